Background: an optimization exercise with open tools, aiming at small area. Do not read the settings as production practice. Where RTL was checked, it was by simulation tests only, not by an equivalence proof against the original. Order is by start time. A run may have started before the one above it ended, and the first run may already hold edits. Some runs may be left out. An edit can pass the tests and still lose a function that they never use. No functional check of the RTL was part of run 3. The clock input has no modelled driver; a real chip could not lean on it and would need a root buffer or a full tree. Power is estimated from default activity; no workload was simulated.

[design/flow/run.sh]
#!/bin/bash
# synth_recipe.tcl (not shown) runs the flow's synth.tcl, then flattens the netlist and writes it again
# the make line also repeats each setting of config.mk as NAME=value (left out here)
make -C /OpenROAD-flow-scripts/flow DESIGN_CONFIG=/design/flow/config.mk WORK_HOME=/design/flow/orfs CLKGATE_MAP_FILE= SYNTH_SCRIPT=/design/flow/synth_recipe.tcl finish
[design/flow/config.mk]
export PLATFORM = sky130hd
export DESIGN_NAME = upcounter
export DESIGN_NICKNAME = upcounter
export VERILOG_FILES = /design/flow/design.v
export SDC_FILE = /design/flow/constraint.sdc
export NUM_CORES = 4
export LEC_CHECK = 0
export CAP_MARGIN = 20
export CORE_MARGIN = 2
export CORE_UTILIZATION = 40
export CTS_BUF_LIST = sky130_fd_sc_hd__clkbuf_8
export SLEW_MARGIN = 20
[design/flow/design.v]
`timescale 1ns / 1ps
module clock_divider #(
    parameter HALF_PERIOD = 5_000
    )(
    input i_clk, i_reset,
    output o_clk,
    output o_tick   
    );
    localparam CW = (HALF_PERIOD > 2) ? $clog2(HALF_PERIOD) : 1;
    reg [CW-1:0] r_counter;
    reg r_clk;
    assign o_clk = r_clk;
    assign o_tick = (r_counter == HALF_PERIOD - 1) && !r_clk;
    always @(posedge i_clk or posedge i_reset) begin
        if(i_reset) begin
            r_clk <= 0;
            r_counter <= 0;
        end
        else begin
            if(r_counter == HALF_PERIOD - 1) begin
                r_counter <= 0;
                r_clk <= ~r_clk;
            end
            else begin
                r_counter <= r_counter + 1;
            end
        end
    end
endmodule
`timescale 1ns / 1ps
module clock_digit_divider #(
    parameter HALF_PERIOD = 5_000_000
    )(
    input i_clk, i_reset,
    output o_clk,
    output o_tick   
    );
    localparam CW = (HALF_PERIOD > 2) ? $clog2(HALF_PERIOD) : 1;
    reg [CW-1:0] r_counter;
    reg r_clk;
    assign o_clk = r_clk;
    assign o_tick = (r_counter == HALF_PERIOD - 1) && !r_clk;
    always @(posedge i_clk or posedge i_reset) begin
        if(i_reset) begin
            r_clk <= 0;
            r_counter <= 0;
        end
        else begin
            if(r_counter == HALF_PERIOD - 1) begin
                r_counter <= 0;
                r_clk <= ~r_clk;
            end
            else begin
                r_counter <= r_counter + 1;
            end
        end
    end
endmodule
`timescale 1ns / 1ps
module counter_fnd(
    input i_clk, i_reset,
    input i_en,
    output [1:0] o_counter
    );
    reg r_clk;
    reg [1:0] r_counter;
    assign o_counter = r_counter;
    always @(posedge i_clk or posedge i_reset) begin
        if(i_reset) begin
            r_counter <= 0;
            r_clk <= 0;
        end
        else if (i_en) begin
            r_counter <= r_counter + 1;
        end
    end
endmodule
`timescale 1ns / 1ps
module counter_data(
    input i_clk, i_reset,
    input i_en,
    output [31:0] o_counter
    );
    reg r_clk;
    reg [31:0] r_counter;
    assign o_counter = r_counter;
    always @(posedge i_clk or posedge i_reset) begin
        if (i_reset) begin
            r_clk <= 0;
            r_counter <= 0;
        end
        else if (i_en) begin
            if(r_counter == 10_000 - 1) begin
                r_counter <= 0;
                r_clk <= ~r_clk;
            end
            else begin
                r_counter <= r_counter + 1;
            end
        end
    end
endmodule
`timescale 1ns / 1ps
module decoder_2x4(
    input [1:0] i_digit,
    output [3:0] o_digit
    );
    reg [3:0] r_digit;
    assign o_digit = r_digit;
    always @(*) begin
        r_digit = 4'b1111;
        case(i_digit)
            2'b00 : r_digit = 4'b1110;
            2'b01 : r_digit = 4'b1101;
            2'b10 : r_digit = 4'b1011;
            2'b11 : r_digit = 4'b0111;
        endcase
    end
endmodule
`timescale 1ns / 1ps
module digit_divider(
    input [31:0] i_value,
    output [3:0] o_four, o_three, o_two, o_one
);
    assign o_four = i_value/1000%10;
    assign o_three = i_value/100%10;
    assign o_two = i_value/10%10;
    assign o_one = i_value%10;
endmodule
`timescale 1ns / 1ps
module mux_4x1(
    input [1:0] i_digit,
    input [3:0] i_four, i_three, i_two, i_one,
    output [3:0] o_value
    );
    reg [3:0] r_value;
    assign o_value = r_value;
    always @(*) begin
        case (i_digit)
            2'b00 : r_value = i_one;
            2'b01 : r_value = i_two;
            2'b10 : r_value = i_three;
            2'b11 : r_value = i_four;
        endcase
    end
endmodule
`timescale 1ns / 1ps
module BCDtoFND_decoder(
    input [3:0] i_value,
    input i_En,
    output [7:0] o_font
    );
    reg [7:0] r_font;
    assign o_font = r_font;
    always @(*) begin
        if (i_En) begin
            r_font = 8'hff;
        end
        else begin
            r_font = 8'hff;
            case (i_value)
                4'h0 : r_font = 8'hc0;
                4'h1 : r_font = 8'hf9;
                4'h2 : r_font = 8'ha4;
                4'h3 : r_font = 8'hb0;
                4'h4 : r_font = 8'h99;
                4'h5 : r_font = 8'h92;
                4'h6 : r_font = 8'h82;
                4'h7 : r_font = 8'hf8;
                4'h8 : r_font = 8'h80;
                4'h9 : r_font = 8'h90;
                4'ha : r_font = 8'h7f;
            endcase
        end
    end
endmodule
`timescale 1ns / 1ps
module upcounter #(
    parameter SCAN_HALF_PERIOD = 2,
    parameter COUNT_HALF_PERIOD = 16
    )(
    input i_clk, i_reset,
    output [7:0] o_font,
    output [3:0] o_digit
    );
    wire w_clk, w_digit_clk, w_tick, w_digit_tick;
    wire [1:0] w_cnt_digit;
    wire [31:0] w_value;
    wire [3:0] w_four, w_three, w_two, w_one, w_BCD;
    clock_divider #(.HALF_PERIOD(SCAN_HALF_PERIOD)) clk_div(
        .i_clk(i_clk),
        .i_reset(i_reset),
        .o_clk(w_clk),
        .o_tick(w_tick)
    );
    counter_fnd clk_fnd(
        .i_clk(i_clk),
        .i_en(w_tick),
        .i_reset(i_reset),
        .o_counter(w_cnt_digit)
    );
    decoder_2x4 decoder2x4(
        .i_digit(w_cnt_digit),
        .o_digit(o_digit)
    );
    clock_digit_divider #(.HALF_PERIOD(COUNT_HALF_PERIOD)) clk_digit_div(
        .i_clk(i_clk),
        .i_reset(i_reset),
        .o_clk(w_digit_clk),
        .o_tick(w_digit_tick)
    );
    counter_data cnt_data(
        .i_clk(i_clk),
        .i_en(w_digit_tick),
        .i_reset(i_reset),
        .o_counter(w_value)
    );
    digit_divider digit_data(
        .i_value(w_value),
        .o_four(w_four),
        .o_three(w_three),
        .o_two(w_two),
        .o_one(w_one)
    );
    mux_4x1 mux_1(
        .i_digit(w_cnt_digit),
        .i_four(w_four),
        .i_three(w_three),
        .i_two(w_two),
        .i_one(w_one),
        .o_value(w_BCD)
    );
    BCDtoFND_decoder BCD(
        .i_value(w_BCD),
        .i_En(i_reset),
        .o_font(o_font)
    );
endmodule
[design/flow/constraint.sdc]
create_clock -name core_clock -period 120.0 [get_ports {i_clk}]
set_input_delay 24.0000 -clock core_clock [delete_from_list [all_inputs] [get_ports {i_clk}]]
set_output_delay 24.0000 -clock core_clock [all_outputs]
set_load 0.01 [all_outputs]
==> run summary, run 1 <==
status=no timing/DRC/antenna violations; Critical Path Slowest Stage Cell=o31ai_2; Setup crit start=clk_fnd.r_counter[1]; CTS tree=built; worst hold path class=reg2reg; IO Pins=14; Max Slew Vio Count=0; Crit. End Element=output port; Max Fclk=0.00956 GHz; Syn Inst Count=3861; total number of vias=29.1k; actual slew at the worst max-slew pin=1.09 ns; drt drc=0; Final Critical Period=104.55 ns; Critical R2R Launch=cnt_data.r_counter[18]; Die H=262 microns; worst-path fanout max=43; # hold bufs at CTS=0; kind of critical path=reg2out; CTS buffer count=5; largest net degree at the start of global routing=49; initial antenna violation count=0; Root Buffer=clkbuf_8; fin crit share=0.871; WP data required=96.00 ns; Total GRT Usage=0.232; Core Footprint=65900 sq um; Die ar.=68800 sq um; PortBufs=13; FF-to-FF setup slack=117.29 ns; FILL cells=6895; Setup Viol. Count Final=0; Final #Nets=4005; drt wl/cell=18.3 microns; number of synthesized register bits=41; leading area contributor after synthesis=ha_1; Area Overhead vs Synth=3.15%; clk slew on worst S/H paths=0.09 ns; antenna viol nets, final=0; dpl cells=4625; Detailed Route Iter0 Violations=2361; Post-Syn Area=26700 sq um; Yosys top cell area share=0.110; dominant synthesized flop cell=dfrtp_1; Synth area leaders=ha_1 11%, xnor2_1 6.1%, a21oi_1 5.5%; Pre-antenna DRT Iters=9; max incr delay on CP=0.95 ns; setup TNS=0 ns; r2r worst-path depth=6; Syn Area/Cell=6.91 sq um; Initial Utilization=0.405; Fin. Hold Viols=0; FP Rows=94; post_cts resized=0; number of max-cap violations=0; Die Wd=262 microns; number of synthesized flops with an enable pin=0; routability-driven placement congestion ratio=0.949; share of layout cells above drive strength 1=0.0730; Final HPWL DP=67400 microns; Seq/Total Area, Yosys=0.0385; post-CTS setup buffers=0; clk latency of the worst-skew pair=0.30 ns; global-route wire length before repair=138000 microns; number of library cell types mapped by synthesis=151; CP endpoint=o_font[4]; DR vias/cell=6.27; ant diodes=0; CP Launch Type=flip-flop; clk_skew=0.0106 ns; clock sink count=41; largest buffer count on any clock path=2; global route overflow=0; terminus of the critical flop-to-flop path=cnt_data.r_counter[10]; crit path DAT=80.55 ns; Max-slew headroom=0.270; H-tree levels=2; vias in the first global route=26.6k; most used cell, CP=ha_1; syn nets=4097; Finished Layout Cells=4633; fin util=0.418; async set-reset flop share out of synthesis=1.00; WL final=84800 microns; RSZ-0062 raised after global routing=no; Ys Warns=7
[area by class of cell]
class / instances / area [sq um] / share of cell area
inverter: 132 / 498 / 0.0181
multi-input combinational: 3544 / 24400 / 0.888
clock buffer: 5 / 68.8 / 0.00250
clock inverter: 2 / 35.0 / 0.00127
tap: 864 / 1080 / 0.0393
timing repair buffer: 45 / 380 / 0.0138
sequential: 41 / 1030 / 0.0373
[sequential cells by signal, indices dropped and copies added (netlist names)]
name                     count
clk_digit_div.r_clk          1
clk_digit_div.r_counter      4
clk_div.r_clk                1
clk_div.r_counter            1
clk_fnd.r_counter            2
cnt_data.r_counter          32
[layout by cell type (no fill, tap or decap), types with 16 or more instances in the layout]
cell	instances
nand2b_1	76
o2111ai_1	16
and4_1	26
or3_1	49
nand3_1	133
nor4_1	38
xnor2_1	186
xor2_1	91
mux2_2	41
a31oi_1	48
mux2i_1	83
a211o_1	17
nor2_1	382
nand2_1	353
or4_1	22
buf_4	30
o21ai_0	241
and2_1	61
nor2b_1	37
o31ai_1	44
nor3b_1	18
nor3_1	124
o21ai_1	43
o31a_1	17
or2_2	32
o21a_1	81
dfrtp_1	41
nand4_1	70
o21bai_1	22
ha_1	232
a21boi_0	18
o22ai_1	17
and3_1	45
o211a_1	20
a21oi_1	295
a21o_1	86
a211oi_1	39
inv_1	125
o211ai_1	51
[metrics by stage]
step	instance area (sq um)	worst slack, ns	hold slack [ns]
final	27500	15.45	0.471
after global routing	27500	8.60	0.502
after CTS	27500	16.45	0.474
after detailed placement	27400	17.09	0.460
after global placement	27400	18.67	0.452
after floorplan	26700	29.77	0.433
[Yosys cell counts, types with 18 or more instances]
library cell and number:
or3_1 49, mux2i_1 83, nor2b_1 37, nor3b_1 18, inv_1 127, xnor2_1 186
dfrtp_1 41, a211oi_1 39, and3_1 45, nand4_1 70, or2_2 31, a31oi_1 48
xor2_1 91, or4_1 22, o21ai_1 43, o31ai_1 44, o211ai_1 51, a21oi_1 295
nor3_1 124, and2_1 61, o21bai_1 22, nor4_1 39, o21a_1 81, a21boi_0 18
buf_4 30, clkbuf_1 89, nand3_1 133, o211a_1 20, nand2_1 353, nor2_1 382
mux2_2 41, nand2b_1 76, ha_1 234, o21ai_0 241, a21o_1 86, and4_1 26
[layer usage]
layer | up-vias | track usage | wire, microns
met5 | - | 0 | 0
met4 | 0 | 0.0461 | 1530
met3 | 121 | 0.0141 | 4180
met2 | 878 | 0.383 | 38300
met1 | 13600 | 0.332 | 40700
li1 | 14500 | - | -
[worst min path at each step]
stage | end | from | slack (ns) | cells after the start
2_1_floorplan | clk_div.r_clk | clk_div.r_clk | 0.43 | 1
3_3_place_gp | clk_div.r_counter | clk_div.r_counter | 0.45 | 1
3_5_place_dp | clk_div.r_counter | clk_div.r_counter | 0.46 | 1
4_1_cts | clk_div.r_counter | clk_div.r_counter | 0.47 | 1
5_1_grt | clk_div.r_counter | clk_div.r_counter | 0.50 | 1
6_report | clk_div.r_counter | clk_div.r_counter | 0.47 | 1
[worst max-delay path: cells and delay by family, from the launching register on]
family	cells	cell delay, ns
flip-flops	1	0.45
adder cells (fa/ha/maj)	33	10.41
multiplexers	14	4.77
buffers and inverters	11	1.95
AND/OR/NAND/NOR	110	30.12
AO/OA/AOI/OAI	134	32.45
[cell families after synthesis]
group / count (synthesis) / synth area share
adders and majority gates: 237 / 0.111
and+or+nand+nor: 1586 / 0.315
buffers and inverters: 276 / 0.0463
muxes: 135 / 0.0544
AOI/OAI and AO/OA: 1306 / 0.342
DFF: 41 / 0.0385
xor gates and xnor gates: 280 / 0.0928
Power of run 1 is not shown: the default activity estimate is doubtful for this run.
==> run 2: changes to the inputs <==
==> design/flow/design.v (replaced) <==
`timescale 1ns / 1ps
module upcounter (
    input i_clk, i_reset,
    output [7:0] o_font,
    output [3:0] o_digit
    );
    reg [1:0] q;
    reg [1:0] s;
    reg h;
    reg [3:0] d0, d1, d2, d3;
    wire q_is1 = ~q[1] & q[0];
    wire q_is3 = q[1] & ~q[0];
    wire s_adv = q_is1;
    wire tick = q_is3 & (s == 2'd0) & h;
    wire c0 = tick;
    wire c1 = c0 & d0[3] & d0[0];
    wire c2 = c1 & d1[3] & d1[0];
    wire c3 = c2 & d2[3] & d2[0];
    function [3:0] inc10(input [3:0] x);
        inc10 = (x[3] & x[0]) ? 4'd0 : x + 4'd1;
    endfunction
    always @(posedge i_clk or posedge i_reset) begin
        if (i_reset) begin
            q <= 2'b00;
            s <= 2'd0;
            h <= 1'b0;
            d0 <= 4'd0; d1 <= 4'd0; d2 <= 4'd0; d3 <= 4'd0;
        end else begin
            q <= {q[0], ~q[1]};
            if (s_adv) begin
                s <= s + 2'd1;
                if (s == 2'd3) h <= ~h;
            end
            if (c0) d0 <= inc10(d0);
            if (c1) d1 <= inc10(d1);
            if (c2) d2 <= inc10(d2);
            if (c3) d3 <= inc10(d3);
        end
    end
    reg [3:0] sel;
    always @(*) begin
        case (s)
            2'd0: sel = d0;
            2'd1: sel = d1;
            2'd2: sel = d2;
            default: sel = d3;
        endcase
    end
    reg [6:0] seg;
    always @(*) begin
        case (sel)
            4'd0: seg = 7'h40;
            4'd1: seg = 7'h79;
            4'd2: seg = 7'h24;
            4'd3: seg = 7'h30;
            4'd4: seg = 7'h19;
            4'd5: seg = 7'h12;
            4'd6: seg = 7'h02;
            4'd7: seg = 7'h78;
            4'd8: seg = 7'h00;
            default: seg = 7'h10;
        endcase
    end
    assign o_font = {1'b1, seg[6], seg[5:0] | {6{i_reset}}};
    assign o_digit = ~(4'b0001 << s);
endmodule
==> run 2 against run 1 <==
Highest routed layer unchanged. Sequential share of layout area grew 30 points. Clock-buffer cell count fell by 2. Final cell count decreased by 96%. Non-clock buffer count down 33. Utilization increased by 7.9 points. Synthesized cell count shrank 97%. Maximum frequency up 110%. Clock skew down 0.0084 ns. Die area shrank 94%. Critical endpoint is now o_font[0]. Still clean. First-iteration DRC count down 98%.
==> run summary, run 2 <==
syn nets=150; antenna viol nets, final=0; total number of vias=970; FP Rows=20; FF-to-FF setup slack=117.90 ns; clk latency of the worst-skew pair=0.25 ns; PD cells=7.73 nW/um^2; crit path DAT=25.83 ns; Finished Layout Cells=193; number of synthesized flops with an enable pin=0; LEAKAGE=0.691 nW; H-tree levels=1; Setup Viol. Count Final=0; hold path endpoint=q[1]; IO Pins=14; Syn Inst Count=135; Final HPWL DP=1880 microns; global-route wire length before repair=4260 microns; Initial Utilization=0.429; share of layout cells above drive strength 1=0.0604; drt drc=0; Critical Path Slowest Stage Cell=inv_1; max incr delay on CP=0.65 ns; Seq pwr share=0.594; Core Footprint=3100 sq um; Critical R2R Launch=s[0]; number of max-cap violations=0; WL final=2380 microns; worst hold path class=reg2reg; Die Wd=61.7 microns; Syn Area/Cell=9.87 sq um; post_cts resized=0; r2r worst-path depth=6; CTS buffer count=3; Ys Warns=1; switching share of power=0.201; dpl cells=189; status=no timing/DRC/antenna violations; Max-slew headroom=0.425; Detailed Route Iter0 Violations=47; clk slew on worst S/H paths=0.07 ns; WP data required=96.00 ns; Pre-antenna DRT Iters=4; routability-driven placement congestion ratio=0.809; vias in the first global route=968; Post-Syn Area=1330 sq um; worst-path fanout max=26; CTS tree=built; Total GRT Usage=0.153; Die H=61.7 microns; most frequent cells in the layout=21 x dfrtp_1, 19 x inv_1, 17 x nand2_1; Synth area leaders=dfrtp_1 39%, ha_1 12%, mux2i_1 6.0%; CP Launch Type=input pin; Hold Crit Start=q[0]; # hold bufs at CTS=0; ant diodes=0; Seq/Total Area, Yosys=0.394; CP cell instances=clkdlybuf4s50_1 > inv_1 > o21ai_0 > clkdlybuf4s50_1; Worst VDD drop=0.00378 mV; Seq. cell area=526 sq um; global route overflow=0; Crit. End Element=output port; combinational share of power=0.035; Final Critical Period=49.83 ns; dominant synthesized flop cell=dfrtp_1; clock sink count=21; FILL cells=307; DR vias/cell=5.03; most used cell, CP=clkdlybuf4s50_1; initial antenna violation count=0; Internal Power=9.51 uW; largest net degree at the start of global routing=27; Fin. Hold Viols=0; fin crit share=0.415; Yosys top cell area share=0.394; RSZ-0062 raised after global routing=no; terminus of the critical flop-to-flop path=d3[3]; Max Slew Vio Count=0; top cells by count, synth=21 x dfrtp_1, 18 x inv_1, 17 x nand2_1; leading area contributor after synthesis=dfrtp_1; Area Overhead vs Synth=15.7%; Max Fclk=0.0201 GHz; kind of critical path=in2out; drt wl/cell=12.3 microns; top-count cell post-synth=dfrtp_1; number of library cell types mapped by synthesis=33; Die ar.=3810 sq um; actual slew at the worst max-slew pin=0.861 ns; Clock power frac=0.371; clk_skew=0.00218 ns; PortBufs=12; P_sw=2.40 uW; hold path cells=0; multi-input logic area=728 sq um; largest buffer count on any clock path=2; Final #Nets=165; Root Buffer=clkbuf_8; post-CTS setup buffers=0; number of synthesized register bits=21; async set-reset flop share out of synthesis=1.00; most common cell after layout, fill and taps aside=dfrtp_1; setup TNS=0 ns
-- run 2: cell types whose count changed in the layout (fill, tap and decap cells not counted), sizes merged, moves of 109 or more --
| cell | change |
|---|---|
| nor2 | -381 |
| nand2 | -340 |
| a21oi | -299 |
| o21ai | -282 |
| ha | -221 |
| xnor2 | -183 |
| nor3 | -136 |
| nand3 | -135 |
| inv | -109 |
-- run 2: metrics by stage --
step / hold WS [ns] / utilization / area, sq um / power [mW] / setup WS (ns)
detailed placement: 0.406 / 0.482 / 1500 / 0.00765 / 70.06
CTS: 0.426 / 0.497 / 1540 / 0.0122 / 70.05
floorplan: 0.381 / - / 1330 / 0.00745 / 71.18
finish: 0.424 / 0.497 / 1540 / 0.0119 / 70.17
global route: 0.438 / 0.497 / 1540 / 0.0125 / 69.88
global placement: 0.399 / 0.482 / 1500 / 0.00764 / 70.13
-- run 2: cell type report --
class	count	area share
Sequential cell	21	0.341
Inverter	18	0.0438
Clock buffer	3	0.0268
Clock inverter	1	0.00244
Multi-Input combinational cell	94	0.472
Timing Repair Buffer	12	0.0779
Tap cell	44	0.0357
-- run 2: metal layers --
metal | vias up | GRT usage | share of wire
met1 | 446 | 0.208 | 0.46
met3 | 9 | 0.0248 | 0.045
met4 | 0 | 0.0881 | 0.037
met5 | - | 0 | 0
li1 | 484 | - | -
met2 | 31 | 0.232 | 0.45
-- run 2: power by group through the flow --
stage	Combinational [mW]	Sequential [mW]	Clock (mW)
2_1_floorplan	0.000237	0.00721	0
3_3_place_gp	0.000429	0.00721	0
3_5_place_dp	0.000440	0.00721	0
4_1_cts	0.000440	0.00707	0.00467
5_1_grt	0.000483	0.00707	0.00497
6_report	0.000416	0.00707	0.00443
-- run 2: worst max-delay path by stage --
stage	from	end	slack (ns)	cells past startpoint
CTS	i_reset	o_font[0]	70.05	4
finish	i_reset	o_font[0]	70.17	4
floorplan	i_reset	o_font[0]	71.18	2
global route	i_reset	o_font[0]	69.88	4
detailed placement	i_reset	o_font[0]	70.06	4
global placement	i_reset	o_font[1]	70.13	4
-- run 2: cell families (layout without fill, tap and decap cells) --
logic type      Yosys count  after routing  share of synthesized area
simple gates             42             42                      0.179
fa+ha+maj                13             13                      0.122
other cells               1              1                    0.00281
flops                    21             21                      0.394
buf+inv                  20             34                     0.0592
mux                      11             11                     0.0939
compound gates           18             18                     0.0892
xor+xnor                  9              9                     0.0592
-- run 2: worst max-delay path, delay by kind of cell --
family                 cells  cell delay, ns
buffers and inverters      3            1.62
AO/OA/AOI/OAI              1            0.20
==> run 3: changes to the inputs <==
--- a/design/flow/design.v
+++ b/design/flow/design.v
@@ -18,5 +18,8 @@
     wire c3 = c2 & d2[3] & d2[0];
     function [3:0] inc10(input [3:0] x);
-        inc10 = (x[3] & x[0]) ? 4'd0 : x + 4'd1;
+        inc10 = {x[3] ^ (x[0] & (x[3] | (x[1] & x[2]))),
+                 x[2] ^ (x[0] & x[1]),
+                 x[1] ^ (x[0] & ~x[3]),
+                 ~x[0]};
     endfunction
     always @(posedge i_clk or posedge i_reset) begin
@@ -29,6 +32,6 @@
             q <= {q[0], ~q[1]};
             if (s_adv) begin
-                s <= s + 2'd1;
-                if (s == 2'd3) h <= ~h;
+                s <= {s[1] ^ s[0], ~s[0]};
+                if (s[1] & s[0]) h <= ~h;
             end
             if (c0) d0 <= inc10(d0);
==> design/flow/flow/run.sh (new file) <==
#!/bin/bash
# Own layout flow: the standard ORFS flow, with
#  - the standard synthesis passes and register names, but an area-oriented ABC script
#    and no half/full-adder extraction (my_synth.tcl, area.abc);
#  - minimum-size port buffers;
#  - a small clock tree.
# Each tool's full output goes to orfs/logs (ORFS) and to flow_*.log here.
set -euo pipefail
W=$(pwd)
F=$W/flow
bash standard.sh \
  ADDER_MAP_FILE= \
  SYNTH_SCRIPT=$F/my_synth.tcl \
  MY_ABC_SCRIPT=$F/area.abc \
  "BUFFER_PORTS_ARGS=-buffer_cell sky130_fd_sc_hd__buf_1" \
  "CTS_ARGS=-sink_clustering_enable -repair_clock_nets -buf_list sky130_fd_sc_hd__clkbuf_4 -root_buf sky130_fd_sc_hd__clkbuf_4 -sink_clustering_size 30 -sink_clustering_max_diameter 300 -dont_use_dummy_load" \
  finish > $W/flow_make.log 2>&1
==> design/flow/flow/area.abc (new file) <==
strash
&get -n
&deepsyn -T 30
&put
dch -f
map -a
topo
==> design/flow/flow/my_synth.tcl (new file) <==
proc synth {args} { yosys synth -nofsm -noshare {*}$args }
proc abc {args} {
  set i [lsearch -exact $args -script]
  if { $i >= 0 } { lset args [expr { $i + 1 }] $::env(MY_ABC_SCRIPT) }
  set j [lsearch -exact $args -D]
  if { $j >= 0 } { set args [lreplace $args $j [expr { $j + 1 }]] }
  yosys abc {*}$args
}
source $::env(SCRIPTS_DIR)/synth.tcl
# left out here: clear keep_hierarchy, flatten, clean up, hide names made inside functions, write 1_2_yosys.v
==> design/flow/standard.sh (new file) <==
#!/bin/bash
# synth_recipe.tcl (not shown) runs the flow's synth.tcl, then flattens the netlist and writes it again
# the make line also repeats each setting of config.mk as NAME=value (left out here)
make -C /OpenROAD-flow-scripts/flow DESIGN_CONFIG=/design/flow/config.mk WORK_HOME=/design/flow/orfs CLKGATE_MAP_FILE= SYNTH_SCRIPT=/design/flow/synth_recipe.tcl "${@:-finish}"
--- a/design/flow/config.mk
+++ b/design/flow/config.mk
@@ -9,4 +9,3 @@
 export CORE_MARGIN = 2
 export CORE_UTILIZATION = 40
-export CTS_BUF_LIST = sky130_fd_sc_hd__clkbuf_8
 export SLEW_MARGIN = 20
removed: design/flow/run.sh
==> run 3 against run 2 <==
Still clean. Final cell count fell by 12%. Final area decreased by 27%. Synthesized cell count fell by 7.4%. Total power fell by 12%. Maximum frequency grew 0.88%. Clock power fell by 29%. Combinational power fell by 24%. Worst setup slack better by 0.43 ns. Critical path depth rose by 1. Die area is 22% lower. Sequential power barely moved. Sequential share of layout area up 13 points. Critical path type unchanged.
==> run summary, run 3 <==
Synth area leaders=dfrtp_1 51%, nor2_1 9.6%, clkinv_1 7.4%; ant diodes=0; Die ar.=2970 sq um; clk_skew=0.0161 ns; DR vias/cell=4.84; Final #Nets=143; kind of critical path=in2out; Detailed Route Iter0 Violations=9; Die H=54.5 microns; Critical R2R Launch=s[1]; clock sink count=21; WL final=1840 microns; global route overflow=0; Hold Crit Start=q[0]; IO Pins=14; worst-path fanout max=27; drt drc=0; most frequent cells in the layout=26 x nor2_1, 21 x dfrtp_1, 20 x clkinv_1; number of synthesized register bits=21; FP Rows=18; Pre-antenna DRT Iters=3; Final HPWL DP=1440 microns; most common cell after layout, fill and taps aside=nor2_1; Core Footprint=2450 sq um; largest buffer count on any clock path=2; Seq/Total Area, Yosys=0.515; Yosys top cell area share=0.515; FILL cells=260; Ys Warns=1; Root Buffer=clkbuf_4; number of max-cap violations=0; Initial Utilization=0.416; top cells by count, synth=26 x nor2_1, 21 x dfrtp_1, 20 x clkinv_1; largest net degree at the start of global routing=28; Die Wd=54.5 microns; Max-slew headroom=0.403; CTS tree=built; Syn Inst Count=125; Pwr Total=10.5 uW; hold path cells=0; Total GRT Usage=0.151; clk slew on worst S/H paths=0.12 ns; PD cells=9.41 nW/um^2; PortBufs=12; CTS buffer count=3; initial antenna violation count=0; # hold bufs at CTS=0; async set-reset flop share out of synthesis=1.00; crit path DAT=25.40 ns; CP Launch Type=input pin; LEAKAGE=0.520 nW; post-CTS setup buffers=0; clk latency of the worst-skew pair=0.30 ns; setup TNS=0 ns; share of layout cells above drive strength 1=0.0288; RSZ-0062 raised after global routing=no; Fin. Hold Viols=0; vias in the first global route=739; Worst VDD drop=0.00745 mV; routability-driven placement congestion ratio=0.817; number of library cell types mapped by synthesis=18; Max Fclk=0.0202 GHz; Post-Syn Area=1020 sq um; status=no timing/DRC/antenna violations; actual slew at the worst max-slew pin=0.891 ns; syn nets=127; leading area contributor after synthesis=dfrtp_1; worst hold path class=reg2reg; Setup crit start=i_reset; fin crit share=0.412; drt wl/cell=10.9 microns; Syn Area/Cell=8.17 sq um; antenna viol nets, final=0; WP data required=96.00 ns; number of synthesized flops with an enable pin=0; total number of vias=818; Max Slew Vio Count=0; Area Overhead vs Synth=9.56%; H-tree levels=1; top-count cell post-synth=nor2_1; r2r worst-path depth=16; Final Critical Period=49.40 ns; Seq. cell area=526 sq um; Setup Viol. Count Final=0; post_cts resized=0; Crit. End Element=output port; global-route wire length before repair=3160 microns; multi-input logic area=413 sq um; dominant synthesized flop cell=dfrtp_1
-- run 3: cell types whose count changed after synthesis, moves of 8 or more --
cell,change
clkinv_1,+20
ha_1,-13
inv_1,-18
mux2i_1,-8
nor2_1,+18
-- run 3: stage by stage --
| step | std cells | cell area [sq um] | setup WS (ns) | hold slack [ns] | utilization |
|---|---|---|---|---|---|
| 3_3_place_gp | 166 | 1100 | 70.57 | 0.410 | 0.446 |
| 6_report | 169 | 1120 | 70.60 | 0.448 | 0.456 |
| 3_5_place_dp | 166 | 1100 | 70.52 | 0.416 | 0.446 |
| 5_1_grt | 169 | 1120 | 70.33 | 0.462 | 0.456 |
| 2_1_floorplan | 125 | 1020 | 70.91 | 0.395 | - |
| 4_1_cts | 169 | 1120 | 70.53 | 0.444 | 0.456 |
-- run 3: cell families (layout without fill, tap and decap cells) --
kind of cell / after synthesis / in the layout / share of synthesized area
xor gates and xnor gates: 10 / 10 / 0.0858
AOI/OAI and AO/OA: 14 / 14 / 0.0784
other: 1 / 1 / 0.00367
and+or+nand+nor: 58 / 58 / 0.237
DFF: 21 / 21 / 0.515
buffers and inverters: 21 / 35 / 0.0809
-- run 3: final cells by class --
cell class              count  area share
flip-flops and latches     21       0.470
multi-input cells          83       0.369
inverters                  20      0.0671
clock buffers               3      0.0201
well taps                  30      0.0336
repair buffers             12      0.0403
-- run 3: routing by layer --
| metal | vias to the layer above | GRT usage | routed length (microns) |
|---|---|---|---|
| li1 | 428 | - | - |
| met1 | 374 | 0.204 | 889 |
| met2 | 14 | 0.241 | 866 |
| met3 | 2 | 0.0328 | 69 |
| met4 | 0 | 0.0500 | 18 |
| met5 | - | 0 | 0 |
-- run 3: worst paths after layout --
check	end	slack (ns)
worst max-delay path	o_font[1]	70.60
worst min-delay path	q[1]	0.45
worst max register to register	d3[3]	117.47
worst min register to register	q[1]	0.45
max in group asynchronous	d3[0]	95.84
min in group asynchronous	d2[0]	23.73
-- run 3: power breakdown --
part / switching [mW] / internal [mW]
clock: 0.00197 / 0.00117
sequential: 0 / 0.00707
combinational: 0.000253 / 0.0000610
total: 0.00222 / 0.00830
-- run 3: worst max-delay path, stage by stage --
cell and delay (ns):
buf_1 0.07, clkinv_1 0.69, nand4_1 0.38, o31ai_1 0.09, buf_1 0.16
==> run 4: changes to the inputs <==
==> design/flow/design.v (replaced) <==
`timescale 1ns / 1ps
module upcounter (
    input i_clk, i_reset,
    output [7:0] o_font,
    output [3:0] o_digit
    );
    reg [1:0] q;
    reg [1:0] s;
    reg h;
    reg [15:0] r;
    wire q_is1 = ~q[1] & q[0];           
    wire q_is3 = q[1] & ~q[0];           
    wire upd = q_is3 & h;                
    wire [3:0] a = {r[1], r[2], r[3], r[4]};
    wire ea = upd & (s == 2'd0);         
    wire [3:0] b = {r[13], r[14], r[15], r[0]};
    wire a9 = a[3] & a[0];
    wire z8 = ~|r[8:1];                  
    wire z12 = z8 & ~|r[12:9];           
    wire eb = upd & ((s == 2'd0) & a9 | (s == 2'd1) & z8 | (s == 2'd2) & z12);
    function [3:0] inc10(input [3:0] x, input e);
        inc10 = {x[3] ^ (e & x[0] & (x[3] | (x[1] & x[2]))),
                 x[2] ^ (e & x[0] & x[1]),
                 x[1] ^ (e & x[0] & ~x[3]),
                 x[0] ^ e};
    endfunction
    wire [3:0] na = inc10(a, ea);
    wire [3:0] nb = inc10(b, eb);
    always @(posedge i_clk or posedge i_reset) begin
        if (i_reset) begin
            q <= 2'b00;
            s <= 2'd0;
            h <= 1'b0;
            r <= 16'd0;
        end else begin
            q <= {q[0], ~q[1]};
            if (q_is1) begin
                s <= {s[1] ^ s[0], ~s[0]};
                if (s[1] & s[0]) h <= ~h;
            end
            r <= {nb[2], nb[3], r[12:5], na[0], na[1], na[2], na[3], nb[0], nb[1]};
        end
    end
    reg [3:0] sel;
    always @(*) begin
        case (q)    
            2'b00: sel = {r[2], r[3], r[4], r[5]};    
            2'b01: sel = {r[3], r[4], r[5], r[6]};    
            2'b11: sel = {r[0], r[1], r[2], r[3]};    
            default: sel = {r[1], r[2], r[3], r[4]};  
        endcase
    end
    reg [6:0] seg;
    always @(*) begin
        case (sel)
            4'd0: seg = 7'h40;
            4'd1: seg = 7'h79;
            4'd2: seg = 7'h24;
            4'd3: seg = 7'h30;
            4'd4: seg = 7'h19;
            4'd5: seg = 7'h12;
            4'd6: seg = 7'h02;
            4'd7: seg = 7'h78;
            4'd8: seg = 7'h00;
            default: seg = 7'h10;
        endcase
    end
    assign o_font = {1'b1, seg[6], seg[5:0] | {6{i_reset}}};
    assign o_digit = ~(4'b0001 << s);
endmodule
--- a/design/flow/flow/run.sh
+++ b/design/flow/flow/run.sh
@@ -15,3 +15,4 @@
   "BUFFER_PORTS_ARGS=-buffer_cell sky130_fd_sc_hd__buf_1" \
   "CTS_ARGS=-sink_clustering_enable -repair_clock_nets -buf_list sky130_fd_sc_hd__clkbuf_4 -root_buf sky130_fd_sc_hd__clkbuf_4 -sink_clustering_size 30 -sink_clustering_max_diameter 300 -dont_use_dummy_load" \
+  POST_CTS_TCL=$F/post_cts.tcl \
   finish > $W/flow_make.log 2>&1
==> design/flow/flow/area.abc (replaced) <==
strash
&get -n
&deepsyn -T 30
&put
dch -f
amap
topo
==> design/flow/flow/post_cts.tcl (new file) <==
# After CTS: drop a root clock buffer that only drives other clock buffers, and let the
# clock port drive those buffers (at most 3 pins) directly. The leaf buffers stay balanced.
set block [ord::get_db_block]
set clknet [$block findNet i_clk]
set roots {}
foreach it [$clknet getITerms] {
  set inst [$it getInst]
  if { [string match "sky130_fd_sc_hd__clkbuf*" [[$inst getMaster] getName]] } {
    lappend roots $inst
  }
}
if { [llength $roots] == 1 } {
  set inst [lindex $roots 0]
  set onet [[$inst findITerm X] getNet]
  set loads {}
  set all_bufs 1
  foreach lt [$onet getITerms] {
    set li [$lt getInst]
    if { $li == $inst } { continue }
    if { ![string match "sky130_fd_sc_hd__clkbuf*" [[$li getMaster] getName]] } { set all_bufs 0 }
    lappend loads $lt
  }
  if { $all_bufs && [llength $loads] >= 1 && [llength $loads] <= 3 } {
    puts "post_cts: removing root clock buffer [$inst getName], port drives [llength $loads] buffers"
    foreach lt $loads {
      $lt disconnect
      $lt connect $clknet
    }
    [$inst findITerm A] disconnect
    [$inst findITerm X] disconnect
    odb::dbInst_destroy $inst
    odb::dbNet_destroy $onet
  }
}
==> run 4 against run 3 <==
Still clean. Sequential share of layout area rose by 3.7 points. Global-route usage fell by 0.88 points. Total power fell by 5.8%. Critical endpoint unchanged.
==> run summary, run 4 <==
total number of vias=770; PortBufs=12; crit path DAT=25.56 ns; top cells by count, synth=21 x clkinv_1, 21 x dfrtp_1, 13 x nor2_1; async set-reset flop share out of synthesis=1.00; clk_skew=0.00891 ns; fin crit share=0.413; Die ar.=2780 sq um; vias in the first global route=671; Syn Area/Cell=9.21 sq um; Biggest register=r; initial antenna violation count=0; global route overflow=0; IO Pins=14; Max Fclk=0.0202 GHz; Synth area leaders=dfrtp_1 55%, clkinv_1 8.3%, nor2_1 5.1%; Pwr Total=9.91 uW; status=no timing/DRC/antenna violations; Die Wd=52.7 microns; Seq/Total Area, Yosys=0.554; Crit. End Element=output port; number of synthesized flops with an enable pin=0; Die H=52.7 microns; max FFs per register=16; Max-slew headroom=0.447; Initial Utilization=0.425; fin util=0.464; Post-Syn Area=948 sq um; routability-driven placement congestion ratio=0.851; largest net degree at the start of global routing=26; kind of critical path=in2out; Max Slew Vio Count=0; CP Launch Type=input pin; WL final=1700 microns; Area Overhead vs Synth=9.23%; DR vias/cell=5.35; setup TNS=0 ns; number of synthesized register bits=21; ant diodes=0; Total GRT Usage=0.143; Final Critical Period=49.56 ns; worst hold path class=reg2reg; clk slew on worst S/H paths=0.10 ns; Syn Inst Count=103; share of layout cells above drive strength 1=0.0172; max incr delay on CP=0.64 ns; CP cell instances=buf_1 > clkinv_1 > o31ai_1 > a31o_1 > o21bai_1 > o31ai_1 > buf_1; Ys Warns=1; actual slew at the worst max-slew pin=0.824 ns; Pre-antenna DRT Iters=4; Yosys top cell area share=0.554; drt wl/cell=11.8 microns; number of max-cap violations=0; Final #Nets=120; multi-input logic area=337 sq um; Detailed Route Iter0 Violations=9; drt drc=0; RSZ-0062 raised after global routing=no; clock sink count=21; LEAKAGE=0.433 nW; Core Footprint=2230 sq um; clk latency of the worst-skew pair=0.17 ns; fin area=1040 sq um; most frequent cells in the layout=21 x clkinv_1, 21 x dfrtp_1, 13 x nor2_1; FP Rows=17; dominant synthesized flop cell=dfrtp_1; Worst VDD drop=0.00833 mV; PD cells=9.57 nW/um^2; Top Registers=r (16), q (2), s (2); Critical Path Slowest Stage Cell=clkinv_1; leading area contributor after synthesis=dfrtp_1; Final HPWL DP=1280 microns; WP data required=96.00 ns; Setup Viol. Count Final=0; Fin. Hold Viols=0; worst-path fanout max=25; dpl cell area=1020 sq um; syn nets=105; number of library cell types mapped by synthesis=25; global-route wire length before repair=2930 microns; Seq. cell area=526 sq um; antenna viol nets, final=0; FILL cells=228
[run 4: area by class of cell]
class	instances	area share
Sequential cell	21	0.507
Multi-Input combinational cell	60	0.325
Inverter	21	0.0761
Timing Repair Buffer	12	0.0435
Tap cell	28	0.0338
Clock buffer	2	0.0145
[run 4: cells by family after synthesis]
group,after synthesis,synth area share
other,1,0.00395
buffers and inverters,22,0.0910
AND/OR/NAND/NOR,30,0.136
flip-flops,21,0.554
AO/OA/AOI/OAI,29,0.215
[run 4: worst max-delay path: cells and delay by family]
family	cells	cell delay [ns]
buffers and inverters	3	0.87
AOI/OAI and AO/OA	4	0.68
[run 4: layer usage]
layer | GRT usage | vias up | part of all wire | wire [microns]
li1 | - | 378 | - | -
met3 | 0.0343 | 2 | 0.052 | 88
met1 | 0.205 | 367 | 0.48 | 809
met4 | 0.0385 | 0 | 0.0082 | 14
met2 | 0.213 | 23 | 0.46 | 784
met5 | 0 | - | 0 | 0
[run 4: per-stage QoR]
step / hold WS, ns / instances / setup slack (ns)
after floorplan: 0.346 / 103 / 70.67
after global placement: 0.350 / 142 / 70.45
after detailed placement: 0.360 / 142 / 70.38
after global routing: 0.407 / 144 / 70.19
final: 0.386 / 144 / 70.44
[run 4: worst paths after layout]
check / cells past startpoint / slack (ns) / to / startpoint
setup / recovery: 7 / 70.44 / o_font[1] / i_reset
hold / removal: 0 / 0.39 / r[10] / r[9]
setup reg to reg: 7 / 117.70 / r[14] / h
hold reg to reg: 0 / 0.39 / r[10] / r[9]
max in group asynchronous: 2 / 95.75 / r[14] / i_reset
min in group asynchronous: 2 / 23.85 / r[7] / i_reset
[run 4: power by group]
part	switching (mW)	internal (mW)	total, mW
clock	0.00170	0.000801	0.00251
combinational	0.000253	0.0000806	0.000334
sequential	0	0.00707	0.00707
==> run 5: changes to the inputs <==
==> design/flow/flow/area.abc (replaced) <==
strash
&get -n
&deepsyn -T 30
&put
&get -n
&dch -f
&nf -a -R 1000
&put
topo
--- a/design/flow/config.mk
+++ b/design/flow/config.mk
@@ -7,5 +7,5 @@
 export LEC_CHECK = 0
 export CAP_MARGIN = 20
-export CORE_MARGIN = 2
-export CORE_UTILIZATION = 40
+export CORE_AREA = 2.5 2.5 61.5 61.5
+export DIE_AREA = 0 0 64 64
 export SLEW_MARGIN = 20
==> run 5 against run 4 <==
Wire length rose by 7.4%. Worst hold slack got worse by 0.011 ns. Die area up 48%. Worst setup slack improved by 0.28 ns. Synthesized cell count down 6.8%. Clock-buffer cell count is the same. Register-to-register slack improved by 0.30 ns. Highest routed layer unchanged. Synthesized area is 0.92% lower. Clock skew up 0.0025 ns. Sequential power about the same. First-iteration DRC count grew to 2.6 times the previous value. Maximum frequency grew 0.57%.
==> run summary, run 5 <==
initial antenna violation count=0; most frequent cells in the layout=21 x dfrtp_1, 18 x nand2_1, 12 x buf_1; CP Depth=4; Seq pwr share=0.716; share of layout cells above drive strength 1=0.0275; most common cell after layout, fill and taps aside=dfrtp_1; Initial Utilization=0.282; syn nets=98; fin crit share=0.411; Syn Area/Cell=9.79 sq um; Seq. cell area=526 sq um; PortBufs=12; Max Fclk=0.0203 GHz; Worst VDD drop=0.00334 mV; Buf/Inv on CP=3; Die H=64 microns; switching share of power=0.196; Biggest register=r; actual slew at the worst max-slew pin=0.810 ns; largest family of logic cells by synthesized area=simple AND/OR/NAND/NOR gates; dominant synthesized flop cell=dfrtp_1; number of synthesized register bits=21; WP data required=96.00 ns; ant diodes=0; Critical Path Slowest Stage Cell=clkinv_1; Core Footprint=3340 sq um; combinational share of power=0.033; Pre-antenna DRT Iters=5; clk_skew=0.0115 ns; Final Critical Period=49.28 ns; Final HPWL DP=1390 microns; top cells by count, synth=21 x dfrtp_1, 18 x nand2_1, 7 x clkinv_1, 7 x nor2_1, 6 x nand3_1; Die Wd=64 microns; global route overflow=0; CP Launch Type=input pin; P_sw=1.94 uW; FP Rows=21; post-synthesis mux area share=0.0240; CP cell instances=buf_1 > clkinv_1 > o211ai_1 > buf_1; multi-input logic area=380 sq um; setup TNS=0 ns; largest net degree at the start of global routing=25; routability-driven placement congestion ratio=0.776; Detailed Route Iter0 Violations=23; DR vias/cell=4.63; clock sink count=21; WL final=1820 microns; top-count cell post-synth=dfrtp_1; post-synthesis xor/xnor area fraction=0.0652; Seq/Total Area, Yosys=0.559; Max-slew headroom=0.457; Yosys top cell area share=0.559; number of library cell types mapped by synthesis=26; async set-reset flop share out of synthesis=1.00; IO Pins=14; Ys Warns=1; Internal Power=7.94 uW; Top Registers=r (16), q (2), s (2); FILL cells=364; Die ar.=4100 sq um; number of max-cap violations=0; Crit. End Element=output port; delay-heaviest family, CP=buffers and inverters; worst hold path class=reg2reg; Final #Nets=113; RSZ-0062 raised after global routing=no; r2r worst-path depth=9; number of synthesized flops with an enable pin=0; status=no timing/DRC/antenna violations; Syn Inst Count=96; PD cells=9.41 nW/um^2; complex-gate fraction of the synthesized area=0.0905; dpl ws=70.63 ns; Max Slew Vio Count=0; worst-path fanout max=24; global-route wire length before repair=3000 microns; Adder-Cell Fraction of Synth Area=0; Fin. Hold Viols=0; Synth area leaders=dfrtp_1 56%, nand2_1 7.2%, xnor2_1 3.7%; final worst slack=70.72 ns; Post-Syn Area=940 sq um; max FFs per register=16; kind of critical path=in2out; Simple-Gate Fraction of Synth Area=0.221; Clock power frac=0.251; total number of vias=718; Setup Viol. Count Final=0; Critical R2R Launch=q[1]; drt wl/cell=11.8 microns; clk slew on worst S/H paths=0.11 ns; vias in the first global route=667; LEAKAGE=0.477 nW; leading area contributor after synthesis=dfrtp_1; crit path DAT=25.28 ns; clk latency of the worst-skew pair=0.17 ns; max incr delay on CP=0.65 ns; CP endpoint=o_font[4]; antenna viol nets, final=0; Area Overhead vs Synth=11.7%; terminus of the critical flop-to-flop path=r[14]; Total GRT Usage=0.0935; FF-to-FF setup slack=118.00 ns; drt drc=0; most used cell, CP=buf_1; Setup crit start=i_reset
[run 5: worst min-delay path by stage]
stage           from    end  slack, ns  depth (start not counted)
2_1_floorplan  r[11]  r[12]       0.35                          0
3_3_place_gp   r[11]  r[12]       0.36                          0
3_5_place_dp   r[12]  r[13]       0.37                          0
5_1_grt         r[7]   r[8]       0.37                          0
6_report        r[7]   r[8]       0.38                          0
[run 5: layout make-up]
| class | instances | area share |
|---|---|---|
| clock buffer | 2 | 0.0143 |
| inverter | 7 | 0.0250 |
| multi-input combinational | 67 | 0.362 |
| sequential | 21 | 0.501 |
| tap | 46 | 0.0548 |
| timing repair buffer | 12 | 0.0429 |
[run 5: logic make-up after synthesis]
family / after synthesis
AO/OA/AOI/OAI: 13
XOR/XNOR: 7
buffers and inverters: 8
flip-flops: 21
multiplexers: 1
other: 1
AND/OR/NAND/NOR: 45
[run 5: stage by stage]
step | instances | cell area [sq um] | total power, mW | hold slack, ns | utilization
floorplan | 96 | 940 | 0.00746 | 0.346 | -
global placement | 153 | 1030 | 0.00753 | 0.358 | 0.310
detailed placement | 153 | 1030 | 0.00756 | 0.366 | 0.310
global route | 155 | 1050 | 0.0104 | 0.373 | 0.315
finish | 155 | 1050 | 0.00988 | 0.376 | 0.315
[run 5: per-layer routing]
metal  vias to the layer above  share of wire  GRT usage
met2                        23           0.46      0.156
li1                        352              -          -
met5                         -              0          0
met1                       340           0.47      0.118
met4                         0          0.017     0.0408
met3                         3          0.049     0.0158
[run 5: power by group through the flow]
stage               Sequential, mW  Combinational [mW]  Clock, mW
finish                     0.00707            0.000328    0.00247
floorplan                  0.00721            0.000246          0
detailed placement         0.00721            0.000344          0
global route               0.00708            0.000381    0.00295
global placement           0.00721            0.000322          0
==> run 6: changes to the inputs <==
--- a/design/flow/config.mk
+++ b/design/flow/config.mk
@@ -9,3 +9,4 @@
 export CORE_AREA = 2.5 2.5 61.5 61.5
 export DIE_AREA = 0 0 64 64
+export PLACE_DENSITY = 0.9
 export SLEW_MARGIN = 20
==> run 6 against run 5 <==
Flip-flop and latch count is the same. Critical path type unchanged. Final cell count shrank 3.9%. Critical endpoint is now o_font[1]. Critical path depth is the same. Clock skew shrank 0.0083 ns. Synthesized cell count shrank 6.3%. Worst setup slack gained 0.10 ns.
==> run summary, run 6 <==
status=no timing/DRC/antenna violations; Seq pwr share=0.716; DR vias/cell=4.58; routability-driven placement congestion ratio=0.832; worst-path fanout max=23; Routed met2 length=666 microns; Ys Warns=1; Max-slew headroom=0.496; total number of vias=683; global route overflow=0; Finished Layout Cells=149; fin util=0.314; actual slew at the worst max-slew pin=0.752 ns; most common cell after layout, fill and taps aside=dfrtp_1; FP Rows=21; Core Footprint=3340 sq um; number of library cell types mapped by synthesis=24; Fin. Hold Viols=0; top cells by count, synth=21 x dfrtp_1, 11 x nand2_1, 8 x nor2_1; PortBufs=12; max layer used=met4; FILL cells=357; Detailed Route Iter0 Violations=12; Syn Inst Count=90; drt drc=0; Final Critical Period=49.17 ns; Die H=64 microns; number of max-cap violations=0; number of synthesized register bits=21; clk latency of the worst-skew pair=0.16 ns; Biggest register=r; Synth area leaders=dfrtp_1 56%, mux4_2 4.8%, xnor2_1 4.7%; Final HPWL DP=1180 microns; WL met3=118 microns; kind of critical path=in2out; WL met1=756 microns; leading area contributor after synthesis=dfrtp_1; Clock power frac=0.252; Yosys top cell area share=0.561; Max Slew Vio Count=0; vias in the first global route=610; clock sink count=21; switching share of power=0.196; clk slew on worst S/H paths=0.10 ns; Internal Power=7.94 uW; hold slack=0.384 ns; async set-reset flop share out of synthesis=1.00; Initial Utilization=0.281; Syn Area/Cell=10.4 sq um; top-count cell post-synth=dfrtp_1; Top Registers=r (16), q (2), s (2); P_sw=1.94 uW; dpl cells=147; Seq/Total Area, Yosys=0.561; PD cells=9.43 nW/um^2; Die Wd=64 microns; crit path DAT=25.17 ns; dominant synthesized flop cell=dfrtp_1; syn nets=92; CP Launch Type=input pin; setup TNS=0 ns; Post-Syn Area=937 sq um; Die ar.=4100 sq um; Crit. End Element=output port; max FFs per register=16; drt wl/cell=10.4 microns; global-route wire length before repair=2800 microns; WL final=1550 microns; LEAKAGE=0.451 nW; Final #Nets=107; initial antenna violation count=0; IO Pins=14; largest net degree at the start of global routing=24; worst hold path class=reg2reg; Area Overhead vs Synth=11.7%; share of layout cells above drive strength 1=0.0388; number of synthesized flops with an enable pin=0; Total GRT Usage=0.0871; clk_skew=0.00316 ns; Pre-antenna DRT Iters=4; antenna viol nets, final=0; Setup Viol. Count Final=0; Worst VDD drop=0.00679 mV; most frequent cells in the layout=21 x dfrtp_1, 12 x buf_1, 11 x nand2_1; combinational share of power=0.032; RSZ-0062 raised after global routing=no; Max Fclk=0.0203 GHz; WP data required=96.00 ns; fin crit share=0.410; ant diodes=0
## run 6: cell types whose count changed after synthesis, sizes merged, moves of 2 or more
| cell | previous run | this run |
|---|---|---|
| nand2 | 18 | 11 |
| clkinv | 7 | 4 |
| nor3 | 5 | 2 |
| a21oi | 2 | 4 |
| a22oi | 0 | 2 |
| o21ai | 3 | 5 |
| xor2 | 3 | 1 |
## run 6: power by group through the flow
stage	combinational [mW]	sequential, mW	clock (mW)
after floorplan	0.000243	0.00721	0
after global placement	0.000318	0.00721	0
after detailed placement	0.000330	0.00721	0
after global routing	0.000379	0.00708	0.00292
final	0.000312	0.00707	0.00249
## run 6: path summary, 6_finish.rpt
check | start | cells after the start | to | slack (ns)
min in group asynchronous | i_reset | 2 | r[3] | 23.87
min | r[10] | 0 | r[11] | 0.38
min reg2reg | r[10] | 0 | r[11] | 0.38
max reg2reg | q[1] | 7 | r[0] | 117.95
max | i_reset | 4 | o_font[1] | 70.83
max in group asynchronous | i_reset | 2 | r[10] | 95.77
## run 6: area by class of cell
class	instances	area [sq um]	share of cell area
Inverter	4	15.0	0.0143
Clock buffer	2	15.0	0.0143
Sequential cell	21	526	0.502
Tap cell	46	57.6	0.0550
Multi-Input combinational cell	64	389	0.372
Timing Repair Buffer	12	45.0	0.0430
## run 6: cells by family after synthesis
group / count (synthesis) / synth area share
AO/OA/AOI/OAI: 16 / 0.101
flip-flops: 21 / 0.561
XOR/XNOR: 6 / 0.0561
multiplexers: 2 / 0.0481
AND/OR/NAND/NOR: 39 / 0.206
buffers and inverters: 5 / 0.0240
other: 1 / 0.00400
## run 6: per-layer routing
layer,vias to the layer above,global-route usage
met4,0,0.0163
met3,2,0.0264
li1,339,-
met1,321,0.125
met5,-,0
met2,21,0.130
## run 6: through the flow
step | instance area, sq um | setup WS [ns] | power (mW)
6_report | 1050 | 70.83 | 0.00987
5_1_grt | 1050 | 70.51 | 0.0104
3_5_place_dp | 1030 | 70.74 | 0.00754
3_3_place_gp | 1030 | 70.80 | 0.00753
2_1_floorplan | 937 | 71.12 | 0.00745
## run 6: critical path, stage by stage
cell	delay, ns
buf_1	0.12
clkinv_1	0.61
o21ai_0	0.26
buf_1	0.18
==> run 7: changes to the inputs <==
--- a/design/flow/design.v
+++ b/design/flow/design.v
@@ -15,16 +15,17 @@
     wire ea = upd & (s == 2'd0);         
     wire [3:0] b = {r[13], r[14], r[15], r[0]};
-    wire a9 = a[3] & a[0];
+    wire a9 = (a[1] & ~a[3]);                      
     wire z8 = ~|r[8:1];                  
     wire z12 = z8 & ~|r[12:9];           
     wire eb = upd & ((s == 2'd0) & a9 | (s == 2'd1) & z8 | (s == 2'd2) & z12);
-    function [3:0] inc10(input [3:0] x, input e);
-        inc10 = {x[3] ^ (e & x[0] & (x[3] | (x[1] & x[2]))),
-                 x[2] ^ (e & x[0] & x[1]),
-                 x[1] ^ (e & x[0] & ~x[3]),
-                 x[0] ^ e};
-    endfunction
-    wire [3:0] na = inc10(a, ea);
-    wire [3:0] nb = inc10(b, eb);
+    wire [3:0] na, nb;
+    assign na[0] = (a[0] & ~a[1]) | (a[0] & ~ea) | (a[2] & a[3] & ea);
+    assign na[1] = (a[1] & a[3]) | (a[1] & ~ea) | (a[0] & a[3] & ea);
+    assign na[2] = (~a[0] & a[2]) | (a[2] & ~ea) | (~a[0] & a[3] & ea);
+    assign na[3] = (~a[2] & a[3]) | (a[3] & ~ea) | (~a[2] & ea);
+    assign nb[0] = (b[0] & ~b[1]) | (b[0] & ~eb) | (b[2] & b[3] & eb);
+    assign nb[1] = (b[1] & b[3]) | (b[1] & ~eb) | (b[0] & b[3] & eb);
+    assign nb[2] = (~b[0] & b[2]) | (b[2] & ~eb) | (~b[0] & b[3] & eb);
+    assign nb[3] = (~b[2] & b[3]) | (b[3] & ~eb) | (~b[2] & eb);
     always @(posedge i_clk or posedge i_reset) begin
         if (i_reset) begin
@@ -51,20 +52,13 @@
         endcase
     end
-    reg [6:0] seg;
-    always @(*) begin
-        case (sel)
-            4'd0: seg = 7'h40;
-            4'd1: seg = 7'h79;
-            4'd2: seg = 7'h24;
-            4'd3: seg = 7'h30;
-            4'd4: seg = 7'h19;
-            4'd5: seg = 7'h12;
-            4'd6: seg = 7'h02;
-            4'd7: seg = 7'h78;
-            4'd8: seg = 7'h00;
-            default: seg = 7'h10;
-        endcase
-    end
-    assign o_font = {1'b1, seg[6], seg[5:0] | {6{i_reset}}};
+    wire [6:0] seg;
+    assign seg[0] = (i_reset) | (sel[0] & ~sel[2] & ~sel[3]) | (~sel[0] & ~sel[1] & ~sel[2] & sel[3]);
+    assign seg[1] = (sel[0] & sel[3]) | (i_reset);
+    assign seg[2] = (i_reset) | (~sel[0] & ~sel[1] & sel[2]);
+    assign seg[3] = (~sel[0] & ~sel[2] & sel[3]) | (i_reset) | (sel[0] & ~sel[2] & ~sel[3]);
+    assign seg[4] = (sel[0] & ~sel[1]) | (~sel[0] & ~sel[2] & sel[3]) | (i_reset) | (sel[0] & sel[2]);
+    assign seg[5] = (~sel[1] & sel[2]) | (~sel[0] & ~sel[2] & sel[3]) | (i_reset);
+    assign seg[6] = (~sel[0] & ~sel[2]);
+    assign o_font = {1'b1, seg};
     assign o_digit = ~(4'b0001 << s);
 endmodule
==> design/flow/flow/run.sh (replaced) <==
#!/bin/bash
# Own layout flow: the standard ORFS flow, with
#  - the standard synthesis passes and register names, but an area-oriented ABC script
#    and no half/full-adder extraction (my_synth.tcl keeps the smallest of abc*.abc);
#  - minimum-size port buffers;
#  - a small clock tree: clkbuf_4 leaves driven straight from the clock port (post_cts.tcl).
# Each tool's full output goes to orfs/logs (ORFS) and to flow_*.log here.
set -euo pipefail
W=$(pwd)
F=$W/flow
bash standard.sh \
  ADDER_MAP_FILE= \
  SYNTH_SCRIPT=$F/my_synth.tcl \
  "MY_ABC_SCRIPTS=$F/abc1.abc $F/abc2.abc $F/abc3.abc" \
  "BUFFER_PORTS_ARGS=-buffer_cell sky130_fd_sc_hd__buf_1" \
  "CTS_ARGS=-sink_clustering_enable -repair_clock_nets -buf_list sky130_fd_sc_hd__clkbuf_4 -root_buf sky130_fd_sc_hd__clkbuf_4 -sink_clustering_size 30 -sink_clustering_max_diameter 300 -dont_use_dummy_load" \
  POST_CTS_TCL=$F/post_cts.tcl \
  finish > $W/flow_make.log 2>&1
==> design/flow/flow/abc1.abc (new file) <==
strash
dch -f
amap
topo
==> design/flow/flow/abc2.abc (new file) <==
strash
&get -n
&deepsyn -I 4 -J 200
&put
dch -f
amap
topo
==> design/flow/flow/abc3.abc (new file) <==
strash
&get -n
&deepsyn -I 4 -J 200
&put
&get -n
&dch -f
&nf -a -R 1000
&put
topo
==> design/flow/flow/my_synth.tcl (replaced) <==
proc synth {args} { yosys synth -nofsm -noshare {*}$args }
proc abc {args} {
  set j [lsearch -exact $args -D]
  if { $j >= 0 } { set args [lreplace $args $j [expr { $j + 1 }]] }
  set lib [lindex $args [expr { [lsearch -exact $args -liberty] + 1 }]]
  set i [lsearch -exact $args -script]
  design -save my_pre_abc
  set best_area 1e18
  set best_script ""
  foreach script $::env(MY_ABC_SCRIPTS) {
    design -load my_pre_abc
    lset args [expr { $i + 1 }] $script
    yosys abc {*}$args
    yosys opt_clean
    set st [yosys tee -q -s result.string stat -liberty $lib]
    if { ![regexp {Chip area for module[^:]*:\s*([0-9.]+)} $st -> area] } { set area 1e17 }
    puts "my_synth: ABC script $script gives area $area"
    if { $area < $best_area } {
      set best_area $area
      set best_script $script
      design -save my_best_abc
    }
  }
  design -load my_best_abc
  puts "my_synth: kept ABC script $best_script, area $best_area"
}
source $::env(SCRIPTS_DIR)/synth.tcl
# left out here: clear keep_hierarchy, flatten, clean up, hide names made inside functions, write 1_2_yosys.v
removed: design/flow/flow/area.abc
==> run 7 against run 6 <==
Final area down 2.9%. Wire length up 10%. Synthesized cell count up 16%. Via count up 7.3%. Clock power about the same. Worst hold slack better by 0.0033 ns. Register-to-register slack worse by 0.39 ns. First-iteration DRC count up 130%. Global-route usage up 0.31 points. Utilization down 0.90 points. Critical endpoint is now o_font[4].
==> run summary, run 7 <==
status=no timing/DRC/antenna violations; Total GRT Usage=0.0901; ant diodes=0; number of synthesized flops with an enable pin=0; r2r worst-path depth=7; RSZ-0062 raised after global routing=no; global-route wire length before repair=2880 microns; most frequent cells in the layout=21 x dfrtp_1, 20 x nor2_1, 16 x nand2_1; antenna viol nets, final=0; max FFs per register=16; top cells by count, synth=21 x dfrtp_1, 20 x nor2_1, 16 x nand2_1; Setup Viol. Count Final=0; multi-input logic area=318 sq um; DR vias/cell=4.50; Die ar.=4100 sq um; WL final=1710 microns; Seq/Total Area, Yosys=0.579; Post-Syn Area=907 sq um; Biggest register=r; PortBufs=12; Hold Crit Start=r[12]; number of max-cap violations=0; dominant synthesized flop cell=dfrtp_1; syn nets=106; FILL cells=374; drt wl/cell=10.5 microns; Finished Layout Cells=163; Syn Area/Cell=8.72 sq um; Max Slew Vio Count=0; Fin. Hold Viols=0; drt drc=0; total number of vias=733; kind of critical path=in2out; number of synthesized register bits=21; PD cells=9.72 nW/um^2; IO Pins=14; LEAKAGE=0.434 nW; leading area contributor after synthesis=dfrtp_1; Most Used Layer, Global Route=met2; Pre-antenna DRT Iters=4; Core Footprint=3340 sq um; Seq. cell area=526 sq um; fin util=0.305; Ys Warns=1; Initial Utilization=0.272; Die Wd=64 microns; Final HPWL DP=1340 microns; GRT met1 Usage=0.117; Setup crit start=i_reset; Global Route met2 Usage=0.146; Die H=64 microns; met3 usage=0.0264; fin crit share=0.411; final worst slack=70.72 ns; hold path cells=0; share of layout cells above drive strength 1=0.0171; async set-reset flop share out of synthesis=1.00; CP Launch Type=input pin; FP Rows=21; Area Overhead vs Synth=12.1%; Pwr Total=9.89 uW; most common cell after layout, fill and taps aside=dfrtp_1; Synth area leaders=dfrtp_1 58%, nor2_1 8.3%, nand2_1 6.6%; top-count cell post-synth=dfrtp_1; clk_skew=0.0124 ns; routability-driven placement congestion ratio=0.814; Syn Inst Count=104; Max-slew headroom=0.443; Yosys top cell area share=0.579; clk slew on worst S/H paths=0.10 ns; Crit. End Element=output port; Critical R2R Launch=r[10]; worst hold path class=reg2reg; initial antenna violation count=0; clk latency of the worst-skew pair=0.17 ns; actual slew at the worst max-slew pin=0.830 ns; crit path DAT=25.28 ns; largest net degree at the start of global routing=27; Final Critical Period=49.28 ns; dpl ws=70.63 ns; Top Registers=r (16), q (2), s (2); Final #Nets=121; Max Fclk=0.0203 GHz; WP data required=96.00 ns; Worst VDD drop=0.00238 mV; clock sink count=21; Detailed Route Iter0 Violations=27; setup TNS=0 ns; number of library cell types mapped by synthesis=18; vias in the first global route=652; global route overflow=0; worst-path fanout max=26; dpl cells=161
## run 7: routing by layer
metal	up-vias	wire length [microns]
met5	-	0
met4	0	21
met3	3	57
met2	11	769
met1	339	859
li1	380	-
## run 7: worst max-delay path, stage by stage
cell,delay (ns)
buf_1,0.10
clkinv_1,0.66
o211ai_1,0.34
buf_1,0.18
## run 7: path summary, 6_finish.rpt
kind | end | slack [ns]
worst max-delay path | o_font[4] | 70.72
worst min-delay path | r[13] | 0.39
worst max register to register | r[0] | 117.56
worst min register to register | r[13] | 0.39
max in group asynchronous | q[1] | 95.72
min in group asynchronous | r[1] | 23.87
## run 7: logic make-up (layout without fill, tap and decap cells)
group,count (synthesis),after routing,share of synthesized area
flip-flops,21,21,0.579
AND/OR/NAND/NOR,43,43,0.196
buffers and inverters,16,29,0.0703
AO/OA/AOI/OAI,23,23,0.150
other,1,1,0.00413
## run 7: area by class of cell
cell class / instances / share of cell area
tap: 46 / 0.0566
multi-input combinational: 67 / 0.312
timing repair buffer: 12 / 0.0443
clock buffer: 2 / 0.0148
sequential: 21 / 0.517
inverter: 15 / 0.0554
## run 7: power breakdown
group / leakage (nW) / switching, mW / internal, mW
combinational: 0.150 / 0.000248 / 0.0000617
clock: 0.00920 / 0.00170 / 0.000801
sequential: 0.275 / 0 / 0.00707
total: 0.434 / 0.00195 / 0.00794
## run 7: through the flow
| stage | hold WS, ns | area, sq um |
|---|---|---|
| after floorplan | 0.346 | 907 |
| after global placement | 0.353 | 1000 |
| after detailed placement | 0.353 | 1000 |
| after global routing | 0.398 | 1020 |
| final | 0.387 | 1020 |
==> run 8: changes to the inputs <==
--- a/design/flow/design.v
+++ b/design/flow/design.v
@@ -16,6 +16,9 @@
     wire [3:0] b = {r[13], r[14], r[15], r[0]};
     wire a9 = (a[1] & ~a[3]);                      
-    wire z8 = ~|r[8:1];                  
-    wire z12 = z8 & ~|r[12:9];           
+    wire [3:0] w0 = {r[1], r[2], r[3], r[4]};
+    wire [3:0] w1 = {r[5], r[6], r[7], r[8]};
+    wire [3:0] w2 = {r[9], r[10], r[11], r[12]};
+    wire z8 = ~(((w0[3]) | (w0[0])) | ((w1[3]) | (w1[0])));          
+    wire z12 = z8 & ~(((w2[3]) | (w2[0])));            
     wire eb = upd & ((s == 2'd0) & a9 | (s == 2'd1) & z8 | (s == 2'd2) & z12);
     wire [3:0] na, nb;
--- a/design/flow/flow/run.sh
+++ b/design/flow/flow/run.sh
@@ -12,5 +12,5 @@
   ADDER_MAP_FILE= \
   SYNTH_SCRIPT=$F/my_synth.tcl \
-  "MY_ABC_SCRIPTS=$F/abc1.abc $F/abc2.abc $F/abc3.abc" \
+  "MY_ABC_SCRIPTS=$(echo $F/abc*.abc)" \
   "BUFFER_PORTS_ARGS=-buffer_cell sky130_fd_sc_hd__buf_1" \
   "CTS_ARGS=-sink_clustering_enable -repair_clock_nets -buf_list sky130_fd_sc_hd__clkbuf_4 -root_buf sky130_fd_sc_hd__clkbuf_4 -sink_clustering_size 30 -sink_clustering_max_diameter 300 -dont_use_dummy_load" \
==> design/flow/flow/abc2.abc (replaced) <==
strash
&get -n
&dch -f
&nf -a -R 1000
&put
topo
==> design/flow/flow/abc3.abc (replaced) <==
strash
&get -n
&deepsyn -I 4 -J 200
&put
dch -f
amap
topo
==> design/flow/flow/abc4.abc (new file) <==
strash
&get -n
&deepsyn -I 4 -J 200 -S 1
&put
dch -f
amap
topo
==> design/flow/flow/abc5.abc (new file) <==
strash
&get -n
&deepsyn -I 4 -J 200
&put
&get -n
&dch -f
&nf -a -R 1000
&put
topo
==> design/flow/flow/abc6.abc (new file) <==
strash
&get -n
&deepsyn -I 4 -J 200 -S 1
&put
&get -n
&dch -f
&nf -a -R 1000
&put
topo
==> design/flow/flow/abc7.abc (new file) <==
strash
&get -n
&deepsyn -I 4 -J 200 -S 2
&put
&get -n
&dch -f
&nf -a -R 1000
&put
topo
==> design/flow/flow/abc8.abc (new file) <==
strash
&get -n
&deepsyn -I 4 -J 200 -S 3
&put
&get -n
&dch -f
&nf -a -R 1000
&put
topo
==> run 8 against run 7 <==
Total power shrank 0.56%. Critical path type unchanged. Final area shrank 2.1%. Clock-buffer cell count is the same. Sequential share of layout area grew 1.1 points. Utilization shrank 0.64 points. Via count shrank 5.3%. Maximum frequency grew 0.24%.
==> run summary, run 8 <==
hold slack=0.356 ns; drt drc=0; routability-driven placement congestion ratio=0.762; worst-path fanout max=24; global-route wire length before repair=2950 microns; DR vias/cell=4.60; dpl cells=149; final worst slack=70.84 ns; global route overflow=0; drt wl/cell=11.0 microns; WL final=1660 microns; Die H=64 microns; share of layout cells above drive strength 1=0.0190; Internal Power=7.93 uW; number of max-cap violations=0; leading area contributor after synthesis=dfrtp_1; Worst VDD drop=0.00282 mV; clock sink count=21; Pre-antenna DRT Iters=4; Finished Layout Cells=151; Fin. Hold Viols=0; P_sw=1.90 uW; Clock power frac=0.250; terminus of the critical flop-to-flop path=r[1]; Total GRT Usage=0.0915; CP endpoint=o_font[2]; IO Pins=14; clk slew on worst S/H paths=0.10 ns; initial antenna violation count=0; FP Rows=21; crit path DAT=25.16 ns; FILL cells=356; Syn Area/Cell=9.63 sq um; Top Registers=r (16), q (2), s (2); top-count cell post-synth=dfrtp_1; fin crit share=0.410; Seq pwr share=0.719; WP data required=96.00 ns; Core Footprint=3340 sq um; Critical R2R Launch=s[0]; Syn Inst Count=92; number of synthesized flops with an enable pin=0; most frequent cells in the layout=21 x dfrtp_1, 18 x nand2_1, 14 x a21oi_1; Final HPWL DP=1220 microns; Setup Viol. Count Final=0; status=no timing/DRC/antenna violations; LEAKAGE=0.430 nW; Detailed Route Iter0 Violations=40; most common cell after layout, fill and taps aside=dfrtp_1; Seq/Total Area, Yosys=0.593; Synth area leaders=dfrtp_1 59%, a21oi_1 7.9%, nand2_1 7.6%; worst hold path class=reg2reg; setup TNS=0 ns; number of synthesized register bits=21; Pwr Total=9.83 uW; Max-slew headroom=0.491; Yosys top cell area share=0.593; Final #Nets=109; RSZ-0062 raised after global routing=no; ant diodes=0; kind of critical path=in2out; FF-to-FF setup slack=117.59 ns; antenna viol nets, final=0; Max Slew Vio Count=0; number of library cell types mapped by synthesis=22; switching share of power=0.194; CP Launch Type=input pin; Ys Warns=1; clk latency of the worst-skew pair=0.17 ns; Area Overhead vs Synth=12.4%; top cells by count, synth=21 x dfrtp_1, 18 x nand2_1, 14 x a21oi_1; PD cells=9.87 nW/um^2; combinational share of power=0.030; Biggest register=r; dominant synthesized flop cell=dfrtp_1; Crit. End Element=output port; clk_skew=0.00991 ns; Die ar.=4100 sq um; async set-reset flop share out of synthesis=1.00; Die Wd=64 microns; Initial Utilization=0.265; r2r worst-path depth=7; max FFs per register=16; PortBufs=12; vias in the first global route=690; Post-Syn Area=886 sq um; Max Fclk=0.0203 GHz; largest net degree at the start of global routing=25; dpl ws=70.76 ns; Setup crit start=i_reset; Final Critical Period=49.16 ns; actual slew at the worst max-slew pin=0.759 ns; syn nets=94; total number of vias=694
## run 8: changes by cell type after synthesis, sizes merged, moves of 3 or more
cell,previous run,this run
clkinv,15,6
o21ai,5,2
a21oi,6,14
nor2,20,8
o22ai,7,1
nand3,2,5
## run 8: metal layers
layer  wire length, microns  track usage  vias up
met2                    817        0.154       10
met5                      0            0        -
li1                       -            -      346
met4                     27       0.0353        0
met1                    747        0.110      335
met3                     63       0.0264        3
## run 8: area by class of cell
type | count | area [sq um] | area share
multi-input cells | 64 | 330 | 0.332
flip-flops and latches | 21 | 526 | 0.528
repair buffers | 12 | 45.0 | 0.0452
clock buffers | 2 | 15.0 | 0.0151
inverters | 6 | 22.5 | 0.0226
well taps | 46 | 57.6 | 0.0578
## run 8: cells by family after synthesis
group	Yosys count	synth area share
AND/OR/NAND/NOR	37	0.179
AO/OA/AOI/OAI	24	0.169
flip-flops	21	0.593
buffers and inverters	7	0.0339
XOR/XNOR	2	0.0198
other	1	0.00423
## run 8: power groups by stage
stage / combinational (mW) / clock [mW] / sequential, mW
after floorplan: 0.000234 / 0 / 0.00721
after global placement: 0.000305 / 0 / 0.00721
after detailed placement: 0.000315 / 0 / 0.00721
after global routing: 0.000361 / 0.00278 / 0.00708
final: 0.000299 / 0.00246 / 0.00707
## run 8: critical path, stage by stage
cell and delay, ns:
buf_1 0.11, clkinv_1 0.62, o21ai_0 0.26, buf_1 0.18
## run 8: worst min path at each step
stage               cells after the start  slack, ns   from     to
global route                            0       0.36   r[7]   r[8]
finish                                  0       0.36   r[7]   r[8]
global placement                        0       0.33   r[7]   r[8]
floorplan                               0       0.33  r[10]  r[11]
detailed placement                      0       0.33   r[7]   r[8]
## run 8: through the flow
step                      instance area, sq um   util
final                                      996  0.298
after global routing                       996  0.298
after detailed placement                   981  0.294
after global placement                     981  0.294
after floorplan                            886      -
==> run 9: changes to the inputs <==
==> design/flow/flow/post_cts.tcl (replaced) <==
# After CTS: collapse the clock tree into one buffer. The clock port drives a single
# clkbuf_8 (the tree's root, resized), which drives every register's clock pin directly,
# so all registers see the same clock arrival.
set block [ord::get_db_block]
set clknet [$block findNet i_clk]
set roots {}
foreach it [$clknet getITerms] {
  set inst [$it getInst]
  if { [string match "sky130_fd_sc_hd__clkbuf*" [[$inst getMaster] getName]] } {
    lappend roots $inst
  }
}
if { [llength $roots] == 1 } {
  set root [lindex $roots 0]
  set rnet [[$root findITerm X] getNet]
  set leaves {}
  foreach lt [$rnet getITerms] {
    set li [$lt getInst]
    if { $li == $root } { continue }
    if { [string match "sky130_fd_sc_hd__clkbuf*" [[$li getMaster] getName]] } { lappend leaves $li }
  }
  foreach leaf $leaves {
    set lnet [[$leaf findITerm X] getNet]
    foreach st [$lnet getITerms] {
      if { [$st getInst] == $leaf } { continue }
      $st disconnect
      $st connect $rnet
    }
    [$leaf findITerm A] disconnect
    [$leaf findITerm X] disconnect
    odb::dbInst_destroy $leaf
    odb::dbNet_destroy $lnet
  }
  $root swapMaster [[ord::get_db] findMaster sky130_fd_sc_hd__clkbuf_8]
  puts "post_cts: one clkbuf_8 ([$root getName]) now drives the clock of [llength [$rnet getITerms]] pins, [llength $leaves] leaf buffers removed"
  detailed_placement
  check_placement -verbose
}
==> run 9 against run 8 <==
Still clean. Final cell count down 0.66%. Clock skew down 0.0089 ns. Via count up 2.0%. Die area unchanged. Worst setup slack worse by 0.0087 ns. Global-route usage up 1.0 points. Highest routed layer unchanged.
==> run summary, run 9 <==
vias in the first global route=674; PD cells=9.78 nW/um^2; number of synthesized flops with an enable pin=0; Total GRT Usage=0.102; most used cell, CP=buf_1; delay-heaviest family, CP=buffers and inverters; share of layout cells above drive strength 1=0.00962; setup TNS=0 ns; Detailed Route Iter0 Violations=54; Fin. Hold Viols=0; IO Pins=14; DR vias/cell=4.72; WL final=1630 microns; Buf/Inv on CP=3; clk_skew=0.00105 ns; Max Fclk=0.0203 GHz; dpl cells=149; crit path DAT=25.17 ns; max incr delay on CP=0.62 ns; max FFs per register=16; drt wl/cell=10.9 microns; Initial Utilization=0.265; Top Registers=r (16), q (2), s (2); actual slew at the worst max-slew pin=0.764 ns; LEAKAGE=0.428 nW; CP Launch Type=input pin; number of library cell types mapped by synthesis=22; Area Overhead vs Synth=12.3%; clock sink count=21; Critical Path Slowest Stage Cell=clkinv_1; number of synthesized register bits=21; drt drc=0; WP data required=96.00 ns; most frequent cells in the layout=21 x dfrtp_1, 18 x nand2_1, 14 x a21oi_1; routability-driven placement congestion ratio=0.762; Ys Warns=1; Final #Nets=108; Biggest register=r; Crit. End Element=output port; Pre-antenna DRT Iters=4; number of max-cap violations=0; worst-path fanout max=24; global route overflow=0; FP Rows=21; Setup Viol. Count Final=0; clk latency of the worst-skew pair=0.16 ns; Die ar.=4100 sq um; antenna viol nets, final=0; Finished Layout Cells=150; RSZ-0062 raised after global routing=no; Seq/Total Area, Yosys=0.593; largest net degree at the start of global routing=25; Max-slew headroom=0.487; worst hold path class=reg2reg; async set-reset flop share out of synthesis=1.00; total number of vias=708; Synth area leaders=dfrtp_1 59%, a21oi_1 7.9%, nand2_1 7.6%; Syn Area/Cell=9.63 sq um; Final Critical Period=49.17 ns; leading area contributor after synthesis=dfrtp_1; Post-Syn Area=886 sq um; Core Footprint=3340 sq um; CP cell instances=buf_1 > clkinv_1 > o21ai_0 > buf_1; global-route wire length before repair=2930 microns; top-count cell post-synth=dfrtp_1; Final HPWL DP=1220 microns; Die Wd=64 microns; Worst VDD drop=0.00439 mV; Die H=64 microns; syn nets=94; Syn Inst Count=92; fin crit share=0.410; kind of critical path=in2out; initial antenna violation count=0; top cells by count, synth=21 x dfrtp_1, 18 x nand2_1, 14 x a21oi_1; status=no timing/DRC/antenna violations; clk slew on worst S/H paths=0.11 ns; Max Slew Vio Count=0; PortBufs=12; dominant synthesized flop cell=dfrtp_1; ant diodes=0; most common cell after layout, fill and taps aside=dfrtp_1; Yosys top cell area share=0.593
-- run 9: cell count changes in the layout (fill, tap and decap cells not counted), sizes merged --
cell / before / now
clkbuf: 2 / 1
-- run 9: per-layer routing --
metal | part of all wire | routed length [microns] | vias to the layer above | track usage
li1 | - | - | 345 | -
met1 | 0.42 | 685 | 334 | 0.126
met2 | 0.51 | 840 | 25 | 0.181
met3 | 0.058 | 94 | 4 | 0.0264
met4 | 0.0074 | 12 | 0 | 0.0163
met5 | 0 | 0 | - | 0
-- run 9: cells by family after synthesis --
group | after synthesis | share of synthesized area
DFF | 21 | 0.593
other | 1 | 0.00423
buffers and inverters | 7 | 0.0339
xor gates and xnor gates | 2 | 0.0198
AOI/OAI and AO/OA | 24 | 0.169
and+or+nand+nor | 37 | 0.179
-- run 9: report_power, final --
group	switching, mW	internal [mW]
combinational	0.000244	0.0000553
sequential	0	0.00707
clock	0.00157	0.000780
total	0.00182	0.00791
-- run 9: worst register-to-register path: stages (launching register included) --
cell       delay (ns)
dfrtp_1          0.45
nand2b_1         0.18
or3_1            0.30
a2111oi_0        0.40
a21oi_1          0.07
nor3_1           0.57
nand2_1          0.12
a32o_1           0.23
-- run 9: layout make-up --
class	instances	area [sq um]
tap	46	57.6
fill	352	2340
timing repair buffer	12	45.0
multi-input combinational	64	330
inverter	6	22.5
clock buffer	1	13.8
sequential	21	526
-- run 9: per-stage QoR --
step | hold WS [ns] | util | power, mW | worst slack (ns) | area, sq um
5_1_grt | 0.369 | 0.298 | 0.0102 | 70.56 | 995
3_5_place_dp | 0.335 | 0.294 | 0.00753 | 70.76 | 981
6_report | 0.360 | 0.298 | 0.00973 | 70.83 | 995
2_1_floorplan | 0.331 | - | 0.00745 | 71.14 | 886
3_3_place_gp | 0.332 | 0.294 | 0.00752 | 70.82 | 981
-- run 9: worst paths after layout --
check | cells past startpoint | endpoint | slack (ns) | startpoint
worst max-delay path | 4 | o_font[2] | 70.83 | i_reset
worst min-delay path | 0 | r[8] | 0.36 | r[7]
worst max register to register | 7 | r[1] | 117.57 | s[0]
worst min register to register | 0 | r[8] | 0.36 | r[7]
max in group asynchronous | 2 | r[15] | 95.77 | i_reset
min in group asynchronous | 2 | s[0] | 23.87 | i_reset
==> run 10: changes to the inputs <==
--- a/design/flow/design.v
+++ b/design/flow/design.v
@@ -13,5 +13,5 @@
     wire upd = q_is3 & h;                
     wire [3:0] a = {r[1], r[2], r[3], r[4]};
-    wire ea = upd & (s == 2'd0);         
+    wire ea = upd & (s == 2'b00);         
     wire [3:0] b = {r[13], r[14], r[15], r[0]};
     wire a9 = (a[1] & ~a[3]);                      
@@ -21,5 +21,5 @@
     wire z8 = ~(((w0[3]) | (w0[0])) | ((w1[3]) | (w1[0])));          
     wire z12 = z8 & ~(((w2[3]) | (w2[0])));            
-    wire eb = upd & ((s == 2'd0) & a9 | (s == 2'd1) & z8 | (s == 2'd2) & z12);
+    wire eb = upd & ((s == 2'b00) & a9 | (s == 2'b01) & z8 | (s == 2'b11) & z12);
     wire [3:0] na, nb;
     assign na[0] = (a[0] & ~a[1]) | (a[0] & ~ea) | (a[2] & a[3] & ea);
@@ -36,10 +36,10 @@
             s <= 2'd0;
             h <= 1'b0;
-            r <= 16'd0;
+            r <= 16'h0000;
         end else begin
             q <= {q[0], ~q[1]};
             if (q_is1) begin
-                s <= {s[1] ^ s[0], ~s[0]};
-                if (s[1] & s[0]) h <= ~h;
+                s <= {s[0], ~s[1]};            
+                if (s[1] & ~s[0]) h <= ~h;
             end
             r <= {nb[2], nb[3], r[12:5], na[0], na[1], na[2], na[3], nb[0], nb[1]};
@@ -64,4 +64,4 @@
     assign seg[6] = (~sel[0] & ~sel[2]);
     assign o_font = {1'b1, seg};
-    assign o_digit = ~(4'b0001 << s);
+    assign o_digit = {~(s == 2'b10), ~(s == 2'b11), ~(s == 2'b01), ~(s == 2'b00)};
 endmodule
==> run 10 against run 9 <==
Clock power hardly changed. First-iteration DRC count is 140% higher. Still clean. Die area stayed put.
==> run summary, run 10 <==
PortBufs=12; fin area=992 sq um; Total GRT Usage=0.0972; WP data required=96.00 ns; most frequent cells in the layout=21 x dfrtp_1, 15 x nand2_1, 14 x a21oi_1; number of library cell types mapped by synthesis=18; Fin. Hold Viols=0; clk latency of the worst-skew pair=0.16 ns; vias in the first global route=620; Critical R2R Launch=q[1]; dpl cell area=978 sq um; terminus of the critical flop-to-flop path=r[1]; initial antenna violation count=0; setup TNS=0 ns; max FFs per register=16; drt drc=0; ant diodes=0; CP Launch Type=input pin; Ys Warns=1; Final Critical Period=49.17 ns; routability-driven placement congestion ratio=0.838; FP Rows=21; Syn Area/Cell=9.71 sq um; Yosys top cell area share=0.595; clk_skew=0.000945 ns; Final #Nets=107; Initial Utilization=0.265; Core Footprint=3340 sq um; number of synthesized register bits=21; IO Pins=14; dominant synthesized flop cell=dfrtp_1; total number of vias=676; top cells by count, synth=21 x dfrtp_1, 15 x nand2_1, 14 x a21oi_1; Max-slew headroom=0.499; status=no timing/DRC/antenna violations; worst-path fanout max=23; clock sink count=21; most common cell after layout, fill and taps aside=dfrtp_1; hold path cells=0; Crit. End Element=output port; share of layout cells above drive strength 1=0.00971; global-route wire length before repair=2770 microns; worst hold path class=reg2reg; actual slew at the worst max-slew pin=0.747 ns; hold path endpoint=r[11]; Final HPWL DP=1140 microns; Die ar.=4100 sq um; clk slew on worst S/H paths=0.11 ns; Post-Syn Area=883 sq um; leading area contributor after synthesis=dfrtp_1; WL final=1560 microns; Synth area leaders=dfrtp_1 59%, a21oi_1 7.9%, nand2_1 6.4%; DR vias/cell=4.54; Max Slew Vio Count=0; antenna viol nets, final=0; largest net degree at the start of global routing=24; Detailed Route Iter0 Violations=127; Area Overhead vs Synth=12.3%; Seq/Total Area, Yosys=0.595; Pre-antenna DRT Iters=7; crit path DAT=25.17 ns; top-count cell post-synth=dfrtp_1; drt wl/cell=10.5 microns; kind of critical path=in2out; global route overflow=0; r2r worst-path depth=8; syn nets=93; FF-to-FF setup slack=117.61 ns; Setup Viol. Count Final=0; Worst VDD drop=0.00382 mV; RSZ-0062 raised after global routing=no; LEAKAGE=0.425 nW; Syn Inst Count=91; Die H=64 microns; Hold Crit Start=r[10]; PD cells=9.82 nW/um^2; Top Registers=r (16), q (2), s (2); Biggest register=r; Max Fclk=0.0203 GHz; fin crit share=0.410; Die Wd=64 microns; async set-reset flop share out of synthesis=1.00; number of max-cap violations=0; number of synthesized flops with an enable pin=0
run 10: cell count changes after synthesis, sizes merged, moves of 2 or more:
cell,previous run,this run
nand3,5,7
a221o,2,0
clkinv,6,4
a22oi,2,4
o21ai,2,4
nand2,18,15
nand2b,1,3
run 10: area by class of cell:
type,count,area (sq um)
clock buffer,1,13.8
multi-input combinational,65,335
sequential,21,526
inverter,4,15.0
fill,346,2340
tap,46,57.6
timing repair buffer,12,45.0
run 10: worst max path at each step:
stage | from | end | slack, ns | cells past startpoint
floorplan | i_reset | o_font[2] | 71.16 | 2
global placement | i_reset | o_font[2] | 70.80 | 4
detailed placement | i_reset | o_font[2] | 70.77 | 4
global route | i_reset | o_font[2] | 70.57 | 4
finish | i_reset | o_font[2] | 70.83 | 4
run 10: kinds of logic after synthesis:
group,share of synthesized area
flops,0.595
other cells,0.00425
compound gates,0.159
buf+inv,0.0255
xor+xnor,0.00992
mux,0.0127
simple gates,0.194
run 10: power breakdown:
group | total, mW | internal (mW) | switching, mW
sequential | 0.00707 | 0.00707 | 0
clock | 0.00237 | 0.000781 | 0.00159
combinational | 0.000303 | 0.0000553 | 0.000247
run 10: critical path, stage by stage:
cell	delay, ns
buf_1	0.12
clkinv_1	0.61
o21ai_0	0.26
buf_1	0.18
run 10: metal layers:
| metal | part of all wire | global-route usage |
|---|---|---|
| met4 | 0.011 | 0.0245 |
| met2 | 0.45 | 0.164 |
| met1 | 0.45 | 0.122 |
| met5 | 0 | 0 |
| met3 | 0.092 | 0.0264 |
run 10: stage by stage:
stage          setup slack [ns]  std cells  total power, mW  hold slack, ns  utilization
2_1_floorplan             71.16         91          0.00745           0.331            -
3_3_place_gp              70.80        148          0.00752           0.334        0.293
3_5_place_dp              70.77        148          0.00753           0.336        0.293
5_1_grt                   70.57        149           0.0102           0.389        0.297
6_report                  70.83        149          0.00974           0.368        0.297
==> run 11: changes to the inputs <==
--- a/design/flow/flow/run.sh
+++ b/design/flow/flow/run.sh
@@ -4,6 +4,8 @@
 #    and no half/full-adder extraction (my_synth.tcl keeps the smallest of abc*.abc);
 #  - minimum-size port buffers;
-#  - a small clock tree: clkbuf_4 leaves driven straight from the clock port (post_cts.tcl).
-# Each tool's full output goes to orfs/logs (ORFS) and to flow_*.log here.
+#  - a one-buffer clock tree: after CTS, post_cts.tcl collapses the tree into a single
+#    clkbuf_8 that the clock port drives and that drives every register.
+# Each ORFS step writes its tool's full output to orfs/logs/; make's own output goes to
+# flow_make.log here.
 set -euo pipefail
 W=$(pwd)
==> run 11 against run 10 <==
Worst hold slack unchanged. Total power unchanged. Still clean on timing, DRC and antenna. Flip-flop and latch count unchanged. Largest power group unchanged. Final area unchanged. Combinational power about the same.
==> run summary, run 11 <==
Top Registers=r (16), q (2), s (2); Core Footprint=3340 sq um; antenna viol nets, final=0; share of layout cells above drive strength 1=0.00971; worst hold path class=reg2reg; top cells by count, synth=21 x dfrtp_1, 15 x nand2_1, 14 x a21oi_1; Max-slew headroom=0.499; total number of vias=676; Worst VDD drop=0.00382 mV; LEAKAGE=0.425 nW; Max Fclk=0.0203 GHz; most common cell after layout, fill and taps aside=dfrtp_1; clock sink count=21; Ys Warns=1; most frequent cells in the layout=21 x dfrtp_1, 15 x nand2_1, 14 x a21oi_1; largest net degree at the start of global routing=24; routability-driven placement congestion ratio=0.838; Setup crit start=i_reset; Critical Path Slowest Stage Cell=clkinv_1; Synth area leaders=dfrtp_1 59%, a21oi_1 7.9%, nand2_1 6.4%; number of max-cap violations=0; hold slack=0.368 ns; FF-to-FF setup slack=117.61 ns; global-route wire length before repair=2770 microns; Fin. Hold Viols=0; clk slew on worst S/H paths=0.11 ns; worst-path fanout max=23; Setup Viol. Count Final=0; Syn Inst Count=91; most used cell, CP=buf_1; Die ar.=4100 sq um; dpl ws=70.77 ns; Crit. End Element=output port; Seq/Total Area, Yosys=0.595; FP Rows=21; number of synthesized register bits=21; r2r worst-path depth=8; Critical R2R Launch=q[1]; drt drc=0; Final #Nets=107; IO Pins=14; ant diodes=0; Syn Area/Cell=9.71 sq um; Final HPWL DP=1140 microns; Die Wd=64 microns; CP cell instances=buf_1 > clkinv_1 > o21ai_0 > buf_1; DR vias/cell=4.54; number of library cell types mapped by synthesis=18; RSZ-0062 raised after global routing=no; Biggest register=r; Pwr Total=9.74 uW; Initial Utilization=0.265; terminus of the critical flop-to-flop path=r[1]; Post-Syn Area=883 sq um; max FFs per register=16; global route overflow=0; syn nets=93; PortBufs=12; leading area contributor after synthesis=dfrtp_1; CP Launch Type=input pin; async set-reset flop share out of synthesis=1.00; Yosys top cell area share=0.595; Finished Layout Cells=149; PD cells=9.82 nW/um^2; fin crit share=0.410; top-count cell post-synth=dfrtp_1; Detailed Route Iter0 Violations=127; fin area=992 sq um; setup TNS=0 ns; fin util=0.297; vias in the first global route=620; crit path DAT=25.17 ns; status=no timing/DRC/antenna violations; number of synthesized flops with an enable pin=0; Area Overhead vs Synth=12.3%; Max Slew Vio Count=0; actual slew at the worst max-slew pin=0.747 ns; dominant synthesized flop cell=dfrtp_1; dpl cell area=978 sq um; CP endpoint=o_font[2]; Final Critical Period=49.17 ns; clk_skew=0.000945 ns; max incr delay on CP=0.61 ns; final worst slack=70.83 ns; dpl cells=148; Die H=64 microns; Pre-antenna DRT Iters=7; kind of critical path=in2out; initial antenna violation count=0; drt wl/cell=10.5 microns; clk latency of the worst-skew pair=0.16 ns; Total GRT Usage=0.0972; WP data required=96.00 ns; WL final=1560 microns
[run 11: cell counts in the layout (fill, tap and decap cells not counted)]
Identical to the previous run, type by type.
[run 11: critical path, delay by kind of cell]
family | cells | cell delay [ns]
buffers and inverters | 3 | 0.91
AOI/OAI and AO/OA | 1 | 0.26
[run 11: power by group]
group,switching [mW],total (mW),internal (mW)
Sequential,0,0.00707,0.00707
Combinational,0.000247,0.000303,0.0000553
Clock,0.00159,0.00237,0.000781
[run 11: kinds of logic after synthesis]
| logic type | Yosys count | synth area share |
|---|---|---|
| xor gates and xnor gates | 1 | 0.00992 |
| and+or+nand+nor | 38 | 0.194 |
| DFF | 21 | 0.595 |
| buffers and inverters | 5 | 0.0255 |
| other | 1 | 0.00425 |
| muxes | 1 | 0.0127 |
| AOI/OAI and AO/OA | 24 | 0.159 |
[run 11: area by class of cell]
cell class,count,area (sq um)
Tap cell,46,57.6
Multi-Input combinational cell,65,335
Timing Repair Buffer,12,45.0
Fill cell,346,2340
Clock buffer,1,13.8
Inverter,4,15.0
Sequential cell,21,526
[run 11: worst min-delay path by stage]
| stage | slack [ns] | cells past startpoint | to | start |
|---|---|---|---|---|
| 3_3_place_gp | 0.33 | 0 | r[12] | r[11] |
| 5_1_grt | 0.39 | 0 | r[11] | r[10] |
| 2_1_floorplan | 0.33 | 0 | r[11] | r[10] |
| 6_report | 0.37 | 0 | r[11] | r[10] |
| 3_5_place_dp | 0.34 | 0 | r[11] | r[10] |
[run 11: layer usage]
layer  track usage  share of wire  wire length, microns
met4        0.0245          0.011                    17
met2         0.164           0.45                   698
met3        0.0264          0.092                   143
met1         0.122           0.45                   702
met5             0              0                     0

[separate check: timing with driven ports]
How much do the figures lean on ideal ports? The routed layouts below were timed once more, with nothing changed but the port constraints. Step 1 (the two cells are an assumption about what drives the block):
set clk [get_ports {i_clk}]
set_driving_cell -lib_cell sky130_fd_sc_hd__clkbuf_16 $clk
set_driving_cell -lib_cell sky130_fd_sc_hd__buf_2 [delete_from_list [all_inputs] $clk]
Step 2 times the ports against the registers' clock, not the clock port: input delays grow and output delays shrink by t, the midpoint of the rising clock arrivals with the driver on. a / b / c = no drivers / after step 1 / after step 2; a / b = the first two.
| run | shift t [ns] | setup WS [ns] | worst setup path at the end | worst register clock-pin slew, ns |
|---|---|---|---|---|
| run 1 | 0.336 | 15.448 / 15.403 / 15.739 | register to output | 0.09 / 0.09 |
| run 2 | 0.278 | 70.168 / 70.143 / 70.143 | input to output | 0.07 / 0.07 |
| run 3 | 0.314 | 70.600 / 70.579 / 70.579 | input to output | 0.12 / 0.12 |
| run 4 | 0.190 | 70.445 / 70.423 / 70.423 | input to output | 0.11 / 0.11 |
| run 5 | 0.192 | 70.725 / 70.702 / 70.702 | input to output | 0.11 / 0.11 |
| run 6 | 0.189 | 70.828 / 70.804 / 70.804 | input to output | 0.11 / 0.11 |
| run 7 | 0.190 | 70.718 / 70.694 / 70.694 | input to output | 0.11 / 0.11 |
| run 8 | 0.193 | 70.837 / 70.814 / 70.814 | input to output | 0.11 / 0.11 |
| run 9 | 0.189 | 70.828 / 70.805 / 70.805 | input to output | 0.11 / 0.11 |
| run 10 | 0.190 | 70.832 / 70.809 / 70.809 | input to output | 0.11 / 0.11 |
| run 11 | 0.190 | 70.832 / 70.809 / 70.809 | input to output | 0.11 / 0.11 |
After both steps every run listed still meets setup and hold. For run 2, which loses most, drivers alone change the setup slack by -0.025 ns; drivers and shift together by -0.025 ns.
